From an optimization exercise on the open Yosys and OpenROAD flow, aimed at a short achievable clock period and few clock cycles; shortcuts taken in it are not production practice. RTL that was checked went through simulation tests only; none was proved equivalent to the original. Runs are listed by start time; runs that overlapped did not see each other's results, and the first one shown may already differ from the original design. Not every run is shown, and edits may drop behaviour that the tests do not exercise. Function not checked in runs 4, 8 to 10 and 13: the RTL went through the layout flow alone. Power and IR drop assume default switching activity.

==> design/flow/design.v <==
module riscv_processor(clk, rst, imem_addr, imem_rdata, dmem_addr, dmem_wdata, dmem_we, dmem_rdata);
    input clk, rst;
    output [31:0] imem_addr;
    input  [31:0] imem_rdata;
    output [31:0] dmem_addr;
    output [31:0] dmem_wdata;
    output dmem_we;
    input  [31:0] dmem_rdata;
    reg [31:0] fa;                   
    reg        f2v;                  
    reg [31:0] f2pc;
    reg        skv;                  
    reg [31:0] sk, skpc;
    reg        dv;                   
    reg [31:0] ir, dpc;
    reg [31:0] ea, eb, eimm, epc4, ebt;             
    reg        eaM, eaW, ebM, ebW;                  
    reg        e_bimm, e_sub, e_rsum, e_rand, e_ror, e_rslt, e_rimm, e_rlink;
    reg        e_br, e_bne, e_pred, e_jalr, e_load, e_store, e_we;
    reg [4:0]  erd;
    reg [31:0] mres, mwd;                           
    reg        mst, mload, mwe;
    reg [4:0]  mrd;
    reg [31:0] wres;                                
    reg        wload, wwe;
    reg [4:0]  wrd;
    reg [31:0] wbv;                                 
    reg        w2we;
    reg [4:0]  w2rd;
    reg [31:0] rf [1:31];
    reg [31:1] rv;                                  
    wire [4:0] dop = ir[6:2];
    wire d_R  = dop == 5'b01100;
    wire d_I  = dop == 5'b00100;
    wire d_L  = dop == 5'b00000;
    wire d_S  = dop == 5'b01000;
    wire d_B  = dop == 5'b11000;
    wire d_J  = dop == 5'b11011;
    wire d_JR = dop == 5'b11001;
    wire d_U  = dop == 5'b01101;
    wire [2:0] f3 = ir[14:12];
    wire [4:0] rs1 = ir[19:15];
    wire [4:0] rs2 = ir[24:20];
    wire [4:0] rd  = ir[11:7];
    wire use1 = d_R | d_I | d_L | d_S | d_B | d_JR;
    wire use2 = d_R | d_S | d_B;
    wire d_we = (d_R | d_I | d_L | d_J | d_JR | d_U) & (rd != 5'd0);
    wire [31:0] immI = {{20{ir[31]}}, ir[31:20]};
    wire [31:0] immS = {{20{ir[31]}}, ir[31:25], ir[11:7]};
    wire [31:0] immB = {{20{ir[31]}}, ir[7], ir[30:25], ir[11:8], 1'b0};
    wire [31:0] immJ = {{12{ir[31]}}, ir[19:12], ir[20], ir[30:21], 1'b0};
    wire [31:0] immU = {ir[31:12], 12'b0};
    wire [31:0] dimm = d_S ? immS : (d_U ? immU : immI);
    wire [31:0] dbt  = dpc + (d_J ? immJ : immB);
    wire [31:0] dpc4 = dpc + 32'd4;
    wire [31:0] rv0 = {rv, 1'b0};
    wire [31:0] rf1 = rv0[rs1] ? rf[rs1] : 32'd0;
    wire [31:0] rf2 = rv0[rs2] ? rf[rs2] : 32'd0;
    wire hE1 = e_we & (erd == rs1);
    wire hM1 = mwe  & (mrd == rs1);
    wire hW1 = wwe  & (wrd == rs1);
    wire hX1 = w2we & (w2rd == rs1);
    wire hE2 = e_we & (erd == rs2);
    wire hM2 = mwe  & (mrd == rs2);
    wire hW2 = wwe  & (wrd == rs2);
    wire hX2 = w2we & (w2rd == rs2);
    wire st1 = use1 & ((hE1 & e_load) | (~hE1 & hM1 & mload));
    wire st2 = use2 & ((hE2 & e_load) | (~hE2 & hM2 & mload));
    wire stallD = dv & (st1 | st2);
    wire [31:0] dA = hM1 ? mres : hW1 ? wres : hX1 ? wbv : rf1;
    wire [31:0] dB = hM2 ? mres : hW2 ? wres : hX2 ? wbv : rf2;
    wire [31:0] A  = eaM ? mres : (eaW ? wbv : ea);
    wire [31:0] Bv = ebM ? mres : (ebW ? wbv : eb);
    wire [31:0] B  = e_bimm ? eimm : Bv;
    wire [33:0] s34 = {1'b0, A, 1'b1} + {1'b0, B ^ {32{e_sub}}, e_sub};
    wire [31:0] sum = s34[32:1];
    wire lt = ~s34[33];
    wire [31:0] res = ({32{e_rsum}} & sum) | ({32{e_rand}} & (A & B)) | ({32{e_ror}} & (A | B)) |
                      {31'd0, e_rslt & lt} | ({32{e_rimm}} & eimm) | ({32{e_rlink}} & epc4);
    wire eq = (A == Bv);
    wire taken = e_br & (eq ^ e_bne);
    wire redirE = (e_br & (taken ^ e_pred)) | e_jalr;
    wire [31:0] tgtE = e_jalr ? sum : (e_pred ? epc4 : ebt);
    wire redirD = dv & ~stallD & ~redirE & (d_J | (d_B & ir[31]));
    wire flush = redirE | redirD;
    wire issue = dv & ~stallD & ~redirE;
    assign imem_addr = fa;
    always @(posedge clk or posedge rst) begin
        if (rst) begin
            fa <= 32'd0; f2v <= 1'b0; skv <= 1'b0; dv <= 1'b0;
        end else begin
            fa   <= redirE ? tgtE : (redirD ? dbt : (stallD ? fa : fa + 32'd4));
            f2v  <= ~flush & ~stallD;
            if (flush) begin
                skv <= 1'b0;
                dv  <= 1'b0;
            end else if (stallD) begin
                if (~skv) skv <= f2v;
            end else begin
                skv <= 1'b0;
                dv  <= skv | f2v;
            end
        end
    end
    always @(posedge clk) begin
        f2pc <= fa;
        if (stallD) begin
            if (~skv) begin
                sk   <= imem_rdata;
                skpc <= f2pc;
            end
        end else begin
            ir  <= skv ? sk : imem_rdata;
            dpc <= skv ? skpc : f2pc;
        end
    end
    always @(posedge clk or posedge rst) begin
        if (rst) begin
            e_br <= 1'b0; e_jalr <= 1'b0; e_load <= 1'b0; e_store <= 1'b0; e_we <= 1'b0;
        end else begin
            e_br    <= issue & d_B;
            e_jalr  <= issue & d_JR;
            e_load  <= issue & d_L;
            e_store <= issue & d_S;
            e_we    <= issue & d_we;
        end
    end
    always @(posedge clk) begin
        begin
            ea   <= dA;
            eb   <= dB;
            eimm <= dimm;
            epc4 <= dpc4;
            ebt  <= dbt;
            eaM  <= hE1;
            eaW  <= ~hE1 & ~hM1 & hW1 & wload;
            ebM  <= hE2;
            ebW  <= ~hE2 & ~hM2 & hW2 & wload;
            e_bimm  <= d_I | d_L | d_S | d_JR | d_U;
            e_sub   <= (d_R & (f3 == 3'b000) & ir[30]) | ((d_R | d_I) & (f3 == 3'b010));
            e_rsum  <= ((d_R | d_I) & (f3 == 3'b000)) | d_L | d_S;
            e_rand  <= (d_R | d_I) & (f3 == 3'b111);
            e_ror   <= (d_R | d_I) & (f3 == 3'b110);
            e_rslt  <= (d_R | d_I) & (f3 == 3'b010);
            e_rimm  <= d_U;
            e_rlink <= d_J | d_JR;
            e_bne   <= ir[12];
            e_pred  <= ir[31];
            erd     <= rd;
        end
    end
    assign dmem_addr  = mres;
    assign dmem_wdata = mwd;
    assign dmem_we    = mst;
    always @(posedge clk or posedge rst) begin
        if (rst) begin
            mst <= 1'b0; mload <= 1'b0; mwe <= 1'b0;
            wload <= 1'b0; wwe <= 1'b0; w2we <= 1'b0;
        end else begin
            mst   <= e_store;
            mload <= e_load;
            mwe   <= e_we;
            wload <= mload;
            wwe   <= mwe;
            w2we  <= wwe;
        end
    end
    always @(posedge clk) begin
        mres <= res;
        mwd  <= Bv;
        mrd  <= erd;
        wres <= mres;
        wrd  <= mrd;
        wbv  <= wload ? dmem_rdata : wres;
        w2rd <= wrd;
    end
    always @(posedge clk or posedge rst) begin
        if (rst) rv <= 31'd0;
        else if (w2we) rv[w2rd] <= 1'b1;
    end
    always @(posedge clk) begin
        if (w2we) rf[w2rd] <= wbv;
    end
endmodule
==> design/flow/run.sh <==
#!/bin/bash
# synth_recipe.tcl (not shown) runs the flow's synth.tcl, then flattens the netlist and writes it again
# the make line also repeats each setting of config.mk as NAME=value (left out here)
make -C /OpenROAD-flow-scripts/flow DESIGN_CONFIG=/design/flow/config.mk WORK_HOME=/design/flow/orfs CLKGATE_MAP_FILE= SYNTH_SCRIPT=/design/flow/synth_recipe.tcl finish
==> design/flow/config.mk <==
export PLATFORM = sky130hd
export DESIGN_NAME = riscv_processor
export DESIGN_NICKNAME = riscv_processor
export VERILOG_FILES = /design/flow/design.v
export SDC_FILE = /design/flow/constraint.sdc
export NUM_CORES = 4
export LEC_CHECK = 0
export ABC_CLOCK_PERIOD_IN_PS = 3000
export CAP_MARGIN = 20
export CORE_MARGIN = 2
export CORE_UTILIZATION = 40
export SETUP_SLACK_MARGIN = 5
export SLEW_MARGIN = 20
==> design/flow/constraint.sdc <==
create_clock -name core_clock -period 12.0 [get_ports {clk}]
set_input_delay 2.4000 -clock core_clock [delete_from_list [all_inputs] [get_ports {clk}]]
set_output_delay 2.4000 -clock core_clock [all_outputs]
set_load 0.01 [all_outputs]
==> results.txt, run 1 <==
vias in the first global route between 40,000 and 50,000; DR WL/cell 30.4 um; first-pass GRT wire length roughly 320 mm; Fin Clk Skew ~22 ps; Final Cycle Share 0.476; fill count 15,600; HP Class flop to flop; area growth from synthesis to layout 13.2%; Final Hold Vio Count 0; top cells by area, synth edfxtp_1 46%, mux4_2 18%, dfxtp_1 9.9%; Port Buffers 160; Die Wd 431 um; #FFs+latches synth 1,555; Synth Instances 4,780; max_slew headroom 0.220; cell area after synthesis about 0.073 mm2; Resized Gates After CTS 0; simple-gate area share of the yosys netlist 0.0497; f_max 175 MHz; Worst Path Max Fanout 32; worst path arrival time approximately 6300 ps; sequential element share of the synthesized area 0.585; clock slew at reported path FFs 60 ps; Sink Count 1,555; met1 wire length about 95 mm; Peak VDD IR roughly 0.16 mV; Setup CP Type flop to flop; Main synth FF type edfxtp_1; DR vias/cell 6.12; synthesis warning total 1; DRC Markers 0; P_leak about 28 nW; post-synthesis mux area share 0.238; status complete, no violations; Num CTS Buffers 163; Initial DRC Count 6,004; Distinct cells, synth 88; xor/xnor share of the synthesized area 0.0247; worst-skew pair later-pin latency 790 ps; EDFF count, synth roughly 1,100; H-Tree Depth 4; routed wl met3 ~18 mm; largest net degree at the start of global routing 98; TritonCTS clock tree done; Die Y 431 um; starting density of the core 0.403; initial antenna violation count 7; Slew Limit Fails 0; IO Count between 150 and 200; Placement Cell Area around 0.077 mm2; placed insts ~7,100; Root Driver clkbuf_16; WP data required 12,620 ps; most frequent cells in the layout 1,116 x edfxtp_1, 594 x mux4_2, 357 x nand2_1; grt total ovfl 0; share of layout cells above drive strength 1 0.230; Final HPWL DP around 130 mm; Synthesized Nets between 4,000 and 5,000; DRT Wirelength 225 mm; Total GRT Usage 0.240; maxcap violations 0; compound-cell area share of the yosys netlist 0.0689; Power Density 168 mW/mm2; RSZ-0062 raised after global routing false; top routing layer used met4; met2 WL 104 mm; final setup TNS 0 ps; Syn Area/Cell 15.3 um2; Die ar. 0.186 mm2; crit path time final 5710 ps; Final Setup Violations 0; Synth top area share 0.459; drt pass-1 iters 8; GP Congestion 0.912; Final Non-Filler Cells around 7,400; via count 45,300; CP endpoint kind flop; NumNets Final 5,027; area share of fa/ha/maj cells after synthesis 0.0135; row cnt ~160; CP startpoint kind flop; top cell type by total area after synthesis edfxtp_1; design area 0.0826 mm2; CORE AREA 0.181 mm2; most common cell after layout, fill and taps aside edfxtp_1; DRT antenna net count 0; largest family of logic cells by synthesized area multiplexers; worst slew pin tran 1170 ps; Clock Path Buffers 3; hold buffers post-CTS 0; postcts setup bufs 0; Synth async-reset ratio 0.0495
## per-layer routing
layer,GRT usage,up-vias
met1,0.342,23600
met5,0,-
met4,0.0881,0
met3,0.0390,377
li1,-,19200
met2,0.371,2009
## sequential cells by signal (all words and copies together), names as in the netlist, 5 cells and up, named ones only
name  cells
w2rd      5
mrd       5
ir       30
rv       31
wrd       5
eb       32
dpc      32
ebt      32
rf      992
erd       5
wres     32
epc4     31
wbv      32
eimm     32
sk       30
ea       32
skpc     32
fa       32
f2pc     32
mres     32
mwd      32
## cell usage after synthesis (21+ instances only)
master    count
a211oi_1     29
nor3_1       30
ha_1         77
a22oi_1      34
mux2_2      121
nand3_1      59
o21bai_1     28
buf_2        31
nand2b_1     22
dfxtp_1     362
edfxtp_1   1116
nor2_1      196
o211ai_1     77
buf_1        77
nor2b_1      21
clkbuf_1    204
nand2_1     358
mux4_2      594
a21o_1       68
a221o_1      28
mux2i_1     256
o21ai_0     211
a21oi_1     134
inv_1        53
xor2_1       73
xnor2_1     133
o21ai_1      66
dfrtp_1      77
nand4_1      33
and3_1       29
## critical path, cell delays in order, from the launching register on
cell and delay, ps:
dfxtp_2 310, buf_4 570, mux2i_1 450, o21ai_1 200
mux2_2 360, xnor2_1 140, ha_1 370, o211ai_1 130
o211ai_1 260, a41oi_2 370, a2111oi_0 910, or3_1 270
o31ai_1 90, nand2_1 100, a21oi_1 140, o21ai_0 700
nand4_1 150
## cell type report
class                      count  area (um2)  share of cell area
clock buffer                 217        4390              0.0531
timing repair buffer         260        2410              0.0292
antenna                        4        10.0            0.000121
inverter                      56         211             0.00256
tap                         2370        2970              0.0359
clock inverter                84         817             0.00989
sequential                  1555       42800               0.518
multi-input combinational   2847       29100               0.352
## logic make-up (layout without fill, tap and decap cells)
family          after synthesis  after routing
mux                         973            973
xor+xnor                    206            206
simple gates                810            810
flops                      1555           1555
compound gates              780            780
buf+inv                     378            617
fa+ha+maj                    78             78
other cells                   0              4
## report_power, final
part | total [mW] | switching, mW | internal (mW)
Sequential | 6.73 | 0.493 | 6.24
Combinational | 2.17 | 1.18 | 0.996
Clock | 4.99 | 2.13 | 2.86
## metrics by stage
step	util	hold WS (ps)	power, mW	setup slack (ps)
after floorplan	-	331	8.06	7570
after global placement	0.428	344	8.96	6510
after detailed placement	0.428	348	8.98	6370
after CTS	0.456	361	13.9	6340
after global routing	0.457	373	14.4	6050
final	0.457	357	13.9	6290
## worst paths after layout
| kind | endpoint | depth (start not counted) | startpoint | slack [ps] |
|---|---|---|---|---|
| worst max-delay path | mres[0]$_DFF_P_ | 16 | ebW$_DFF_P_ | 6290 |
| worst min-delay path | mst$_DFF_PP0_ | 0 | e_store$_DFF_PP0_ | 360 |
| worst max register to register | mres[0]$_DFF_P_ | 16 | ebW$_DFF_P_ | 6290 |
| worst min register to register | mst$_DFF_PP0_ | 0 | e_store$_DFF_PP0_ | 360 |
| max in group asynchronous | skv$_DFF_PP0_ | 3 | rst | 8860 |
| min in group asynchronous | rv[31]$_DFFE_PP0P_ | 2 | rst | 1930 |
Testbench counts, summed over its fixed seeds: cycles 151,338.
==> run 2, diff against run 1 <==
--- a/design/flow/design.v
+++ b/design/flow/design.v
@@ -6,17 +6,33 @@
     output [31:0] dmem_wdata;
     output dmem_we;
     input  [31:0] dmem_rdata;
+    localparam NB = 4;
     reg [31:0] fa;                   
     reg        f2v;                  
     reg [31:0] f2pc;
+    reg        f2pt;                 
+    reg [NB-1:0] f2hv;               
     reg        skv;                  
     reg [31:0] sk, skpc;
+    reg        skpt;
+    reg [NB-1:0] skhv;
     reg        dv;                   
     reg [31:0] ir, dpc;
+    reg        dpt;
+    reg [NB-1:0] dhv;
+    reg [NB-1:0] bv;
+    reg [31:0] btag [0:NB-1];
+    reg [31:0] btgt [0:NB-1];
+    reg [NB-1:0] bptr;               
+    reg        u_alloc;              
+    reg [NB-1:0] u_inval;
+    reg [31:0] u_pc, u_tgt;
+    reg [31:0] epc;
+    reg [NB-1:0] ehv;
     reg [31:0] ea, eb, eimm, epc4, ebt;             
     reg        eaM, eaW, ebM, ebW;                  
     reg        e_bimm, e_sub, e_rsum, e_rand, e_ror, e_rslt, e_rimm, e_rlink;
-    reg        e_br, e_bne, e_pred, e_jalr, e_load, e_store, e_we;
+    reg        e_br, e_bne, e_pred, e_jalr, e_load, e_store, e_we, e_jal;
     reg [4:0]  erd;
     reg [31:0] mres, mwd;                           
     reg        mst, mload, mwe;
@@ -81,7 +97,19 @@
     wire taken = e_br & (eq ^ e_bne);
     wire redirE = (e_br & (taken ^ e_pred)) | e_jalr;
     wire [31:0] tgtE = e_jalr ? sum : (e_pred ? epc4 : ebt);
-    wire redirD = dv & ~stallD & ~redirE & (d_J | (d_B & ir[31]));
+    wire spred = d_J | (d_B & (ir[31] | (~ir[12] & (rs1 == rs2))));
+    wire redirD = dv & ~stallD & ~redirE & ~dpt & spred;
+    reg [NB-1:0] hv;
+    reg [31:0] btarget;
+    integer k;
+    always @(*) begin
+        btarget = 32'd0;
+        for (k = 0; k < NB; k = k + 1) begin
+            hv[k] = bv[k] & (btag[k] == fa);
+            btarget = btarget | ({32{hv[k]}} & btgt[k]);
+        end
+    end
+    wire bhit = |hv;
     wire flush = redirE | redirD;
     wire issue = dv & ~stallD & ~redirE;
     assign imem_addr = fa;
@@ -89,7 +117,7 @@
         if (rst) begin
             fa <= 32'd0; f2v <= 1'b0; skv <= 1'b0; dv <= 1'b0;
         end else begin
-            fa   <= redirE ? tgtE : (redirD ? dbt : (stallD ? fa : fa + 32'd4));
+            fa   <= redirE ? tgtE : (redirD ? dbt : (stallD ? fa : (bhit ? btarget : fa + 32'd4)));
             f2v  <= ~flush & ~stallD;
             if (flush) begin
                 skv <= 1'b0;
@@ -104,20 +132,28 @@
     end
     always @(posedge clk) begin
         f2pc <= fa;
+        f2pt <= bhit;
+        f2hv <= hv;
         if (stallD) begin
             if (~skv) begin
                 sk   <= imem_rdata;
                 skpc <= f2pc;
+                skpt <= f2pt;
+                skhv <= f2hv;
             end
         end else begin
             ir  <= skv ? sk : imem_rdata;
             dpc <= skv ? skpc : f2pc;
+            dpt <= skv ? skpt : f2pt;
+            dhv <= skv ? skhv : f2hv;
         end
     end
     always @(posedge clk or posedge rst) begin
         if (rst) begin
             e_br <= 1'b0; e_jalr <= 1'b0; e_load <= 1'b0; e_store <= 1'b0; e_we <= 1'b0;
-        end else begin
+            e_jal <= 1'b0;
+        end else begin
+            e_jal   <= issue & d_J;
             e_br    <= issue & d_B;
             e_jalr  <= issue & d_JR;
             e_load  <= issue & d_L;
@@ -145,7 +181,9 @@
             e_rimm  <= d_U;
             e_rlink <= d_J | d_JR;
             e_bne   <= ir[12];
-            e_pred  <= ir[31];
+            e_pred  <= dpt | spred;
+            epc     <= dpc;
+            ehv     <= dhv;
             erd     <= rd;
         end
     end
@@ -174,6 +212,34 @@
         wbv  <= wload ? dmem_rdata : wres;
         w2rd <= wrd;
     end
+    reg [NB-1:0] upres;
+    always @(*) begin
+        for (k = 0; k < NB; k = k + 1) upres[k] = bv[k] & (btag[k] == u_pc);
+    end
+    always @(posedge clk or posedge rst) begin
+        if (rst) begin
+            u_alloc <= 1'b0; u_inval <= {NB{1'b0}};
+            bv <= {NB{1'b0}}; bptr <= {{(NB-1){1'b0}}, 1'b1};
+        end else begin
+            u_alloc <= (taken | e_jal) & ~|ehv;
+            u_inval <= (e_br & ~taken) ? ehv : {NB{1'b0}};
+            if (u_alloc & ~|upres) begin
+                bv   <= (bv & ~u_inval) | bptr;
+                bptr <= {bptr[NB-2:0], bptr[NB-1]};
+            end else begin
+                bv   <= bv & ~u_inval;
+            end
+        end
+    end
+    always @(posedge clk) begin
+        u_pc  <= epc;
+        u_tgt <= ebt;
+        for (k = 0; k < NB; k = k + 1)
+            if (u_alloc & ~|upres & bptr[k]) begin
+                btag[k] <= u_pc;
+                btgt[k] <= u_tgt;
+            end
+    end
     always @(posedge clk or posedge rst) begin
         if (rst) rv <= 31'd0;
         else if (w2we) rv[w2rd] <= 1'b1;
==> design/flow/flow/run.sh (new file) <==
#!/bin/bash
set -euo pipefail
cd "$(dirname "$0")/.."
bash standard.sh SETUP_SLACK_MARGIN=8.3 finish > standard.log 2>&1
==> design/flow/standard.sh (new file) <==
#!/bin/bash
# synth_recipe.tcl (not shown) runs the flow's synth.tcl, then flattens the netlist and writes it again
# the make line also repeats each setting of config.mk as NAME=value (left out here)
make -C /OpenROAD-flow-scripts/flow DESIGN_CONFIG=/design/flow/config.mk WORK_HOME=/design/flow/orfs CLKGATE_MAP_FILE= SYNTH_SCRIPT=/design/flow/synth_recipe.tcl "${@:-finish}"
removed: design/flow/run.sh
==> results.txt, run 2 <==
Die ar. between 0.2 and 0.25 mm2; Sw Ratio 0.295; cell internal pwr 13.3 mW; Synth top cells by count 1,378 x edfxtp_1, 594 x mux4_2, 465 x dfxtp_1, 354 x nand2_1, 280 x clkbuf_1; DR vias/cell just over 6; Final Hold Vio Count 0; FF-to-FF path depth 19; DRT Wirelength 295 mm; Final Setup Violations 0; Peak VDD IR 0.138 mV; H-Tree Depth 4; top cells by area, synth edfxtp_1 47%, mux4_2 15%, dfxtp_1 11%; clock slew at reported path FFs 60 ps; most frequent cells in the layout 1,378 x edfxtp_1, 594 x mux4_2, 359 x dfxtp_1; hold path depth 0; worst path arrival time 5120 ps; CP endpoint kind flop; worst r2r src ebW$_DFF_P_; Switch Pwr 5.59 mW; IO Count 163; max_slew headroom 0.254; registers with the most flip-flops rf x992, btag x128, btgt x124; Port Buffers 160; GP Congestion 0.916; Slew Limit Fails 0; Sink Count 1,934; grt total ovfl 0; #FFs+latches synth 1,934; maxcap violations 0; Syn Area/Cell 15.3 um2; Total GRT Usage 0.258; largest net degree at the start of global routing 74; Top reg by flops rf; Setup CP Type flop to flop; initial antenna violation count 7; final setup TNS 0 ps; via count 56,000; largest family of logic cells by synthesized area multiplexers; worst-skew pair later-pin latency 890 ps; top cell type by total area after synthesis edfxtp_1; row cnt 171; sequential power share 0.467; DRC Markers 0; DRT antenna net count 0; Initial DRC Count between 7,000 and 8,000; Final HPWL DP ~170 mm; post-synthesis mux area share 0.200; WP data required 12,750 ps; f_max ~230 MHz; P_leak 35.7 nW; Die Wd around 470 um; EDFF count, synth 1,378; hold endpoint u_pc[5]$_DFF_P_; Synth async-reset ratio 0.0471; Synth Instances about 5,700; share of layout cells above drive strength 1 0.306; area growth from synthesis to layout 18.5%; Clock Path Buffers 3; Num CTS Buffers 204; status complete, no violations; Die Y 472 um; CP startpoint kind flop; drt pass-1 iters 6; compound-cell area share of the yosys netlist 0.0661; most common cell after layout, fill and taps aside edfxtp_1; simple-gate area share of the yosys netlist 0.0499; RSZ-0062 raised after global routing true; Power Density 182 mW/mm2; Distinct cells, synth just under 90; Main synth FF type edfxtp_1; area share of fa/ha/maj cells after synthesis 0.0112; Comb pwr share 0.186; vias in the first global route approximately 54,000; R2R setup slack 7630 ps; CORE AREA ~0.22 mm2; first-pass GRT wire length just over 400 mm; starting density of the core 0.403; reg2reg end mres[30]$_DFF_P_; clock power share 0.347; cell area after synthesis approximately 0.088 mm2; Final Cycle Share 0.364; HP Class flop to flop; Fin Clk Skew about 47 ps; crit path time final 4370 ps; TritonCTS clock tree done; NumNets Final 6,227; hold buffers post-CTS 0; max reg flops 992; Synth top area share 0.472; DR WL/cell 32.3 um; worst slew pin tran 1120 ps; xor/xnor share of the synthesized area 0.0479; Worst Path Max Fanout 8; hold path startpoint epc[5]$_DFF_P_; most frequent cell after synthesis edfxtp_1; synthesis warning total 3; worst hold slack 322 ps; sequential element share of the synthesized area 0.604; Root Driver clkbuf_16; Synthesized Nets 5,880
==> run 2: critical path: stages (launching register included) <==
cell and delay (ps):
dfxtp_4 420, buf_4 150, buf_12 130, buf_16 160
buf_4 150, mux2_4 340, o311ai_4 300, xnor2_1 100
ha_1 340, a211oi_2 210, nor2_2 70, o211ai_1 170
buf_4 180, a211oi_2 70, buf_4 160, o31ai_4 220
o21ai_2 120, a221o_1 410, xor2_2 190, a221o_1 330
==> run 2: cell families after synthesis <==
group,count (synthesis)
multiplexers,982
AO/OA/AOI/OAI,884
adder cells (fa/ha/maj),78
flip-flops,1934
buffers and inverters,464
XOR/XNOR,479
AND/OR/NAND/NOR,915
==> run 2: final cells by class <==
cell class	count	area, um2
Multi-Input combinational cell	3342	34500
Clock inverter	94	1010
Tap cell	2854	3570
Antenna cell	4	10.0
Inverter	71	287
Timing Repair Buffer	530	5130
Clock buffer	293	5990
Sequential cell	1934	53400
Fill cell	18400	114000
==> run 2: per-stage QoR <==
step	total power [mW]	instances	cell area, um2	utilization	worst slack, ps
2_1_floorplan	10.5	5736	87800	-	7360
3_3_place_gp	11.9	8483	92700	0.426	6660
5_1_grt	19.5	9119	104000	0.478	7500
4_1_cts	18.8	9036	102000	0.471	7680
6_report	18.9	9122	104000	0.478	7630
3_5_place_dp	11.9	8483	92700	0.426	6530
==> run 2: power groups by stage <==
| stage | sequential, mW | clock [mW] | combinational, mW |
|---|---|---|---|
| finish | 8.84 | 6.57 | 3.52 |
| floorplan | 8.43 | 0 | 2.04 |
| CTS | 8.82 | 6.65 | 3.33 |
| global placement | 9.10 | 0 | 2.76 |
| global route | 8.87 | 6.92 | 3.72 |
| detailed placement | 9.12 | 0 | 2.78 |
==> run 2: metal layers <==
metal	wire length, um	up-vias	part of all wire	track usage
met5	0	-	0	0
li1	-	23200	-	-
met1	119000	29100	0.40	0.360
met3	28400	558	0.096	0.0499
met4	14200	0	0.048	0.117
met2	133000	3116	0.45	0.390
==> run 2: how the worst max path moves through the flow <==
stage,from,end
2_1_floorplan,u_pc[8]$_DFF_P_,btag[0][0]$_DFFE_PP_
3_3_place_gp,ebW$_DFF_P_,mres[0]$_DFF_P_
3_5_place_dp,wbv[20]$_DFF_P_,fa[15]$_DFFE_PP0P_
4_1_cts,ebW$_DFF_P_,mres[30]$_DFF_P_
5_1_grt,ebW$_DFF_P_,fa[31]$_DFFE_PP0P_
6_report,ebW$_DFF_P_,mres[30]$_DFF_P_
==> run 2: repair_timing <==
item                       CTS  global route
gates resized for setup    897           163
setup buffers              157            80
pin swaps                   58            70
setup endpoints to repair  564           392
gates cloned                 9             1
Testbench counts for the RTL of run 2, summed over its fixed seeds: cycles 133,059.
==> run 3, diff against run 2 <==
--- a/design/flow/design.v
+++ b/design/flow/design.v
@@ -29,9 +29,8 @@
     reg [31:0] u_pc, u_tgt;
     reg [31:0] epc;
     reg [NB-1:0] ehv;
-    reg [31:0] ea, eb, eimm, epc4, ebt;             
-    reg        eaM, eaW, ebM, ebW;                  
-    reg        e_bimm, e_sub, e_rsum, e_rand, e_ror, e_rslt, e_rimm, e_rlink;
+    reg [31:0] ea, eb, es, eimm, epc4, ebt;
+    reg        e_sub, e_rsum, e_rand, e_ror, e_rslt, e_rimm, e_rlink;
     reg        e_br, e_bne, e_pred, e_jalr, e_load, e_store, e_we, e_jal;
     reg [4:0]  erd;
     reg [31:0] mres, mwd;                           
@@ -43,6 +42,7 @@
     reg [31:0] wbv;                                 
     reg        w2we;
     reg [4:0]  w2rd;
+    wire [31:0] res;                                
     reg [31:0] rf [1:31];
     reg [31:1] rv;                                  
     wire [4:0] dop = ir[6:2];
@@ -60,6 +60,7 @@
     wire [4:0] rd  = ir[11:7];
     wire use1 = d_R | d_I | d_L | d_S | d_B | d_JR;
     wire use2 = d_R | d_S | d_B;
+    wire d_bimm = d_I | d_L | d_S | d_JR | d_U;
     wire d_we = (d_R | d_I | d_L | d_J | d_JR | d_U) & (rd != 5'd0);
     wire [31:0] immI = {{20{ir[31]}}, ir[31:20]};
     wire [31:0] immS = {{20{ir[31]}}, ir[31:25], ir[11:7]};
@@ -67,7 +68,9 @@
     wire [31:0] immJ = {{12{ir[31]}}, ir[19:12], ir[20], ir[30:21], 1'b0};
     wire [31:0] immU = {ir[31:12], 12'b0};
     wire [31:0] dimm = d_S ? immS : (d_U ? immU : immI);
-    wire [31:0] dbt  = dpc + (d_J ? immJ : immB);
+    wire [31:0] dbtJ = dpc + immJ;
+    wire [31:0] dbtB = dpc + immB;
+    wire [31:0] dbt  = ({32{d_J}} & dbtJ) | ({32{~d_J}} & dbtB);    
     wire [31:0] dpc4 = dpc + 32'd4;
     wire [31:0] rv0 = {rv, 1'b0};
     wire [31:0] rf1 = rv0[rs1] ? rf[rs1] : 32'd0;
@@ -83,20 +86,22 @@
     wire st1 = use1 & ((hE1 & e_load) | (~hE1 & hM1 & mload));
     wire st2 = use2 & ((hE2 & e_load) | (~hE2 & hM2 & mload));
     wire stallD = dv & (st1 | st2);
-    wire [31:0] dA = hM1 ? mres : hW1 ? wres : hX1 ? wbv : rf1;
-    wire [31:0] dB = hM2 ? mres : hW2 ? wres : hX2 ? wbv : rf2;
-    wire [31:0] A  = eaM ? mres : (eaW ? wbv : ea);
-    wire [31:0] Bv = ebM ? mres : (ebW ? wbv : eb);
-    wire [31:0] B  = e_bimm ? eimm : Bv;
-    wire [33:0] s34 = {1'b0, A, 1'b1} + {1'b0, B ^ {32{e_sub}}, e_sub};
+    wire [31:0] wbv_n = wload ? dmem_rdata : wres;
+    wire [31:0] dA = hE1 ? res : hM1 ? mres : hW1 ? wbv_n : hX1 ? wbv : rf1;
+    wire [31:0] dB = hE2 ? res : hM2 ? mres : hW2 ? wbv_n : hX2 ? wbv : rf2;
+    wire d_sub = (d_R & (f3 == 3'b000) & ir[30]) | ((d_R | d_I) & (f3 == 3'b010));
+    wire [31:0] A  = ea;
+    wire [31:0] B  = eb;
+    wire [33:0] s34 = {1'b0, A, 1'b1} + {1'b0, B, e_sub};
+    wire [31:0] jt = A + eimm;
     wire [31:0] sum = s34[32:1];
     wire lt = ~s34[33];
-    wire [31:0] res = ({32{e_rsum}} & sum) | ({32{e_rand}} & (A & B)) | ({32{e_ror}} & (A | B)) |
+    assign res = ({32{e_rsum}} & sum) | ({32{e_rand}} & (A & B)) | ({32{e_ror}} & (A | B)) |
                       {31'd0, e_rslt & lt} | ({32{e_rimm}} & eimm) | ({32{e_rlink}} & epc4);
-    wire eq = (A == Bv);
+    wire eq = (A == B);
     wire taken = e_br & (eq ^ e_bne);
     wire redirE = (e_br & (taken ^ e_pred)) | e_jalr;
-    wire [31:0] tgtE = e_jalr ? sum : (e_pred ? epc4 : ebt);
+    wire [31:0] tgtE = e_jalr ? jt : (e_pred ? epc4 : ebt);
     wire spred = d_J | (d_B & (ir[31] | (~ir[12] & (rs1 == rs2))));
     wire redirD = dv & ~stallD & ~redirE & ~dpt & spred;
     reg [NB-1:0] hv;
@@ -164,16 +169,12 @@
     always @(posedge clk) begin
         begin
             ea   <= dA;
-            eb   <= dB;
+            eb   <= (d_bimm ? dimm : dB) ^ {32{d_sub}};
+            es   <= dB;
             eimm <= dimm;
             epc4 <= dpc4;
             ebt  <= dbt;
-            eaM  <= hE1;
-            eaW  <= ~hE1 & ~hM1 & hW1 & wload;
-            ebM  <= hE2;
-            ebW  <= ~hE2 & ~hM2 & hW2 & wload;
-            e_bimm  <= d_I | d_L | d_S | d_JR | d_U;
-            e_sub   <= (d_R & (f3 == 3'b000) & ir[30]) | ((d_R | d_I) & (f3 == 3'b010));
+            e_sub   <= d_sub;
             e_rsum  <= ((d_R | d_I) & (f3 == 3'b000)) | d_L | d_S;
             e_rand  <= (d_R | d_I) & (f3 == 3'b111);
             e_ror   <= (d_R | d_I) & (f3 == 3'b110);
@@ -205,11 +206,11 @@
     end
     always @(posedge clk) begin
         mres <= res;
-        mwd  <= Bv;
+        mwd  <= es;
         mrd  <= erd;
         wres <= mres;
         wrd  <= mrd;
-        wbv  <= wload ? dmem_rdata : wres;
+        wbv  <= wbv_n;
         w2rd <= wrd;
     end
     reg [NB-1:0] upres;
--- a/design/flow/config.mk
+++ b/design/flow/config.mk
@@ -8,6 +8,6 @@
 export ABC_CLOCK_PERIOD_IN_PS = 3000
 export CAP_MARGIN = 20
 export CORE_MARGIN = 2
-export CORE_UTILIZATION = 40
+export CORE_UTILIZATION = 60
 export SETUP_SLACK_MARGIN = 5
 export SLEW_MARGIN = 20
==> results.txt, run 3 <==
Final Cycle Share 0.328; CP top delay family flip-flops; cell area after synthesis 0.0906 mm2; Synth top cells by count 1,382 x edfxtp_1, 544 x mux4_2, 494 x dfxtp_1, 365 x xnor2_1, 346 x a21oi_1; Die Y 393 um; clock power share 0.329; DR vias/cell 6.93; top cells by area, synth edfxtp_1 46%, mux4_2 14%, dfxtp_1 11%; sequential element share of the synthesized area 0.593; Die ar. 0.154 mm2; Worst Path Max Fanout 2; vias in the first global route 58,200; Top reg by flops rf; initial antenna violation count 15; Port Buffers 160; clock slew at reported path FFs 70 ps; Final Hold Vio Count 0; max reg flops 992; worst r2r src fa[11]$_DFFE_PP0P_; worst path arrival time 1540 ps; Num CTS Buffers a little under 200; max_slew headroom 0.160; Final HPWL DP 184 mm; starting density of the core 0.605; routed wl met3 34.5 mm; Main synth FF type edfxtp_1; area growth from synthesis to layout 15.2%; worst slew pin tran 1260 ps; crit path cell chain buf_12, buf_6; DRC Markers 0; EDFF count, synth 1,382; most frequent cell after synthesis edfxtp_1; Root Driver clkbuf_16; DR WL/cell 35.2 um; P_leak between 30 and 40 nW; WP data required 9600 ps; Initial DRC Count 8,189; Crit path buffers/inverters 2; row cnt 142; Synth Instances 6,246; top routing layer used met5; TritonCTS clock tree done; share of layout cells above drive strength 1 0.251; CORE AREA around 0.15 mm2; top cell type by total area after synthesis edfxtp_1; NumNets Final 6,727; Synth async-reset ratio 0.0463; Place WS 6940 ps; Final Worst Setup Slack 8060 ps; Sink Count 1,967; hold path startpoint es[16]$_DFF_P_; Clock Path Buffers 3; CP startpoint kind flop; f_max about 250 MHz; slowest CP cell dfrtp_2; Distinct cells, synth 93; final setup TNS 0 ps; DRT antenna net count 0; most common cell after layout, fill and taps aside edfxtp_1; #FFs+latches synth 1,967; hold buffers post-CTS 0; RSZ-0062 raised after global routing true; Syn Area/Cell 14.5 um2; Slew Limit Fails 0; H-Tree Depth 4; most frequent cells in the layout 1,382 x edfxtp_1, 544 x mux4_2, 387 x dfxtp_1; DRT Wirelength 307 mm; Switch Pwr 5.92 mW; Total GRT Usage 0.397; Fin Clk Skew 50.8 ps; crit path time final 3940 ps; grt total ovfl 0; met2 WL 140 mm; drt pass-1 iters 7; sequential power share 0.463; Setup CP Type flop to output port; CP max stage delay 430 ps; cell internal pwr around 13 mW; Synthesized Nets around 6,500; met1 wire length 111 mm; GP Congestion between 0.9 and 1; Worst Setup SP fa[5]$_DFFE_PP0P_; Sw Ratio 0.305; Die Wd 393 um; worst-skew pair later-pin latency 840 ps; HP Class flop to flop; Final Setup Violations 0; status complete, no violations; first-pass GRT wire length roughly 430 mm; via count just over 60,000; registers with the most flip-flops rf x992, btag x128, btgt x128; Power Density between 150 and 200 mW/mm2; Synth top area share 0.458; fill count 10,100; largest net degree at the start of global routing around 100; IO Count 163; maxcap violations 0; Peak VDD IR 0.150 mV; Comb pwr share 0.208; synthesis warning total 3; CP endpoint kind output port
==> run 3: metal layers <==
metal	vias up	track usage
met1	30600	0.514
met5	-	0
li1	24800	-
met4	14	0.229
met2	3979	0.610
met3	919	0.104
==> run 3: power groups by stage <==
stage                     Sequential [mW]  Combinational, mW  Clock, mW
after floorplan                      8.55               2.30          0
after global placement               9.11               3.34          0
after detailed placement             9.13               3.36          0
after CTS                            8.92               3.88       6.41
after global routing                 8.98               4.24       6.68
final                                8.96               4.04       6.38
==> run 3: path summary, 6_finish.rpt <==
check	end	slack [ps]	depth (start not counted)
min reg2reg	mwd[16]$_DFF_P_	320	0
max in group asynchronous	fa[24]$_DFFE_PP0P_	8880	3
min in group asynchronous	u_inval[2]$_DFF_PP0_	1890	2
max reg2reg	fa[16]$_DFFE_PP0P_	8300	14
min	mwd[16]$_DFF_P_	320	0
max	imem_addr[5]	8060	2
==> run 3: metrics by stage <==
stage | area [um2] | util | hold slack [ps] | std cells | power, mW
detailed placement | 94500 | 0.631 | 313 | 8159 | 12.5
CTS | 104000 | 0.692 | 324 | 8663 | 19.2
finish | 104000 | 0.697 | 321 | 8704 | 19.4
floorplan | 90600 | - | 310 | 6246 | 10.9
global route | 104000 | 0.696 | 327 | 8696 | 19.9
global placement | 94500 | 0.631 | 310 | 8159 | 12.5
==> run 3: logic make-up after synthesis <==
kind of cell,Yosys count,share of synthesized area
buf+inv,591,0.0269
compound gates,1130,0.0814
xor+xnor,469,0.0455
flops,1967,0.593
simple gates,1027,0.0549
fa+ha+maj,156,0.0219
mux,906,0.177
==> run 3: final cells by class <==
class	instances	area, um2	share of cell area
sequential	1967	54000	0.517
tap	2016	2520	0.0242
multi-input combinational	3690	35400	0.340
clock buffer	246	5280	0.0506
clock inverter	125	1410	0.0135
timing repair buffer	471	5010	0.0480
antenna	10	25.0	0.000240
inverter	179	682	0.00654
==> run 3: repair_timing <==
action | in CTS | in global routing
gates cloned | 10 | 3
hold endpoints to repair | 0 | 0
resized for setup | 826 | 110
pin swaps | 22 | 18
setup buffers | 123 | 27
setup endpoints to repair | 641 | 267
Testbench counts for the RTL of run 3, summed over its fixed seeds: cycles 133,059.
==> run 4, diff against run 3 <==
--- a/design/flow/design.v
+++ b/design/flow/design.v
@@ -8,6 +8,7 @@
     input  [31:0] dmem_rdata;
     localparam NB = 4;
     reg [31:0] fa;                   
+    reg [31:0] fa_o;                 
     reg        f2v;                  
     reg [31:0] f2pc;
     reg        f2pt;                 
@@ -117,12 +118,11 @@
     wire bhit = |hv;
     wire flush = redirE | redirD;
     wire issue = dv & ~stallD & ~redirE;
-    assign imem_addr = fa;
-    always @(posedge clk or posedge rst) begin
-        if (rst) begin
-            fa <= 32'd0; f2v <= 1'b0; skv <= 1'b0; dv <= 1'b0;
-        end else begin
-            fa   <= redirE ? tgtE : (redirD ? dbt : (stallD ? fa : (bhit ? btarget : fa + 32'd4)));
+    assign imem_addr = fa_o;
+    always @(posedge clk or posedge rst) begin
+        if (rst) begin
+            f2v <= 1'b0; skv <= 1'b0; dv <= 1'b0;
+        end else begin
             f2v  <= ~flush & ~stallD;
             if (flush) begin
                 skv <= 1'b0;
@@ -134,6 +134,15 @@
                 dv  <= skv | f2v;
             end
         end
+    end
+    wire [31:0] fa_n = redirE ? tgtE : (redirD ? dbt : (stallD ? fa : (bhit ? btarget : fa + 32'd4)));
+    always @(posedge clk or posedge rst) begin
+        if (rst) fa <= 32'd0;
+        else     fa <= fa_n;
+    end
+    always @(posedge clk) begin
+        if (rst) fa_o <= 32'd0;
+        else     fa_o <= fa_n;
     end
     always @(posedge clk) begin
         f2pc <= fa;
@@ -188,21 +197,27 @@
             erd     <= rd;
         end
     end
-    assign dmem_addr  = mres;
+    reg [31:0] maddr;
+    assign dmem_addr  = maddr;
     assign dmem_wdata = mwd;
     assign dmem_we    = mst;
     always @(posedge clk or posedge rst) begin
         if (rst) begin
-            mst <= 1'b0; mload <= 1'b0; mwe <= 1'b0;
+            mload <= 1'b0; mwe <= 1'b0;
             wload <= 1'b0; wwe <= 1'b0; w2we <= 1'b0;
         end else begin
-            mst   <= e_store;
             mload <= e_load;
             mwe   <= e_we;
             wload <= mload;
             wwe   <= mwe;
             w2we  <= wwe;
         end
+    end
+    always @(posedge clk) begin
+        mst <= ~rst & e_store;
+    end
+    always @(posedge clk) begin
+        if (e_load | e_store) maddr <= res;
     end
     always @(posedge clk) begin
         mres <= res;
==> design/flow/flow/run.sh (replaced) <==
#!/bin/bash
set -euo pipefail
cd "$(dirname "$0")/.."
bash standard.sh SETUP_SLACK_MARGIN=8.8 "BUFFER_PORTS_ARGS=-buffer_cell sky130_fd_sc_hd__buf_4" finish > standard.log 2>&1
==> results.txt, run 4 <==
DRC Markers 0; first-pass GRT wire length 459 mm; CORE AREA ~0.15 mm2; HP Class flop to flop; Fin Clk Skew 54.6 ps; Setup CP Type flop to output port; Die ar. 0.158 mm2; Initial DRC Count 9,352; maxcap violations 0; Root Driver clkbuf_16; initial antenna violation count 14; Power Density 179 mW/mm2; IO Count around 160; Total GRT Usage 0.419; CP max stage delay a little under 500 ps; largest net degree at the start of global routing 65; GP Congestion 0.998; #FFs+latches synth 2,031; Clock Path Buffers 3; Synthesized Nets 6,527; DRT antenna net count 0; NumNets Final 7,163; share of layout cells above drive strength 1 0.364; Worst Path Max Fanout 1; worst slew pin tran between 1000 and 1500 ps; H-Tree Depth 4; top cell type by total area after synthesis edfxtp_1; Synth async-reset ratio 0.0443; slowest CP cell edfxtp_1; RSZ-0062 raised after global routing true; grt total ovfl 0; vias in the first global route between 60,000 and 70,000; Final HPWL DP 195 mm; DRT Wirelength 339 mm; worst path arrival time between 1500 and 2000 ps; crit path cell chain buf_6; row cnt around 140; Sink Count approximately 2,000; via count 64,200; EDFF count, synth around 1,400; cell area after synthesis 0.0928 mm2; TritonCTS clock tree done; CP startpoint kind flop; Final Setup Violations 0; max_slew headroom 0.254; Synth top cells by count 1,414 x edfxtp_1, 559 x mux4_2, 527 x dfxtp_1, 320 x xnor2_1, 279 x a21oi_1; Distinct cells, synth 105; synthesis warning total 3; Final Cycle Share 0.326; max reg flops 992; Crit path buffers/inverters 1; fill count 9,441; post-layout util 0.743; hold buffers post-CTS 0; P_leak around 40 nW; Port Buffers 160; Peak VDD IR 0.153 mV; Die Y ~400 um; WP data required around 9600 ps; Main synth FF type edfxtp_1; DR WL/cell 36.9 um; starting density of the core 0.603; f_max 256 MHz; crit path time final between 3000 and 4000 ps; status complete, no violations; Syn Area/Cell 14.7 um2; clock slew at reported path FFs 70 ps; area growth from synthesis to layout 23.2%; Synth Instances approximately 6,300; Die Wd 397 um; DR vias/cell around 7; drt pass-1 iters 6; total power 20.5 mW; worst-skew pair later-pin latency a little under 900 ps; Final Hold Vio Count 0; Num CTS Buffers 203; most frequent cells in the layout 1,414 x edfxtp_1, 559 x mux4_2, 490 x buf_4; CP endpoint kind output port; Slew Limit Fails 0; top cells by area, synth edfxtp_1 46%, mux4_2 14%, dfxtp_1 11%; Synth top area share 0.457; final setup TNS 0 ps; registers with the most flip-flops rf x992, btag x128, btgt x128; most common cell after layout, fill and taps aside edfxtp_1; CP top delay family flip-flops; sequential element share of the synthesized area 0.595; most frequent cell after synthesis edfxtp_1; Top reg by flops rf
==> run 4: layer usage <==
layer	track usage	up-vias	routed length [um]
met5	0	-	52
met4	0.274	8	29200
met3	0.101	1139	40900
met2	0.626	4661	150000
met1	0.551	32500	119000
li1	-	25900	-
==> run 4: cells by family after synthesis <==
kind of cell             Yosys count  share of synthesized area
AO/OA/AOI/OAI                   1122                     0.0817
XOR/XNOR                         438                     0.0415
buffers and inverters            593                     0.0284
multiplexers                     924                      0.177
adder cells (fa/ha/maj)          156                     0.0213
flip-flops                      2031                      0.595
AND/OR/NAND/NOR                 1041                     0.0550
==> run 4: cell type report <==
cell class                      count  area [um2]  share of cell area
Multi-Input combinational cell   3686       38900               0.340
Clock inverter                    106        1280              0.0112
Antenna cell                        5        12.5            0.000109
Timing Repair inverter              6        76.3            0.000667
Clock buffer                      274        5660              0.0495
Inverter                          180         772             0.00675
Sequential cell                  2031       55600               0.486
Tap cell                         2044        2560              0.0224
Timing Repair Buffer              833        9560              0.0836
==> run 4: worst register-to-register path, cell delays in order, from the launching register on <==
cell and delay (ps):
edfxtp_1 420, buf_6 140, buf_12 130, mux4_2 450, mux4_2 490, a22oi_2 250
buf_4 150, buf_6 90, buf_6 140, a311o_2 320, a21oi_4 110, a211o_4 350
a211o_1 300, a311oi_2 170
==> run 4: timing repair <==
item / 4_1_cts / 5_1_grt
pin swaps: 128 / 271
setup buffers: 263 / 206
setup endpoints to repair: 1006 / 626
gates cloned: 60 / 13
gates resized for setup: 820 / 455
==> run 4: final timing paths <==
check,start,end,slack (ps),cells past startpoint
worst min-delay path,es[13]$_DFF_P_,mwd[13]$_DFF_P_,320,0
worst min register to register,es[13]$_DFF_P_,mwd[13]$_DFF_P_,320,0
min in group asynchronous,rst,fa[22]$_DFF_PP0_,1770,2
max in group asynchronous,rst,fa[17]$_DFF_PP0_,9310,3
worst max-delay path,maddr[21]$_DFFE_PP_,dmem_addr[21],8090,1
worst max register to register,ir[20]$_DFFE_PN_,eb[29]$_DFF_P_,8450,13
==> run 4: power by group <==
| part | internal, mW | leakage, nW | switching, mW |
|---|---|---|---|
| Sequential | 8.34 | 18.6 | 1.00 |
| Combinational | 2.09 | 18.9 | 2.48 |
| Clock | 3.80 | 3.39 | 2.81 |
==> run 4: metrics by stage <==
step	hold WS (ps)	setup slack [ps]	instance area, um2	instances
3_5_place_dp	312	5820	96300	8238
4_1_cts	320	8060	111000	8941
3_3_place_gp	310	5950	96200	8238
6_report	317	8090	114000	9165
2_1_floorplan	310	8240	93000	6305
5_1_grt	321	8080	114000	9161
==> run 5, diff against run 4 <==
--- a/design/flow/design.v
+++ b/design/flow/design.v
@@ -33,6 +33,8 @@
     reg [31:0] ea, eb, es, eimm, epc4, ebt;
     reg        e_sub, e_rsum, e_rand, e_ror, e_rslt, e_rimm, e_rlink;
     reg        e_br, e_bne, e_pred, e_jalr, e_load, e_store, e_we, e_jal;
+    reg        e_addi;                              
+    reg [31:0] e_nimm;                              
     reg [4:0]  erd;
     reg [31:0] mres, mwd;                           
     reg        mst, mload, mwe;
@@ -103,8 +105,12 @@
     wire taken = e_br & (eq ^ e_bne);
     wire redirE = (e_br & (taken ^ e_pred)) | e_jalr;
     wire [31:0] tgtE = e_jalr ? jt : (e_pred ? epc4 : ebt);
-    wire spred = d_J | (d_B & (ir[31] | (~ir[12] & (rs1 == rs2))));
-    wire redirD = dv & ~stallD & ~redirE & ~dpt & spred;
+    wire fz = d_B & e_addi & (((rs1 == erd) & (rs2 == 5'd0)) | ((rs1 == 5'd0) & (rs2 == erd)));
+    wire fz_taken = (ea == e_nimm) ^ ir[12];
+    wire spred = ir[31] | (~ir[12] & (rs1 == rs2));
+    wire d_des = d_J | (d_B & (fz ? fz_taken : (dpt | spred)));
+    wire redirD = dv & ~stallD & ~redirE & (d_des ^ dpt);
+    wire [31:0] tgtD = d_des ? dbt : dpc4;
     reg [NB-1:0] hv;
     reg [31:0] btarget;
     integer k;
@@ -135,7 +141,7 @@
             end
         end
     end
-    wire [31:0] fa_n = redirE ? tgtE : (redirD ? dbt : (stallD ? fa : (bhit ? btarget : fa + 32'd4)));
+    wire [31:0] fa_n = redirE ? tgtE : (redirD ? tgtD : (stallD ? fa : (bhit ? btarget : fa + 32'd4)));
     always @(posedge clk or posedge rst) begin
         if (rst) fa <= 32'd0;
         else     fa <= fa_n;
@@ -165,7 +171,7 @@
     always @(posedge clk or posedge rst) begin
         if (rst) begin
             e_br <= 1'b0; e_jalr <= 1'b0; e_load <= 1'b0; e_store <= 1'b0; e_we <= 1'b0;
-            e_jal <= 1'b0;
+            e_jal <= 1'b0; e_addi <= 1'b0;
         end else begin
             e_jal   <= issue & d_J;
             e_br    <= issue & d_B;
@@ -173,6 +179,7 @@
             e_load  <= issue & d_L;
             e_store <= issue & d_S;
             e_we    <= issue & d_we;
+            e_addi  <= issue & d_we & d_I & (f3 == 3'b000);
         end
     end
     always @(posedge clk) begin
@@ -191,7 +198,8 @@
             e_rimm  <= d_U;
             e_rlink <= d_J | d_JR;
             e_bne   <= ir[12];
-            e_pred  <= dpt | spred;
+            e_pred  <= d_des;
+            e_nimm  <= 32'd0 - immI;
             epc     <= dpc;
             ehv     <= dhv;
             erd     <= rd;
@@ -217,7 +225,7 @@
         mst <= ~rst & e_store;
     end
     always @(posedge clk) begin
-        if (e_load | e_store) maddr <= res;
+        maddr <= rst ? 32'd0 : res;
     end
     always @(posedge clk) begin
         mres <= res;
==> results.txt, run 5 <==
DRT Wirelength 343 mm; HP Class flop to flop; RSZ-0062 raised after global routing true; registers with the most flip-flops rf x992, btag x128, btgt x128; NumNets Final between 7,000 and 8,000; Power Density 179 mW/mm2; clock power share 0.327; maxcap violations 0; DRT antenna net count 0; worst slew pin tran 1150 ps; top cell type by total area after synthesis edfxtp_1; row cnt 144; Num CTS Buffers approximately 200; Slew Limit Fails 0; DR WL/cell 37.3 um; cell area after synthesis 0.0934 mm2; hold buffers post-CTS 0; sequential power share 0.469; Setup CP Type flop to flop; Place WS 6640 ps; Synth Instances approximately 6,400; CP startpoint kind flop; CP max stage delay roughly 580 ps; WP data required 12,690 ps; max_slew headroom 0.235; FF/Latch Area between 0.05 and 0.06 mm2; worst-skew pair later-pin latency 840 ps; Switch Pwr 6.26 mW; share of layout cells above drive strength 1 0.347; design area 0.114 mm2; max reg flops 992; top cells by area, synth edfxtp_1 44%, mux4_2 14%, dfxtp_1 12%; Peak VDD IR 0.153 mV; Main synth FF type edfxtp_1; cell internal pwr 14.1 mW; Final Worst Setup Slack 8190 ps; Synth top area share 0.445; initial antenna violation count 16; crit path cell chain buf_12, xor2_1, nor4_2, and3_4, buf_12, nor2_1, buf_6, a22oi_1, nor2_1, a2111oi_4, a21oi_2, mux2_4, xnor2_2; Total GRT Usage 0.421; P_leak a little over 40 nW; H-Tree Depth 4; DRC Markers 0; Final Cycle Share 0.318; CP endpoint kind flop; starting density of the core 0.605; GP Congestion 0.985; Root Driver clkbuf_16; clock slew at reported path FFs around 70 ps; Die Wd roughly 400 um; Final HPWL DP just under 200 mm; Initial DRC Count 9,173; Syn Area/Cell 14.5 um2; Placement Cell Area ~0.097 mm2; EDFF count, synth 1,382; Distinct cells, synth 102; Sw Ratio 0.307; CORE AREA 0.154 mm2; Worst Path Max Fanout 16; vias in the first global route 62,700; Final Setup Violations 0; TritonCTS clock tree done; Die ar. between 0.15 and 0.2 mm2; first-pass GRT wire length 466 mm; #FFs+latches synth 2,045; Fin Clk Skew 55.9 ps; Comb pwr share 0.204; final setup TNS 0 ps; worst path arrival time approximately 4500 ps; drt pass-1 iters 8; f_max 262 MHz; Top reg by flops rf; sequential element share of the synthesized area 0.592; via count 65,000; largest net degree at the start of global routing 108; Crit path buffers/inverters 3; synthesis warning total 3; footprint of the multi-input gates a little under 0.04 mm2; most common cell after layout, fill and taps aside edfxtp_1; grt total ovfl 0; most frequent cells in the layout 1,382 x edfxtp_1, 561 x mux4_2, 377 x dfxtp_1; fill count 9,517; Synth top cells by count 1,382 x edfxtp_1, 572 x dfxtp_1, 561 x mux4_2, 340 x nor2_1, 324 x xnor2_1; most frequent cell after synthesis edfxtp_1; Synth async-reset ratio 0.0445; Clock Path Buffers 3; Synthesized Nets approximately 6,700; slowest CP cell a2111oi_4; area growth from synthesis to layout 21.9%; IO Count 163; crit path time final 3810 ps; Port Buffers 160; Final Hold Vio Count 0; Die Y 398 um; Sink Count approximately 2,000; DR vias/cell 7.07; status complete, no violations; CP top delay family simple AND/OR/NAND/NOR gates
run 5: cell types whose count changed after synthesis, sizes merged, moves of 13 or more:
cell    previous run  this run
dfxtp            527       572
a211oi            81       108
o211ai            91        75
nor3              55        68
nand2            269       249
mux2i            241       262
clkbuf           195       225
a21oi            290       310
buf              218       182
xor2             117       135
edfxtp          1414      1382
a22oi             85        98
nor2             277       341
o21ai            190       172
run 5: cells by family (layout without fill, tap and decap cells):
group,after synthesis,count (layout),synth area share
DFF,2045,2045,0.592
AOI/OAI and AO/OA,1135,1137,0.0812
and+or+nand+nor,1114,1119,0.0581
muxes,945,945,0.178
buffers and inverters,581,1269,0.0260
xor gates and xnor gates,461,461,0.0434
adders and majority gates,158,158,0.0215
other,0,13,0
run 5: layer usage:
layer | global-route usage | up-vias | routed length, um
li1 | - | 26100 | -
met1 | 0.525 | 32900 | 115000
met2 | 0.660 | 4801 | 158000
met3 | 0.0890 | 1229 | 38600
met4 | 0.295 | 8 | 31100
met5 | 0 | - | 56
run 5: final timing paths:
check,startpoint,to,slack (ps),cells past startpoint
worst max register to register,ir[22]$_DFFE_PN_,eb[28]$_DFF_P_,8190,13
max in group asynchronous,rst,wload$_DFF_PP0_,9230,2
worst min-delay path,epc[3]$_DFF_P_,u_pc[3]$_DFF_P_,320,0
worst max-delay path,ir[22]$_DFFE_PN_,eb[28]$_DFF_P_,8190,13
worst min register to register,epc[3]$_DFF_P_,u_pc[3]$_DFF_P_,320,0
min in group asynchronous,rst,fa[28]$_DFF_PP0_,1890,2
run 5: worst register-to-register path, delay by kind of cell, from the launching register on:
family	cells	cell delay (ps)
AND/OR/NAND/NOR	4	1000
AO/OA/AOI/OAI	3	960
buffers and inverters	3	550
flip-flops	1	500
multiplexers	1	350
XOR/XNOR	2	330
run 5: power by group through the flow:
stage | sequential, mW | clock (mW) | combinational [mW]
3_5_place_dp | 9.66 | 0 | 2.98
4_1_cts | 9.44 | 6.67 | 3.80
2_1_floorplan | 8.84 | 0 | 2.28
5_1_grt | 9.55 | 6.96 | 4.36
3_3_place_gp | 9.63 | 0 | 2.96
6_report | 9.55 | 6.67 | 4.16
run 5: area by class of cell:
class / instances / share of cell area
well taps: 2044 / 0.0225
flip-flops and latches: 2045 / 0.489
clock buffers: 270 / 0.0498
repair inverters: 4 / 0.000363
multi-input cells: 3820 / 0.346
inverters: 174 / 0.00627
repair buffers: 711 / 0.0742
clock inverters: 110 / 0.0115
diodes: 13 / 0.000286
run 5: timing repair:
item / in CTS / in global routing
resized for setup: 875 / 353
pin swaps: 161 / 194
gates cloned: 48 / 11
setup buffers: 273 / 111
setup endpoints to repair: 856 / 499
endpoints found under the hold margin: 0 / 0
run 5: stage by stage:
step	hold WS [ps]	cells	total power, mW	utilization
after floorplan	310	6439	11.1	-
after CTS	318	9056	19.9	0.721
after global placement	310	8354	12.6	0.628
final	321	9191	20.4	0.738
after global routing	326	9187	20.9	0.738
after detailed placement	312	8355	12.6	0.628
Testbench counts for the RTL of run 5, summed over its fixed seeds: cycles 131,336.
==> run 6, diff against run 5 <==
--- a/design/flow/design.v
+++ b/design/flow/design.v
@@ -21,6 +21,7 @@
     reg [31:0] ir, dpc;
     reg        dpt;
     reg [NB-1:0] dhv;
+    reg        c1E, c1M, c1W, c1X, c2E, c2M, c2W, c2X;
     reg [NB-1:0] bv;
     reg [31:0] btag [0:NB-1];
     reg [31:0] btgt [0:NB-1];
@@ -78,14 +79,14 @@
     wire [31:0] rv0 = {rv, 1'b0};
     wire [31:0] rf1 = rv0[rs1] ? rf[rs1] : 32'd0;
     wire [31:0] rf2 = rv0[rs2] ? rf[rs2] : 32'd0;
-    wire hE1 = e_we & (erd == rs1);
-    wire hM1 = mwe  & (mrd == rs1);
-    wire hW1 = wwe  & (wrd == rs1);
-    wire hX1 = w2we & (w2rd == rs1);
-    wire hE2 = e_we & (erd == rs2);
-    wire hM2 = mwe  & (mrd == rs2);
-    wire hW2 = wwe  & (wrd == rs2);
-    wire hX2 = w2we & (w2rd == rs2);
+    wire hE1 = e_we & c1E;
+    wire hM1 = mwe  & c1M;
+    wire hW1 = wwe  & c1W;
+    wire hX1 = w2we & c1X;
+    wire hE2 = e_we & c2E;
+    wire hM2 = mwe  & c2M;
+    wire hW2 = wwe  & c2W;
+    wire hX2 = w2we & c2X;
     wire st1 = use1 & ((hE1 & e_load) | (~hE1 & hM1 & mload));
     wire st2 = use2 & ((hE2 & e_load) | (~hE2 & hM2 & mload));
     wire stallD = dv & (st1 | st2);
@@ -105,7 +106,7 @@
     wire taken = e_br & (eq ^ e_bne);
     wire redirE = (e_br & (taken ^ e_pred)) | e_jalr;
     wire [31:0] tgtE = e_jalr ? jt : (e_pred ? epc4 : ebt);
-    wire fz = d_B & e_addi & (((rs1 == erd) & (rs2 == 5'd0)) | ((rs1 == 5'd0) & (rs2 == erd)));
+    wire fz = d_B & e_addi & ((c1E & (rs2 == 5'd0)) | ((rs1 == 5'd0) & c2E));
     wire fz_taken = (ea == e_nimm) ^ ir[12];
     wire spred = ir[31] | (~ir[12] & (rs1 == rs2));
     wire d_des = d_J | (d_B & (fz ? fz_taken : (dpt | spred)));
@@ -150,6 +151,18 @@
         if (rst) fa_o <= 32'd0;
         else     fa_o <= fa_n;
     end
+    wire [31:0] nir = skv ? sk : imem_rdata;
+    always @(posedge clk) begin
+        if (stallD) begin
+            c1E <= 1'b0; c1M <= c1E; c1W <= c1M; c1X <= c1W;
+            c2E <= 1'b0; c2M <= c2E; c2W <= c2M; c2X <= c2W;
+        end else begin
+            c1E <= nir[19:15] == rd;  c1M <= nir[19:15] == erd;
+            c1W <= nir[19:15] == mrd; c1X <= nir[19:15] == wrd;
+            c2E <= nir[24:20] == rd;  c2M <= nir[24:20] == erd;
+            c2W <= nir[24:20] == mrd; c2X <= nir[24:20] == wrd;
+        end
+    end
     always @(posedge clk) begin
         f2pc <= fa;
         f2pt <= bhit;
@@ -162,7 +175,7 @@
                 skhv <= f2hv;
             end
         end else begin
-            ir  <= skv ? sk : imem_rdata;
+            ir  <= nir;
             dpc <= skv ? skpc : f2pc;
             dpt <= skv ? skpt : f2pt;
             dhv <= skv ? skhv : f2hv;
==> results.txt, run 6 <==
CP startpoint kind flop; Die Wd 398 um; DRT antenna net count 0; Clock Path Buffers 3; Synth Instances 6,361; H-Tree Depth 4; Sink Count a little over 2,000; share of layout cells above drive strength 1 0.352; DRC Markers 0; registers with the most flip-flops rf x992, btag x128, btgt x128; grt total ovfl 0; Final Hold Vio Count 0; via count 63,100; #FFs+latches synth 2,053; Peak VDD IR 0.161 mV; vias in the first global route approximately 60,000; slowest CP cell dfxtp_4; design area 0.113 mm2; area growth from synthesis to layout 21.6%; Setup CP Type flop to output port; fill count between 9,000 and 10,000; first-pass GRT wire length 449 mm; Die ar. 0.158 mm2; CORE AREA about 0.15 mm2; Fin Clk Skew between 30 and 40 ps; TritonCTS clock tree done; R2R setup slack ~8500 ps; Power Density 179 mW/mm2; synthesis warning total 3; P_leak 40.4 nW; worst path arrival time 1360 ps; IO Count 163; CP max stage delay 400 ps; EDFF count, synth between 1,000 and 1,500; CP endpoint kind output port; DRT Wirelength 323 mm; Main synth FF type edfxtp_1; WP data required 9600 ps; Worst Path Max Fanout 1; final setup TNS 0 ps; Synth top cells by count 1,382 x edfxtp_1, 593 x mux4_2, 580 x dfxtp_1, 319 x a21oi_1, 297 x nor2_1; max_slew headroom 0.144; top cell type by total area after synthesis edfxtp_1; CP top delay family flip-flops; Crit path buffers/inverters 1; Final Setup Violations 0; HP Class flop to flop; Num CTS Buffers 204; Initial DRC Count ~8,600; largest net degree at the start of global routing 94; Syn Area/Cell 14.6 um2; Distinct cells, synth 95; RSZ-0062 raised after global routing true; most common cell after layout, fill and taps aside edfxtp_1; Root Driver clkbuf_16; worst-skew pair later-pin latency about 860 ps; Synth top area share 0.446; Placement Cell Area 0.0970 mm2; sequential element share of the synthesized area 0.595; DR WL/cell 35.4 um; top cells by area, synth edfxtp_1 45%, mux4_2 14%, dfxtp_1 12%; Synth async-reset ratio 0.0443; starting density of the core 0.605; most frequent cell after synthesis edfxtp_1; hold path startpoint epc[20]$_DFF_P_; NumNets Final just over 7,000; post-layout util 0.735; Slew Limit Fails 0; cell area after synthesis between 0.09 and 0.1 mm2; Final Cycle Share 0.314; Synthesized Nets 6,585; Die Y about 400 um; worst slew pin tran 1280 ps; clock slew at reported path FFs 60 ps; Worst Setup SP fa_o[5]$_SDFF_PP0_; Top reg by flops rf; GP Congestion 1.01; Total GRT Usage 0.404; max reg flops 992; maxcap violations 0; crit path time final 3760 ps; crit path cell chain buf_6; row cnt 144; Port Buffers 160; f_max 266 MHz; worst r2r src ir[14]$_DFFE_PN_; hold buffers post-CTS 0; most frequent cells in the layout 1,382 x edfxtp_1, 593 x mux4_2, 404 x buf_4; initial antenna violation count 10; DR vias/cell 6.92; status complete, no violations; drt pass-1 iters 8; Final HPWL DP 196 mm
[run 6: changes by cell type in the layout (fill, tap and decap cells not counted), moves of 32 or more]
cell,change
mux4_2,+32
buf_12,-33
o21ai_0,+36
nor2_1,-44
mux2i_1,-67
xor2_1,+88
dfxtp_2,-35
a211oi_1,-53
xnor2_1,-87
buf_4,+33
[run 6: where the power goes]
| group | internal [mW] | switching [mW] | total, mW |
|---|---|---|---|
| clock network | 3.79 | 2.79 | 6.58 |
| registers | 8.37 | 0.964 | 9.33 |
| logic | 1.93 | 2.41 | 4.34 |
| total | 14.1 | 6.16 | 20.2 |
[run 6: final timing paths]
| check | end | cells after the start |
|---|---|---|
| max | imem_addr[5] | 1 |
| min | u_pc[20]$_DFF_P_ | 0 |
| max reg2reg | fa_o[25]$_SDFF_PP0_ | 13 |
| min reg2reg | u_pc[20]$_DFF_P_ | 0 |
| max in group asynchronous | fa[17]$_DFF_PP0_ | 3 |
| min in group asynchronous | fa[23]$_DFF_PP0_ | 2 |
[run 6: timing repair]
action,CTS,global route
buffers inserted,290,97
gates cloned,27,7
gates resized for setup,981,304
setup endpoints to repair,794,534
pin swaps,216,197
[run 6: kinds of logic (layout without fill, tap and decap cells)]
logic type,count (synthesis),count (layout),synth area share
XOR/XNOR,462,462,0.0435
buffers and inverters,575,1282,0.0248
adder cells (fa/ha/maj),158,158,0.0216
flip-flops,2053,2053,0.595
AO/OA/AOI/OAI,1101,1102,0.0771
multiplexers,923,924,0.180
other,0,2,0
AND/OR/NAND/NOR,1089,1091,0.0580
[run 6: metal layers]
metal	vias up	GRT usage	wire [um]
li1	25900	-	-
met1	32100	0.508	112000
met2	4019	0.631	150000
met3	1092	0.0896	33300
met4	6	0.271	27100
met5	-	0	45
[run 6: area by class of cell]
class | count | area [um2] | share of cell area
timing repair buffer | 711 | 7650 | 0.0675
multi-input combinational | 3737 | 39600 | 0.349
timing repair inverter | 1 | 7.51 | 0.0000663
antenna | 2 | 5.00 | 0.0000442
inverter | 186 | 782 | 0.00690
sequential | 2053 | 55800 | 0.493
clock inverter | 121 | 1280 | 0.0113
clock buffer | 263 | 5620 | 0.0496
tap | 2044 | 2560 | 0.0226
[run 6: per-stage QoR]
stage          setup WS [ps]  hold WS [ps]  total power [mW]  instances
2_1_floorplan           8570           310              11.0       6361
3_3_place_gp            6740           310              12.5       8311
3_5_place_dp            6850           312              12.5       8311
4_1_cts                 8210           310              19.8       9012
5_1_grt                 8210           322              20.8       9116
6_report                8240           302              20.2       9118
Testbench counts for the RTL of run 6, summed over its fixed seeds: cycles 131,336.
==> run 7, diff against run 6 <==
--- a/design/flow/config.mk
+++ b/design/flow/config.mk
@@ -9,5 +9,8 @@
 export CAP_MARGIN = 20
 export CORE_MARGIN = 2
 export CORE_UTILIZATION = 60
+export CTS_CLUSTER_DIAMETER = 100
+export CTS_CLUSTER_SIZE = 22
+export PLACE_DENSITY = 0.75
 export SETUP_SLACK_MARGIN = 5
 export SLEW_MARGIN = 20
==> results.txt, run 7 <==
first-pass GRT wire length 453 mm; Final Hold Vio Count 0; Crit path buffers/inverters 1; DRC Markers 0; Clock Path Buffers 3; Final Cycle Share 0.307; Main synth FF type edfxtp_1; RSZ-0062 raised after global routing true; P_leak 38.3 nW; CP max stage delay 400 ps; TritonCTS clock tree done; max reg flops 992; final setup TNS 0 ps; vias in the first global route 62,100; most frequent cells in the layout 1,382 x edfxtp_1, 593 x mux4_2, 395 x dfxtp_1; IO Count 163; Final Setup Violations 0; Final Worst Setup Slack 8320 ps; grt total ovfl 0; largest net degree at the start of global routing 76; Final HPWL DP 192 mm; design area 0.109 mm2; Root Driver clkbuf_16; Slew Limit Fails 0; DR vias/cell 7.16; sequential element share of the synthesized area 0.595; worst slew pin tran 1350 ps; most common cell after layout, fill and taps aside edfxtp_1; NumNets Final about 7,000; hold path startpoint epc[10]$_DFF_P_; initial antenna violation count 14; Total GRT Usage 0.406; Synth Instances 6,361; Worst Path Max Fanout 1; Fin Clk Skew 46.6 ps; maxcap violations 0; row cnt 144; Synth async-reset ratio 0.0443; EDFF count, synth 1,382; slowest CP cell dfxtp_4; FF/Latch Area 0.0558 mm2; #FFs+latches synth 2,053; CP top delay family flip-flops; hold endpoint u_pc[10]$_DFF_P_; cell area after synthesis 0.0931 mm2; Num CTS Buffers 103; hold path depth 0; worst-skew pair later-pin latency 810 ps; HP Class flop to flop; Peak VDD IR about 0.15 mV; WP data required 9600 ps; R2R setup slack approximately 8500 ps; Setup CP Type flop to output port; FF-to-FF path depth 9; Die Y ~400 um; Power Density 162 mW/mm2; Port Buffers 160; Die Wd 398 um; status complete, no violations; Sink Count 2,053; H-Tree Depth 3; crit path time final 3680 ps; drt pass-1 iters 8; top cells by area, synth edfxtp_1 45%, mux4_2 14%, dfxtp_1 12%; registers with the most flip-flops rf x992, btag x128, btgt x128; Initial DRC Count roughly 9,700; top cell type by total area after synthesis edfxtp_1; footprint of the multi-input gates just under 0.04 mm2; area growth from synthesis to layout 17.5%; Die ar. 0.158 mm2; DR WL/cell 36.7 um; f_max 272 MHz; hold buffers post-CTS 0; CP startpoint kind flop; synthesis warning total 3; DRT Wirelength between 300 and 400 mm; Distinct cells, synth 95; crit path cell chain buf_6; Synth top cells by count 1,382 x edfxtp_1, 593 x mux4_2, 580 x dfxtp_1, 319 x a21oi_1, 297 x nor2_1; most frequent cell after synthesis edfxtp_1; DRT antenna net count 0; via count 63,600; max_slew headroom 0.0931; Placement Cell Area 0.0969 mm2; Top reg by flops rf; clock slew at reported path FFs 100 ps; reg2reg end eb[24]$_DFF_P_; worst path arrival time 1280 ps; share of layout cells above drive strength 1 0.332; Place WS 6700 ps; Syn Area/Cell about 15 um2; CP endpoint kind output port; Synth top area share 0.446; starting density of the core 0.605; Synthesized Nets 6,585; GP Congestion between 1 and 1.5; CORE AREA 0.154 mm2; fill count about 9,600
[run 7: cell counts after synthesis]
Identical to the previous run, type by type.
[run 7: how the worst max path moves through the flow]
stage | start | end | slack [ps] | depth (start not counted)
5_1_grt | maddr[20]$_SDFF_PP0_ | dmem_addr[20] | 8300 | 1
4_1_cts | maddr[20]$_SDFF_PP0_ | dmem_addr[20] | 8300 | 1
6_report | maddr[20]$_SDFF_PP0_ | dmem_addr[20] | 8320 | 1
3_5_place_dp | flop | eb[8]$_DFF_P_ | 6700 | 11
3_3_place_gp | flop | eb[4]$_DFF_P_ | 6750 | 11
2_1_floorplan | dmem_rdata[30] | eb[30]$_DFF_P_ | 8570 | 5
[run 7: kinds of logic after synthesis]
family,Yosys count,synth area share
flops,2053,0.595
compound gates,1101,0.0771
simple gates,1089,0.0580
mux,923,0.180
buf+inv,575,0.0248
xor+xnor,462,0.0435
fa+ha+maj,158,0.0216
[run 7: per-layer routing]
metal,up-vias,GRT usage,share of wire
met2,5171,0.621,0.45
met1,31500,0.499,0.33
met4,10,0.303,0.095
met3,1373,0.106,0.13
li1,25500,-,-
met5,-,0,0.00018
[run 7: area by class of cell]
type                    instances  share of cell area
diodes                          6            0.000137
clock buffers                 169              0.0258
clock inverters                 9             0.00138
inverters                     186             0.00716
multi-input cells            3737               0.362
flip-flops and latches       2053               0.510
well taps                    2044              0.0234
repair buffers                677              0.0699
repair inverters                2            0.000149
[run 7: power by group]
group / internal (mW) / switching, mW
clock: 1.64 / 2.29
sequential: 8.36 / 1.06
combinational: 1.98 / 2.44
[run 7: what timing repair did]
action,4_1_cts,5_1_grt
pin swaps,207,192
cloned,35,5
setup endpoints to repair,741,523
buffers inserted,271,89
resized for setup,1039,272
[run 7: per-stage QoR]
| stage | utilization | power, mW | hold WS, ps | instances |
|---|---|---|---|---|
| 2_1_floorplan | - | 11.0 | 310 | 6361 |
| 3_3_place_gp | 0.629 | 12.5 | 311 | 8298 |
| 3_5_place_dp | 0.629 | 12.5 | 312 | 8298 |
| 4_1_cts | 0.696 | 17.2 | 321 | 8782 |
| 5_1_grt | 0.710 | 18.1 | 325 | 8878 |
| 6_report | 0.710 | 17.8 | 309 | 8883 |
==> run 8, diff against run 7 <==
--- a/design/flow/design.v
+++ b/design/flow/design.v
@@ -9,6 +9,7 @@
     localparam NB = 4;
     reg [31:0] fa;                   
     reg [31:0] fa_o;                 
+    reg [31:0] fa_b;                 
     reg        f2v;                  
     reg [31:0] f2pc;
     reg        f2pt;                 
@@ -91,8 +92,14 @@
     wire st2 = use2 & ((hE2 & e_load) | (~hE2 & hM2 & mload));
     wire stallD = dv & (st1 | st2);
     wire [31:0] wbv_n = wload ? dmem_rdata : wres;
-    wire [31:0] dA = hE1 ? res : hM1 ? mres : hW1 ? wbv_n : hX1 ? wbv : rf1;
-    wire [31:0] dB = hE2 ? res : hM2 ? mres : hW2 ? wbv_n : hX2 ? wbv : rf2;
+    wire sE1 = hE1, sM1 = ~hE1 & hM1, sW1 = ~hE1 & ~hM1 & hW1, sX1 = ~hE1 & ~hM1 & ~hW1 & hX1;
+    wire sR1 = ~hE1 & ~hM1 & ~hW1 & ~hX1;
+    wire sE2 = hE2, sM2 = ~hE2 & hM2, sW2 = ~hE2 & ~hM2 & hW2, sX2 = ~hE2 & ~hM2 & ~hW2 & hX2;
+    wire sR2 = ~hE2 & ~hM2 & ~hW2 & ~hX2;
+    wire [31:0] dA = ({32{sE1}} & res) | ({32{sM1}} & mres) | ({32{sW1}} & wbv_n) |
+                     ({32{sX1}} & wbv) | ({32{sR1}} & rf1);
+    wire [31:0] dB = ({32{sE2}} & res) | ({32{sM2}} & mres) | ({32{sW2}} & wbv_n) |
+                     ({32{sX2}} & wbv) | ({32{sR2}} & rf2);
     wire d_sub = (d_R & (f3 == 3'b000) & ir[30]) | ((d_R | d_I) & (f3 == 3'b010));
     wire [31:0] A  = ea;
     wire [31:0] B  = eb;
@@ -118,7 +125,7 @@
     always @(*) begin
         btarget = 32'd0;
         for (k = 0; k < NB; k = k + 1) begin
-            hv[k] = bv[k] & (btag[k] == fa);
+            hv[k] = bv[k] & (btag[k] == fa_b);
             btarget = btarget | ({32{hv[k]}} & btgt[k]);
         end
     end
@@ -150,6 +157,9 @@
     always @(posedge clk) begin
         if (rst) fa_o <= 32'd0;
         else     fa_o <= fa_n;
+    end
+    always @(posedge clk) begin
+        fa_b <= fa_n;
     end
     wire [31:0] nir = skv ? sk : imem_rdata;
     always @(posedge clk) begin
==> results.txt, run 8 <==
status complete, no violations; DRT antenna net count 0; vias in the first global route 60,800; Final Worst Setup Slack 8260 ps; worst path arrival time 4390 ps; Num CTS Buffers 105; DRC Markers 0; f_max 268 MHz; initial antenna violation count 23; Worst Path Max Fanout 17; starting density of the core 0.602; most frequent cell after synthesis edfxtp_1; Final Hold Vio Count 0; max_slew headroom 0.224; area growth from synthesis to layout 16.0%; post-synthesis mux area share 0.177; hold path startpoint es[2]$_DFF_P_; R2R setup slack 8260 ps; worst slew pin tran 1160 ps; DR WL/cell 36.3 um; final setup TNS 0 ps; maxcap violations 0; drt pass-1 iters 9; H-Tree Depth 3; share of layout cells above drive strength 1 0.314; largest family of logic cells by synthesized area multiplexers; worst-skew pair later-pin latency 810 ps; CP endpoint kind flop; Die ar. 0.159 mm2; Die Y roughly 400 um; Place WS 6870 ps; grt total ovfl 0; area share of fa/ha/maj cells after synthesis 0.0214; Setup CP Type flop to flop; largest net degree at the start of global routing 67; HP Class flop to flop; Synth top area share 0.443; Final HPWL DP 195 mm; DRT Wirelength roughly 320 mm; most common cell after layout, fill and taps aside edfxtp_1; Main synth FF type edfxtp_1; most frequent cells in the layout 1,382 x edfxtp_1, 593 x mux4_2, 395 x dfxtp_1; FF-to-FF path depth 13; synthesis warning total 3; Clock Path Buffers 3; row cnt 145; Fin Clk Skew 59.4 ps; worst r2r src btag[0][18]$_DFFE_PP_; CORE AREA about 0.16 mm2; Root Driver clkbuf_16; TritonCTS clock tree done; Synth Instances ~6,300; Final Setup Violations 0; top cells by area, synth edfxtp_1 44%, mux4_2 14%, dfxtp_1 13%; compound-cell area share of the yosys netlist 0.0757; DR vias/cell 7.13; max reg flops between 900 and 1,000; Initial DRC Count 9,270; WP data required 12,660 ps; Distinct cells, synth 91; Peak VDD IR 0.165 mV; registers with the most flip-flops rf x992, btag x128, btgt x128; Synth top cells by count 1,382 x edfxtp_1, 612 x dfxtp_1, 593 x mux4_2, 326 x xnor2_1, 271 x nor2_1; Synth async-reset ratio 0.0436; CP startpoint kind flop; Final Cycle Share 0.311; IO Count 163; Total GRT Usage 0.396; footprint of the multi-input gates 0.0394 mm2; first-pass GRT wire length 444 mm; cell area after synthesis ~0.094 mm2; via count about 63,000; Sink Count 2,085; EDFF count, synth 1,382; #FFs+latches synth 2,085; RSZ-0062 raised after global routing true; fill count around 10,000; top cell type by total area after synthesis edfxtp_1; sequential element share of the synthesized area 0.598; reg2reg end fa_o[2]$_SDFF_PP0_; Synthesized Nets 6,558; hold path depth 0; Slew Limit Fails 0; P_leak 37.7 nW; clock slew at reported path FFs 100 ps; xor/xnor share of the synthesized area 0.0441; NumNets Final slightly below 7,000; hold endpoint mwd[2]$_DFF_P_; Syn Area/Cell 14.8 um2; Port Buffers 160; Die Wd 399 um; FF/Latch Area approximately 0.056 mm2; Top reg by flops rf; simple-gate area share of the yosys netlist 0.0600; GP Congestion slightly above 1; Power Density 167 mW/mm2; crit path time final 3740 ps
[run 8: worst max-delay path: stages (launching register included)]
cell,delay (ps)
edfxtp_1,440
xnor2_2,220
nand4_1,130
nor4_1,60
and4_1,200
buf_6,180
buf_4,250
a22o_1,270
a221oi_1,860
o211ai_1,260
o211ai_1,220
a31oi_4,140
buf_12,180
and2_1,150
[run 8: per-stage QoR]
stage / instance area [um2] / cells / util / power (mW) / hold slack [ps]
floorplan: 94200 / 6334 / - / 11.4 / 310
global placement: 97600 / 8284 / 0.627 / 13.1 / 312
detailed placement: 97600 / 8285 / 0.627 / 13.1 / 312
CTS: 107000 / 8718 / 0.686 / 17.7 / 329
global route: 109000 / 8814 / 0.698 / 18.6 / 332
finish: 109000 / 8817 / 0.698 / 18.1 / 323
[run 8: kinds of logic after synthesis]
group | count (synthesis)
buffers and inverters | 569
adders and majority gates | 158
and+or+nand+nor | 1118
xor gates and xnor gates | 472
AOI/OAI and AO/OA | 1029
DFF | 2085
muxes | 903
[run 8: final cells by class]
| type | instances | area share |
|---|---|---|
| antenna | 3 | 0.0000691 |
| clock buffer | 190 | 0.0273 |
| clock inverter | 9 | 0.00140 |
| inverter | 188 | 0.00704 |
| multi-input combinational | 3680 | 0.362 |
| sequential | 2085 | 0.519 |
| tap | 2058 | 0.0237 |
| timing repair buffer | 600 | 0.0592 |
| timing repair inverter | 4 | 0.000242 |
[run 8: how the worst max path moves through the flow]
stage               slack, ps  cells after the start                   from                    to
floorplan                8300                      6         dmem_rdata[14]        eb[14]$_DFF_P_
global placement         6930                      5                    rst  maddr[30]$_SDFF_PP0_
detailed placement       6870                      5                    rst  maddr[30]$_SDFF_PP0_
CTS                      8300                      1         mwd[1]$_DFF_P_         dmem_wdata[1]
global route             8290                     13         ea[13]$_DFF_P_   fa_o[19]$_SDFF_PP0_
finish                   8260                     13  btag[0][18]$_DFFE_PP_    fa_o[2]$_SDFF_PP0_
[run 8: routing by layer]
layer	wire [um]	up-vias	global-route usage
met5	148	-	0
met4	26200	22	0.265
met3	36600	1173	0.0940
met2	148000	4587	0.620
met1	109000	31600	0.494
li1	-	25400	-
[run 8: what timing repair did]
action	4_1_cts	5_1_grt
cloned	22	2
buffers inserted	212	93
pin swaps	161	124
setup endpoints to repair	733	540
hold buffers	0	0
endpoints found under the hold margin	0	0
gates resized for setup	857	256
[run 8: power breakdown]
| part | internal, mW | total, mW | switching (mW) |
|---|---|---|---|
| Combinational | 1.91 | 4.38 | 2.47 |
| Clock | 1.71 | 4.05 | 2.34 |
| Sequential | 8.55 | 9.67 | 1.12 |
==> run 9, diff against run 8 <==
--- a/design/flow/design.v
+++ b/design/flow/design.v
@@ -36,6 +36,7 @@
     reg        e_sub, e_rsum, e_rand, e_ror, e_rslt, e_rimm, e_rlink;
     reg        e_br, e_bne, e_pred, e_jalr, e_load, e_store, e_we, e_jal;
     reg        e_addi;                              
+    reg        e_t4;                                
     reg [31:0] e_nimm;                              
     reg [4:0]  erd;
     reg [31:0] mres, mwd;                           
@@ -111,13 +112,15 @@
                       {31'd0, e_rslt & lt} | ({32{e_rimm}} & eimm) | ({32{e_rlink}} & epc4);
     wire eq = (A == B);
     wire taken = e_br & (eq ^ e_bne);
-    wire redirE = (e_br & (taken ^ e_pred)) | e_jalr;
+    wire redirE = (e_br & ~e_t4 & (taken ^ e_pred)) | e_jalr;
     wire [31:0] tgtE = e_jalr ? jt : (e_pred ? epc4 : ebt);
     wire fz = d_B & e_addi & ((c1E & (rs2 == 5'd0)) | ((rs1 == 5'd0) & c2E));
     wire fz_taken = (ea == e_nimm) ^ ir[12];
     wire spred = ir[31] | (~ir[12] & (rs1 == rs2));
     wire d_des = d_J | (d_B & (fz ? fz_taken : (dpt | spred)));
-    wire redirD = dv & ~stallD & ~redirE & (d_des ^ dpt);
+    wire d_t4 = (d_B & (ir[31:25] == 7'd0) & (ir[11:7] == 5'b00100)) |
+                (d_J & (ir[31:12] == 20'h00400));
+    wire redirD = dv & ~stallD & ~redirE & ~d_t4 & (d_des ^ dpt);
     wire [31:0] tgtD = d_des ? dbt : dpc4;
     reg [NB-1:0] hv;
     reg [31:0] btarget;
@@ -222,6 +225,7 @@
             e_rlink <= d_J | d_JR;
             e_bne   <= ir[12];
             e_pred  <= d_des;
+            e_t4    <= d_t4;
             e_nimm  <= 32'd0 - immI;
             epc     <= dpc;
             ehv     <= dhv;
@@ -268,7 +272,7 @@
             u_alloc <= 1'b0; u_inval <= {NB{1'b0}};
             bv <= {NB{1'b0}}; bptr <= {{(NB-1){1'b0}}, 1'b1};
         end else begin
-            u_alloc <= (taken | e_jal) & ~|ehv;
+            u_alloc <= (taken | e_jal) & ~|ehv & ~e_t4;
             u_inval <= (e_br & ~taken) ? ehv : {NB{1'b0}};
             if (u_alloc & ~|upres) begin
                 bv   <= (bv & ~u_inval) | bptr;
==> results.txt, run 9 <==
NumNets Final 6,794; hold path depth 0; Final Setup Violations 0; simple-gate area share of the yosys netlist 0.0549; clock slew at reported path FFs 90 ps; RSZ-0062 raised after global routing true; WP data required approximately 13,000 ps; post-synthesis mux area share 0.178; via count 62,600; vias in the first global route about 60,000; registers with the most flip-flops rf x992, btag x128, btgt x128; #FFs+latches synth 2,086; worst slew pin tran 1150 ps; area share of fa/ha/maj cells after synthesis 0.0216; hold buffers post-CTS 0; HP Class flop to flop; Final HPWL DP about 180 mm; Top reg by flops rf; Setup CP Type flop to flop; DR vias/cell 7.19; Comb pwr share 0.230; Clock Path Buffers 3; drt pass-1 iters 9; Worst Path Max Fanout 5; area growth from synthesis to layout 16.0%; Die Wd between 300 and 400 um; R2R setup slack between 8000 and 9000 ps; Total GRT Usage 0.383; P_leak 38.0 nW; CP startpoint kind flop; DRT antenna net count 0; DR WL/cell 35.4 um; Placement Cell Area between 0.09 and 0.1 mm2; first-pass GRT wire length 430 mm; sequential power share 0.542; initial antenna violation count 19; worst r2r src ea[13]$_DFF_P_; max_slew headroom 0.232; cell area after synthesis about 0.093 mm2; hold path startpoint epc[15]$_DFF_P_; share of layout cells above drive strength 1 0.315; DRC Markers 0; Fin Clk Skew 37.3 ps; Distinct cells, synth 97; Syn Area/Cell 15.0 um2; compound-cell area share of the yosys netlist 0.0747; worst-skew pair later-pin latency 800 ps; Final Cycle Share 0.312; most common cell after layout, fill and taps aside edfxtp_1; Synth top area share 0.446; Slew Limit Fails 0; Sw Ratio 0.317; status complete, no violations; FF-to-FF path depth 11; clock power share 0.229; design area approximately 0.11 mm2; EDFF count, synth 1,382; Num CTS Buffers 106; Power Density 165 mW/mm2; Switch Pwr about 5.6 mW; Synth Instances 6,215; DRT Wirelength 308 mm; cell internal pwr around 12 mW; crit path time final between 3000 and 4000 ps; most frequent cells in the layout 1,382 x edfxtp_1, 594 x mux4_2, 422 x dfxtp_1; final setup TNS 0 ps; Synth top cells by count 1,382 x edfxtp_1, 613 x dfxtp_1, 594 x mux4_2, 303 x xnor2_1, 279 x nor2_1; synthesis warning total 3; CORE AREA roughly 0.15 mm2; top cells by area, synth edfxtp_1 45%, mux4_2 14%, dfxtp_1 13%; largest family of logic cells by synthesized area multiplexers; worst path arrival time 4410 ps; GP Congestion 1.04; Final Hold Vio Count 0; sequential element share of the synthesized area 0.602; Synth async-reset ratio 0.0436; Main synth FF type edfxtp_1; Sink Count 2,086; f_max 267 MHz; Peak VDD IR 0.172 mV; row cnt 144; hold endpoint u_pc[15]$_DFF_P_; starting density of the core 0.604; H-Tree Depth 3; IO Count 163; CP endpoint kind flop; Synthesized Nets 6,439; Initial DRC Count 10,400; xor/xnor share of the synthesized area 0.0460; grt total ovfl 0; largest net degree at the start of global routing between 100 and 150; reg2reg end fa_o[28]$_SDFF_PP0_; max reg flops ~1,000; most frequent cell after synthesis edfxtp_1; maxcap violations 0; Port Buffers 160; Die Y 398 um; TritonCTS clock tree done; Root Driver clkbuf_16; Die ar. 0.158 mm2; top cell type by total area after synthesis edfxtp_1
-- run 9: final cells by class --
class / instances / area [um2]
flip-flops and latches: 2086 / 56400
fillers: 9823 / 46100
multi-input cells: 3589 / 38700
repair buffers: 602 / 6330
clock buffers: 188 / 2980
well taps: 2044 / 2560
inverters: 184 / 758
clock inverters: 12 / 179
diodes: 4 / 10.0
repair inverters: 1 / 7.51
-- run 9: cells by family after synthesis --
family / after synthesis
simple gates: 1025
mux: 900
buf+inv: 544
flops: 2086
fa+ha+maj: 158
compound gates: 1013
xor+xnor: 489
-- run 9: metal layers --
layer	vias up	global-route usage	part of all wire
li1	25000	-	-
met1	31600	0.501	0.34
met2	4969	0.579	0.46
met3	1035	0.0934	0.13
met4	12	0.241	0.073
met5	-	0	0.00028
-- run 9: worst max-delay path by stage --
stage,startpoint,to,slack [ps],cells past startpoint
4_1_cts,fa_o[30]$_SDFF_PP0_,imem_addr[30],8270,1
2_1_floorplan,dmem_rdata[30],eb[30]$_DFF_P_,8290,7
5_1_grt,ea[13]$_DFF_P_,fa_o[28]$_SDFF_PP0_,8270,11
3_5_place_dp,ea[20]$_DFF_P_,fa_o[7]$_SDFF_PP0_,6730,12
3_3_place_gp,ea[20]$_DFF_P_,fa_o[7]$_SDFF_PP0_,6790,12
6_report,ea[13]$_DFF_P_,fa_o[28]$_SDFF_PP0_,8260,11
-- run 9: worst max-delay path: stages, from the launching register on --
cell and delay (ps):
dfxtp_4 380, or4_4 550, mux2i_4 250, nand4_1 250, or3_4 420, a211oi_4 320, nor3_4 80, o31a_4 460
buf_8 170, and3_4 170, a2111o_1 380, and2_1 190
-- run 9: timing repair --
item | 4_1_cts | 5_1_grt
buffers inserted | 198 | 107
pin swaps | 144 | 174
gates resized for setup | 781 | 312
cloned | 16 | 5
setup endpoints to repair | 756 | 568
-- run 9: power by group through the flow --
stage	clock network [mW]	logic (mW)	registers, mW
after detailed placement	0	3.04	9.75
after global placement	0	3.00	9.71
final	4.06	4.08	9.62
after global routing	4.31	4.25	9.66
after floorplan	0	2.17	9.17
after CTS	4.06	3.70	9.55
-- run 9: per-stage QoR --
| step | hold WS, ps | util | total power [mW] | worst slack [ps] | std cells |
|---|---|---|---|---|---|
| 2_1_floorplan | 310 | - | 11.3 | 8290 | 6215 |
| 3_3_place_gp | 310 | 0.631 | 12.7 | 6790 | 8180 |
| 3_5_place_dp | 312 | 0.631 | 12.8 | 6730 | 8180 |
| 4_1_cts | 325 | 0.685 | 17.3 | 8270 | 8594 |
| 5_1_grt | 335 | 0.701 | 18.2 | 8270 | 8706 |
| 6_report | 315 | 0.701 | 17.8 | 8260 | 8710 |
==> run 10, diff against run 9 <==
--- a/design/flow/design.v
+++ b/design/flow/design.v
@@ -41,6 +41,7 @@
     reg [4:0]  erd;
     reg [31:0] mres, mwd;                           
     reg        mst, mload, mwe;
+    reg        e_early, m_early;                    
     reg [4:0]  mrd;
     reg [31:0] wres;                                
     reg        wload, wwe;
@@ -89,17 +90,20 @@
     wire hM2 = mwe  & c2M;
     wire hW2 = wwe  & c2W;
     wire hX2 = w2we & c2X;
-    wire st1 = use1 & ((hE1 & e_load) | (~hE1 & hM1 & mload));
-    wire st2 = use2 & ((hE2 & e_load) | (~hE2 & hM2 & mload));
+    wire d_ldx0 = dv & d_L & (rs1 == 5'd0) & ~e_load & ~e_store;
+    wire mld = mload & ~m_early;                    
+    wire st1 = use1 & ((hE1 & e_load) | (~hE1 & hM1 & mld));
+    wire st2 = use2 & ((hE2 & e_load) | (~hE2 & hM2 & mld));
     wire stallD = dv & (st1 | st2);
     wire [31:0] wbv_n = wload ? dmem_rdata : wres;
     wire sE1 = hE1, sM1 = ~hE1 & hM1, sW1 = ~hE1 & ~hM1 & hW1, sX1 = ~hE1 & ~hM1 & ~hW1 & hX1;
     wire sR1 = ~hE1 & ~hM1 & ~hW1 & ~hX1;
     wire sE2 = hE2, sM2 = ~hE2 & hM2, sW2 = ~hE2 & ~hM2 & hW2, sX2 = ~hE2 & ~hM2 & ~hW2 & hX2;
     wire sR2 = ~hE2 & ~hM2 & ~hW2 & ~hX2;
-    wire [31:0] dA = ({32{sE1}} & res) | ({32{sM1}} & mres) | ({32{sW1}} & wbv_n) |
+    wire [31:0] mres_n = m_early ? dmem_rdata : mres;
+    wire [31:0] dA = ({32{sE1}} & res) | ({32{sM1}} & mres_n) | ({32{sW1}} & wbv_n) |
                      ({32{sX1}} & wbv) | ({32{sR1}} & rf1);
-    wire [31:0] dB = ({32{sE2}} & res) | ({32{sM2}} & mres) | ({32{sW2}} & wbv_n) |
+    wire [31:0] dB = ({32{sE2}} & res) | ({32{sM2}} & mres_n) | ({32{sW2}} & wbv_n) |
                      ({32{sX2}} & wbv) | ({32{sR2}} & rf2);
     wire d_sub = (d_R & (f3 == 3'b000) & ir[30]) | ((d_R | d_I) & (f3 == 3'b010));
     wire [31:0] A  = ea;
@@ -197,9 +201,10 @@
     always @(posedge clk or posedge rst) begin
         if (rst) begin
             e_br <= 1'b0; e_jalr <= 1'b0; e_load <= 1'b0; e_store <= 1'b0; e_we <= 1'b0;
-            e_jal <= 1'b0; e_addi <= 1'b0;
+            e_jal <= 1'b0; e_addi <= 1'b0; e_early <= 1'b0;
         end else begin
             e_jal   <= issue & d_J;
+            e_early <= issue & d_ldx0;
             e_br    <= issue & d_B;
             e_jalr  <= issue & d_JR;
             e_load  <= issue & d_L;
@@ -238,10 +243,11 @@
     assign dmem_we    = mst;
     always @(posedge clk or posedge rst) begin
         if (rst) begin
-            mload <= 1'b0; mwe <= 1'b0;
+            mload <= 1'b0; mwe <= 1'b0; m_early <= 1'b0;
             wload <= 1'b0; wwe <= 1'b0; w2we <= 1'b0;
         end else begin
             mload <= e_load;
+            m_early <= e_early;
             mwe   <= e_we;
             wload <= mload;
             wwe   <= mwe;
@@ -252,7 +258,7 @@
         mst <= ~rst & e_store;
     end
     always @(posedge clk) begin
-        maddr <= rst ? 32'd0 : res;
+        maddr <= rst ? 32'd0 : (d_ldx0 ? immI : res);
     end
     always @(posedge clk) begin
         mres <= res;
==> results.txt, run 10 <==
clock slew at reported path FFs 90 ps; clock power share 0.230; Synth async-reset ratio 0.0445; Main synth FF type edfxtp_1; Die ar. 0.160 mm2; largest family of logic cells by synthesized area multiplexers; H-Tree Depth 3; CORE AREA 0.156 mm2; Synth Instances 6,415; max_slew headroom 0.232; Comb pwr share 0.223; met2 WL 148 mm; Die Wd 401 um; most common cell after layout, fill and taps aside edfxtp_1; Setup CP Type flop to flop; Switch Pwr 5.65 mW; CP startpoint kind flop; DRT antenna net count 0; met1 wire length 108 mm; IO Count 163; most frequent cell after synthesis edfxtp_1; registers with the most flip-flops rf x992, btag x128, btgt x128; Die Y 401 um; vias in the first global route roughly 62,000; via count ~64,000; Final Cycle Share 0.311; area growth from synthesis to layout 16.6%; RSZ-0062 raised after global routing true; Num CTS Buffers around 110; Place WS 6710 ps; first-pass GRT wire length 441 mm; EDFF count, synth about 1,400; synthesis warning total 3; post-synthesis mux area share 0.179; CP endpoint kind flop; simple-gate area share of the yosys netlist 0.0586; cell internal pwr 12.1 mW; cell area after synthesis 0.0944 mm2; Final Hold Vio Count 0; Distinct cells, synth 95; Port Buffers 160; top cell type by total area after synthesis edfxtp_1; P_leak 38.4 nW; #FFs+latches synth 2,088; area share of fa/ha/maj cells after synthesis 0.0213; Peak VDD IR 0.161 mV; Synth top cells by count 1,382 x edfxtp_1, 613 x dfxtp_1, 594 x mux4_2, 322 x xnor2_1, 296 x a21oi_1; largest net degree at the start of global routing 110; hold buffers post-CTS 0; WP data required 12,620 ps; NumNets Final roughly 7,000; Final HPWL DP 192 mm; routed wl met3 34.9 mm; max reg flops 992; DR vias/cell 7.12; Sw Ratio 0.319; crit path time final 3730 ps; worst-skew pair later-pin latency 790 ps; worst slew pin tran 1150 ps; Total GRT Usage 0.383; Fin Clk Skew 27.0 ps; share of layout cells above drive strength 1 0.322; worst path arrival time 4360 ps; Top reg by flops rf; drt pass-1 iters 8; Clock Path Buffers 3; most frequent cells in the layout 1,382 x edfxtp_1, 594 x mux4_2, 385 x dfxtp_1; Final Setup Violations 0; Final Worst Setup Slack approximately 8300 ps; DRC Markers 0; TritonCTS clock tree done; initial antenna violation count 16; final setup TNS 0 ps; Synthesized Nets 6,639; f_max around 270 MHz; status complete, no violations; Worst Path Max Fanout 3; post-layout util 0.704; top routing layer used met5; compound-cell area share of the yosys netlist 0.0780; Syn Area/Cell between 10 and 15 um2; Sink Count 2,088; xor/xnor share of the synthesized area 0.0445; fill count 9,887; Power Density 161 mW/mm2; maxcap violations 0; sequential element share of the synthesized area 0.594; grt total ovfl 0; DRT Wirelength 315 mm; Initial DRC Count 9,325; Synth top area share 0.440; Root Driver clkbuf_16; HP Class flop to flop; Slew Limit Fails 0; top cells by area, synth edfxtp_1 44%, mux4_2 14%, dfxtp_1 13%; starting density of the core 0.604; sequential power share 0.547; GP Congestion 0.988; DR WL/cell between 30 and 40 um; row cnt ~150
## run 10: changes by cell type in the layout (fill, tap and decap cells not counted), moves of 19 or more
| cell | before | now |
|---|---|---|
| a21oi_1 | 193 | 255 |
| o22ai_1 | 10 | 62 |
| xor2_1 | 183 | 141 |
| dfxtp_1 | 422 | 385 |
| nand2_1 | 207 | 240 |
| o21ai_0 | 133 | 101 |
| a222oi_1 | 42 | 13 |
| dfxtp_2 | 148 | 171 |
| xnor2_1 | 291 | 311 |
| a22oi_1 | 56 | 37 |
## run 10: power groups by stage
stage	Sequential [mW]	Clock (mW)	Combinational (mW)
after floorplan	9.09	0	2.26
after global placement	9.74	0	2.98
after detailed placement	9.78	0	3.01
after CTS	9.63	4.08	3.59
after global routing	9.73	4.32	4.17
final	9.71	4.08	3.96
## run 10: per-layer routing
layer | up-vias | GRT usage
met1 | 32100 | 0.489
met5 | - | 0
li1 | 25800 | -
met3 | 1097 | 0.0762
met2 | 4693 | 0.609
met4 | 6 | 0.234
## run 10: worst paths after layout
path                                start                 end  slack, ps  cells past startpoint
setup / recovery           ea[10]$_DFF_P_  fa_o[4]$_SDFF_PP0_       8270                     16
hold / removal             epc[4]$_DFF_P_     u_pc[4]$_DFF_P_        330                      0
setup reg to reg           ea[10]$_DFF_P_  fa_o[4]$_SDFF_PP0_       8270                     16
hold reg to reg            epc[4]$_DFF_P_     u_pc[4]$_DFF_P_        330                      0
max in group asynchronous             rst       skv$_DFF_PP0_       9090                      4
min in group asynchronous             rst      w2we$_DFF_PP0_       1680                      2
## run 10: layout make-up
type / instances / area [um2] / area share
repair inverters: 2 / 17.5 / 0.000159
clock buffers: 190 / 3020 / 0.0275
repair buffers: 633 / 6830 / 0.0621
multi-input cells: 3764 / 40100 / 0.364
clock inverters: 10 / 158 / 0.00143
flip-flops and latches: 2088 / 56500 / 0.514
diodes: 5 / 12.5 / 0.000114
well taps: 2058 / 2570 / 0.0234
inverters: 194 / 786 / 0.00714
## run 10: cell families after synthesis
logic type	count (synthesis)
simple gates	1106
xor+xnor	480
buf+inv	566
fa+ha+maj	158
mux	937
flops	2088
compound gates	1080
## run 10: through the flow
stage / hold WS, ps / total power [mW] / cells / cell area [um2]
finish: 325 / 17.7 / 8944 / 110000
global route: 326 / 18.2 / 8944 / 110000
CTS: 328 / 17.3 / 8845 / 108000
detailed placement: 312 / 12.8 / 8393 / 98700
global placement: 311 / 12.7 / 8393 / 98700
floorplan: 310 / 11.3 / 6415 / 95100
## run 10: what timing repair did
item / in CTS / in global routing
setup buffers: 231 / 91
pin swaps: 127 / 144
gates cloned: 21 / 2
setup endpoints to repair: 710 / 437
gates resized for setup: 860 / 301
## run 10: worst max-delay path: stages (launching register included)
cell and delay, ps:
dfxtp_4 400, buf_6 140, buf_4 130, xor2_2 180, nor4_4 330, o2111ai_1 170
or3_4 390, o311ai_4 430, nor3_4 90, buf_6 150, buf_6 110, buf_6 100
a21o_4 210, buf_12 130, a21oi_4 130, nor2_4 60, a2111oi_4 420
==> run 11, diff against run 10 <==
--- a/design/flow/design.v
+++ b/design/flow/design.v
@@ -9,7 +9,6 @@
     localparam NB = 4;
     reg [31:0] fa;                   
     reg [31:0] fa_o;                 
-    reg [31:0] fa_b;                 
     reg        f2v;                  
     reg [31:0] f2pc;
     reg        f2pt;                 
@@ -132,7 +131,7 @@
     always @(*) begin
         btarget = 32'd0;
         for (k = 0; k < NB; k = k + 1) begin
-            hv[k] = bv[k] & (btag[k] == fa_b);
+            hv[k] = bv[k] & (btag[k] == fa);
             btarget = btarget | ({32{hv[k]}} & btgt[k]);
         end
     end
@@ -165,9 +164,6 @@
         if (rst) fa_o <= 32'd0;
         else     fa_o <= fa_n;
     end
-    always @(posedge clk) begin
-        fa_b <= fa_n;
-    end
     wire [31:0] nir = skv ? sk : imem_rdata;
     always @(posedge clk) begin
         if (stallD) begin
==> design/flow/flow/run.sh (replaced) <==
#!/bin/bash
set -euo pipefail
cd "$(dirname "$0")/.."
bash standard.sh SETUP_SLACK_MARGIN=8.45 "BUFFER_PORTS_ARGS=-buffer_cell sky130_fd_sc_hd__buf_4" finish > standard.log 2>&1
==> results.txt, run 11 <==
status complete, no violations; initial antenna violation count 32; Clock Path Buffers 3; Port Buffers between 150 and 200; sequential element share of the synthesized area 0.593; Peak VDD IR 0.150 mV; GP Congestion 1.00; clock slew at reported path FFs 90 ps; Die ar. 0.159 mm2; final setup TNS 0 ps; Final Setup Violations 0; FF/Latch Area 0.0559 mm2; Placement Cell Area between 0.09 and 0.1 mm2; footprint of the multi-input gates 0.0384 mm2; max_slew headroom 0.152; Top reg by flops rf; Final Hold Vio Count 0; via count between 60,000 and 70,000; worst-skew pair later-pin latency 800 ps; Total GRT Usage 0.393; top cells by area, synth edfxtp_1 44%, mux4_2 14%, dfxtp_1 12%; Synthesized Nets 6,585; Distinct cells, synth 97; CP max stage delay 420 ps; EDFF count, synth around 1,400; starting density of the core 0.606; Synth top cells by count 1,382 x edfxtp_1, 594 x mux4_2, 581 x dfxtp_1, 286 x a21oi_1, 277 x nor2_1; CP startpoint kind flop; Final Cycle Share 0.309; Syn Area/Cell 14.7 um2; cell area after synthesis 0.0935 mm2; share of layout cells above drive strength 1 0.289; first-pass GRT wire length 440 mm; DR WL/cell 36.2 um; P_leak 37.3 nW; worst slew pin tran 1270 ps; most frequent cell after synthesis edfxtp_1; placed insts 8,309; vias in the first global route 60,200; maxcap violations 0; H-Tree Depth 3; Synth async-reset ratio 0.0452; Main synth FF type edfxtp_1; NumNets Final 6,834; area growth from synthesis to layout 13.6%; Worst Path Max Fanout 1; DR vias/cell 7.11; Sink Count 2,056; Final Non-Filler Cells between 8,000 and 9,000; crit path time final 3710 ps; Synth Instances 6,361; TritonCTS clock tree done; Initial DRC Count 9,054; WP data required 9600 ps; Setup CP Type flop to output port; Num CTS Buffers approximately 100; Die Y 399 um; grt total ovfl 0; Fin Clk Skew 50.5 ps; CP top delay family flip-flops; CORE AREA 0.154 mm2; DRC Markers 0; hold buffers post-CTS 0; IO Count ~160; design area ~0.11 mm2; total power 17.5 mW; Synth top area share 0.444; DRT antenna net count 0; slowest CP cell dfxtp_4; DRT Wirelength 317 mm; row cnt 144; worst path arrival time 1310 ps; max reg flops 992; Die Wd 399 um; CP endpoint kind output port; Final Worst Setup Slack 8290 ps; Final HPWL DP approximately 200 mm; f_max 270 MHz; registers with the most flip-flops rf x992, btag x128, btgt x128; RSZ-0062 raised after global routing true; Slew Limit Fails 0; Crit path buffers/inverters 1; fill count 10,200; top cell type by total area after synthesis edfxtp_1; most common cell after layout, fill and taps aside edfxtp_1; HP Class flop to flop; synthesis warning total 3; Power Density between 150 and 200 mW/mm2; Place WS 6780 ps; Root Driver clkbuf_16; crit path cell chain buf_6; #FFs+latches synth around 2,100; most frequent cells in the layout 1,382 x edfxtp_1, 594 x mux4_2, 401 x dfxtp_1; largest net degree at the start of global routing 91; drt pass-1 iters 7
## run 11: final cells by class
cell class / instances / share of cell area
Tap cell: 2044 / 0.0241
Clock inverter: 10 / 0.00168
Clock buffer: 185 / 0.0276
Inverter: 212 / 0.00797
Multi-Input combinational cell: 3703 / 0.361
Antenna cell: 9 / 0.000212
Sequential cell: 2056 / 0.526
Timing Repair Buffer: 533 / 0.0514
## run 11: stage by stage
stage               hold slack, ps   util
floorplan                      310      -
global placement               310  0.630
detailed placement             312  0.630
CTS                            322  0.674
global route                   332  0.688
finish                         317  0.688
## run 11: report_power, final
part           internal, mW  switching [mW]
combinational          1.73            2.25
clock                  1.72            2.29
sequential             8.38            1.10
## run 11: cells by family after synthesis
group	share of synthesized area
flip-flops	0.593
buffers and inverters	0.0260
adder cells (fa/ha/maj)	0.0215
multiplexers	0.181
AO/OA/AOI/OAI	0.0780
XOR/XNOR	0.0443
AND/OR/NAND/NOR	0.0560
## run 11: path summary, 6_finish.rpt
check,end,cells after the start,from,slack [ps]
worst max-delay path,dmem_addr[31],1,maddr[31]$_SDFF_PP0_,8290
min in group asynchronous,fa[10]$_DFF_PP0_,2,rst,1900
worst min-delay path,mwd[7]$_DFF_P_,0,es[7]$_DFF_P_,320
worst min register to register,mwd[7]$_DFF_P_,0,es[7]$_DFF_P_,320
max in group asynchronous,fa[7]$_DFF_PP0_,3,rst,8880
worst max register to register,fa_o[13]$_SDFF_PP0_,12,ea[12]$_DFF_P_,8360
## run 11: per-layer routing
| layer | up-vias | share of wire | wire [um] | global-route usage |
|---|---|---|---|---|
| met5 | - | 0.00032 | 100 | 0.00787 |
| met4 | 16 | 0.086 | 27400 | 0.274 |
| met3 | 1047 | 0.12 | 36500 | 0.0951 |
| met2 | 4519 | 0.46 | 145000 | 0.604 |
| met1 | 31500 | 0.34 | 108000 | 0.496 |
| li1 | 25200 | - | - | - |
## run 11: what timing repair did
action / 4_1_cts / 5_1_grt
endpoints found under the setup margin: 562 / 310
setup buffers: 110 / 114
hold endpoints to repair: 0 / 0
cloned: 10 / 4
pin swaps: 77 / 88
gates resized for setup: 625 / 257
Testbench counts for the RTL of run 11, summed over its fixed seeds: cycles 128,965.
==> run 12, diff against run 11 <==
==> design/flow/flow/run.sh (replaced) <==
#!/bin/bash
set -euo pipefail
cd "$(dirname "$0")/.."
bash standard.sh SETUP_SLACK_MARGIN=8.8 "BUFFER_PORTS_ARGS=-buffer_cell sky130_fd_sc_hd__buf_4" finish > standard.log 2>&1
==> results.txt, run 12 <==
status complete, no violations; Main synth FF type edfxtp_1; Clock Path Buffers 3; crit path time final 3690 ps; grt total ovfl 0; most common cell after layout, fill and taps aside edfxtp_1; share of layout cells above drive strength 1 0.332; Power Density 161 mW/mm2; P_leak a little under 40 nW; Die Wd 399 um; Fin Clk Skew a little over 50 ps; CORE AREA 0.154 mm2; worst slew pin tran 1220 ps; Synth async-reset ratio 0.0452; DR WL/cell 37.7 um; design area between 0.1 and 0.15 mm2; f_max 271 MHz; max_slew headroom 0.182; EDFF count, synth 1,382; RSZ-0062 raised after global routing true; worst-skew pair later-pin latency 800 ps; top cell type by total area after synthesis edfxtp_1; worst r2r src ir[21]$_DFFE_PN_; NumNets Final 6,974; Total GRT Usage 0.411; area growth from synthesis to layout 17.6%; Syn Area/Cell roughly 15 um2; starting density of the core 0.606; CP endpoint kind flop; CP startpoint kind flop; drt pass-1 iters 8; hold buffers post-CTS 0; GP Congestion 1.02; Synthesized Nets roughly 6,600; Placement Cell Area around 0.098 mm2; max reg flops 992; Final Setup Violations 0; synthesis warning total 3; Synth top area share 0.444; Peak VDD IR 0.138 mV; Top reg by flops rf; Worst Path Max Fanout 6; HP Class flop to flop; clock slew at reported path FFs roughly 100 ps; R2R setup slack 8310 ps; hold path startpoint epc[8]$_DFF_P_; total power between 15 and 20 mW; registers with the most flip-flops rf x992, btag x128, btgt x128; worst hold slack 313 ps; DRT antenna net count 0; Final Cycle Share 0.307; Port Buffers 160; DR vias/cell 7.25; Final HPWL DP 199 mm; DRT Wirelength 335 mm; Num CTS Buffers 104; maxcap violations 0; IO Count approximately 160; Distinct cells, synth 97; H-Tree Depth 3; Sink Count 2,056; #FFs+latches synth 2,056; final setup TNS 0 ps; WP data required 12,680 ps; first-pass GRT wire length between 400 and 500 mm; Final Hold Vio Count 0; row cnt 144; hold path depth 0; reg2reg end fa_o[27]$_SDFF_PP0_; DRC Markers 0; hold endpoint u_pc[8]$_DFF_P_; largest net degree at the start of global routing 105; initial antenna violation count 31; cell area after synthesis between 0.09 and 0.1 mm2; Initial DRC Count 9,821; vias in the first global route 62,600; most frequent cells in the layout 1,382 x edfxtp_1, 594 x mux4_2, 387 x buf_4; Die Y 399 um; via count about 64,000; Slew Limit Fails 0; Root Driver clkbuf_16; Die ar. 0.159 mm2; top cells by area, synth edfxtp_1 44%, mux4_2 14%, dfxtp_1 12%; Synth Instances 6,361; worst path arrival time 4360 ps; FF-to-FF path depth 20; Setup CP Type flop to flop; most frequent cell after synthesis edfxtp_1; Synth top cells by count 1,382 x edfxtp_1, 594 x mux4_2, 581 x dfxtp_1, 286 x a21oi_1, 277 x nor2_1; TritonCTS clock tree done; sequential element share of the synthesized area 0.593
run 12: power by group:
part           total, mW  switching (mW)  internal [mW]
clock               3.99            2.32           1.67
sequential          9.47            1.09           8.38
combinational       4.20            2.37           1.83
run 12: metal layers:
layer	part of all wire	up-vias	track usage
met4	0.096	28	0.297
met3	0.12	1354	0.102
li1	-	25600	-
met2	0.46	5316	0.641
met1	0.33	32200	0.503
met5	0.00053	-	0
run 12: layout make-up:
| type | instances | area [um2] |
|---|---|---|
| antenna | 5 | 12.5 |
| timing repair buffer | 667 | 7440 |
| clock inverter | 12 | 173 |
| tap | 2044 | 2560 |
| fill | 9617 | 44400 |
| clock buffer | 181 | 2890 |
| sequential | 2056 | 55900 |
| multi-input combinational | 3705 | 40100 |
| timing repair inverter | 4 | 31.3 |
| inverter | 212 | 875 |
run 12: through the flow:
| step | setup WS, ps | util | cells |
|---|---|---|---|
| floorplan | 8330 | - | 6361 |
| finish | 8310 | 0.712 | 8886 |
| CTS | 8330 | 0.693 | 8740 |
| global placement | 6700 | 0.632 | 8305 |
| detailed placement | 6690 | 0.632 | 8307 |
| global route | 8320 | 0.712 | 8882 |
run 12: worst max-delay path by stage:
| stage | from | to | slack (ps) | depth (start not counted) |
|---|---|---|---|---|
| finish | ir[21]$_DFFE_PN_ | fa_o[27]$_SDFF_PP0_ | 8310 | 20 |
| global route | fa_o[4]$_SDFF_PP0_ | imem_addr[4] | 8320 | 1 |
| CTS | fa_o[4]$_SDFF_PP0_ | imem_addr[4] | 8330 | 1 |
| detailed placement | fa[22]$_DFF_PP0_ | fa_o[3]$_SDFF_PP0_ | 6690 | 13 |
| global placement | flop | eb[1]$_DFF_P_ | 6700 | 9 |
| floorplan | dmem_rdata[9] | eb[9]$_DFF_P_ | 8330 | 7 |
run 12: repair_timing:
action                     CTS  global route
gates cloned                32            11
setup endpoints to repair  723           428
gates resized for setup    937           306
buffers inserted           208           130
pin swaps                  151           145
run 12: critical path, cell delays in order, from the launching register on:
cell        delay, ps
edfxtp_1          400
buf_12            130
clkinvlp_4        250
ha_4              280
nand2b_4          130
nor2_4             50
ha_4              160
a32o_2            230
nand2_4           100
buf_6             100
o31ai_4            70
o32ai_4           260
nor2_4            100
buf_12            160
inv_16             60
buf_12            140
nor3_4             50
buf_12            160
o2bb2ai_4         110
a2111o_1          430
and2_4            170
run 12: logic make-up (layout without fill, tap and decap cells):
logic type	after synthesis	in the layout	synth area share
compound gates	1085	1087	0.0780
xor+xnor	471	471	0.0443
fa+ha+maj	158	158	0.0215
buf+inv	603	1076	0.0260
flops	2056	2056	0.593
mux	941	941	0.181
other cells	0	5	0
simple gates	1047	1048	0.0560
==> run 13, diff against run 12 <==
--- a/design/flow/design.v
+++ b/design/flow/design.v
@@ -155,7 +155,11 @@
             end
         end
     end
-    wire [31:0] fa_n = redirE ? tgtE : (redirD ? tgtD : (stallD ? fa : (bhit ? btarget : fa + 32'd4)));
+    wire redirD_nE = dv & ~stallD & ~d_t4 & (d_des ^ dpt);
+    wire [31:0] fa_nD = redirD_nE ? tgtD : (stallD ? fa : (bhit ? btarget : fa + 32'd4));
+    wire [31:0] fa_bT = (e_pred | e_t4) ? fa_nD : ebt;      
+    wire [31:0] fa_bN = (e_pred & ~e_t4) ? epc4 : fa_nD;    
+    wire [31:0] fa_n = e_jalr ? jt : (e_br ? (taken ? fa_bT : fa_bN) : fa_nD);
     always @(posedge clk or posedge rst) begin
         if (rst) fa <= 32'd0;
         else     fa <= fa_n;
==> results.txt, run 13 <==
area share of fa/ha/maj cells after synthesis 0.0214; Distinct cells, synth 99; initial antenna violation count 19; share of layout cells above drive strength 1 0.346; largest family of logic cells by synthesized area multiplexers; Final Setup Violations 0; sequential element share of the synthesized area 0.590; clock slew at reported path FFs 90 ps; drt pass-1 iters 10; slowest CP cell dfxtp_4; Sw Ratio 0.327; status complete, no violations; HP Class flop to flop; DRT antenna net count 0; Root Driver clkbuf_16; Num CTS Buffers between 100 and 150; area growth from synthesis to layout 18.7%; DRT Wirelength 336 mm; Synthesized Nets 6,654; Die Y 400 um; P_leak 39.2 nW; first-pass GRT wire length 467 mm; Main synth FF type edfxtp_1; crit path time final 3780 ps; most frequent cell after synthesis edfxtp_1; Comb pwr share 0.252; xor/xnor share of the synthesized area 0.0443; largest net degree at the start of global routing 68; EDFF count, synth 1,382; top cells by area, synth edfxtp_1 44%, mux4_2 14%, dfxtp_1 12%; Placement Cell Area a little under 0.1 mm2; Fin Clk Skew 46.2 ps; grt total ovfl 0; CP endpoint kind output port; total power 18.1 mW; Power Density 162 mW/mm2; CP max stage delay 460 ps; cell internal pwr about 12 mW; Clock Path Buffers 3; NumNets Final 7,119; worst slew pin tran approximately 1300 ps; TritonCTS clock tree done; CP top delay family flip-flops; Initial DRC Count 11,100; most frequent cells in the layout 1,382 x edfxtp_1, 594 x mux4_2, 458 x buf_4; GP Congestion 1.03; cell area after synthesis between 0.09 and 0.1 mm2; Die ar. 0.160 mm2; max_slew headroom 0.166; Synth top area share 0.442; Worst Path Max Fanout 1; final setup TNS 0 ps; DRC Markers 0; Top reg by flops rf; Syn Area/Cell roughly 15 um2; vias in the first global route 63,700; starting density of the core 0.603; compound-cell area share of the yosys netlist 0.0840; f_max 264 MHz; Final Cycle Share 0.315; Sink Count 2,056; WP data required between 9000 and 10,000 ps; Final Hold Vio Count 0; RSZ-0062 raised after global routing true; Die Wd 400 um; Switch Pwr 5.93 mW; Slew Limit Fails 0; Port Buffers 160; H-Tree Depth 3; via count 65,900; worst-skew pair later-pin latency roughly 800 ps; Peak VDD IR 0.219 mV; Synth top cells by count 1,382 x edfxtp_1, 594 x mux4_2, 581 x dfxtp_1, 303 x xnor2_1, 296 x a21oi_1; Synth Instances about 6,400; #FFs+latches synth 2,056; worst hold slack 323 ps; simple-gate area share of the yosys netlist 0.0565; Setup CP Type flop to output port; IO Count 163; CORE AREA 0.156 mm2; Crit path buffers/inverters 1; clock power share 0.223; maxcap violations 0; Final HPWL DP 197 mm; CP startpoint kind flop; top cell type by total area after synthesis edfxtp_1; max reg flops 992; worst path arrival time between 1000 and 1500 ps; synthesis warning total 3; DR WL/cell 37.1 um; DR vias/cell 7.28; row cnt 145; crit path cell chain buf_6; Synth async-reset ratio 0.0452; design area 0.112 mm2; sequential power share 0.525; most common cell after layout, fill and taps aside edfxtp_1; registers with the most flip-flops rf x992, btag x128, btgt x128; post-synthesis mux area share 0.177; Total GRT Usage 0.417
==> run 13: cell types whose count changed in the layout (fill, tap and decap cells not counted), sizes merged, moves of 14 or more <==
cell / change
buf: +93
xnor2: +68
xor2: -64
mux2i: -24
nor2: -20
a21o: -19
inv: -15
nor4: -15
o22ai: +14
==> run 13: layout make-up <==
type	count	area, um2
flip-flops and latches	2056	55900
inverters	201	820
well taps	2058	2570
fillers	9579	44300
repair buffers	767	8520
repair inverters	1	8.76
multi-input cells	3764	40600
diodes	9	22.5
clock buffers	192	3040
clock inverters	4	61.3
==> run 13: worst paths after layout <==
path	to	from	slack [ps]	cells after the start
hold reg to reg	u_pc[30]$_DFF_P_	epc[30]$_DFF_P_	320	0
min in group asynchronous	fa[27]$_DFF_PP0_	rst	1880	3
max in group asynchronous	fa[16]$_DFF_PP0_	rst	9160	4
hold / removal	u_pc[30]$_DFF_P_	epc[30]$_DFF_P_	320	0
setup / recovery	dmem_addr[23]	maddr[23]$_SDFF_PP0_	8220	1
setup reg to reg	fa_o[27]$_SDFF_PP0_	ir[21]$_DFFE_PN_	8380	16
==> run 13: cell families (layout without fill, tap and decap cells) <==
group	count (synthesis)	after routing
fa+ha+maj	158	158
mux	909	909
flops	2056	2056
compound gates	1156	1156
buf+inv	612	1165
other cells	0	9
simple gates	1065	1067
xor+xnor	474	474
==> run 13: layer usage <==
| layer | part of all wire | GRT usage | vias to the layer above |
|---|---|---|---|
| met5 | 0.00045 | 0 | - |
| met4 | 0.085 | 0.272 | 16 |
| met3 | 0.13 | 0.125 | 1372 |
| met2 | 0.44 | 0.623 | 5484 |
| met1 | 0.34 | 0.534 | 33000 |
| li1 | - | - | 26100 |
==> run 13: power by group through the flow <==
stage               Combinational, mW  Sequential (mW)  Clock [mW]
detailed placement               3.01             9.63           0
floorplan                        2.29             8.87           0
global placement                 2.99             9.60           0
global route                     4.71             9.51        4.25
CTS                              3.96             9.38        4.01
finish                           4.57             9.50        4.03
==> run 13: per-stage QoR <==
stage	cells	utilization	setup WS (ps)
after global placement	8372	0.628	6790
final	9052	0.716	8220
after floorplan	6430	-	8210
after detailed placement	8372	0.628	6770
after CTS	8903	0.697	8220
after global routing	9043	0.716	8190
==> run 13: what timing repair did <==
item	4_1_cts	5_1_grt
buffers inserted	298	136
cloned	37	4
pin swaps	188	232
resized for setup	990	366
hold buffers	0	0
endpoints found under the setup margin	787	526
==> run 13: worst reg2reg max path, stage by stage, from the launching register on <==
cell,delay [ps]
edfxtp_1,400
buf_6,140
buf_12,130
ha_4,160
inv_2,50
fa_2,200
nor2b_2,50
o31a_1,290
o2111a_2,310
o21ai_4,310
a31oi_4,160
a311oi_2,260
buf_4,200
xnor2_4,130
nand3_1,90
and3b_2,250
a211oi_4,340
==> run 14, diff against run 13 <==
--- a/design/flow/design.v
+++ b/design/flow/design.v
@@ -95,15 +95,9 @@
     wire st2 = use2 & ((hE2 & e_load) | (~hE2 & hM2 & mld));
     wire stallD = dv & (st1 | st2);
     wire [31:0] wbv_n = wload ? dmem_rdata : wres;
-    wire sE1 = hE1, sM1 = ~hE1 & hM1, sW1 = ~hE1 & ~hM1 & hW1, sX1 = ~hE1 & ~hM1 & ~hW1 & hX1;
-    wire sR1 = ~hE1 & ~hM1 & ~hW1 & ~hX1;
-    wire sE2 = hE2, sM2 = ~hE2 & hM2, sW2 = ~hE2 & ~hM2 & hW2, sX2 = ~hE2 & ~hM2 & ~hW2 & hX2;
-    wire sR2 = ~hE2 & ~hM2 & ~hW2 & ~hX2;
     wire [31:0] mres_n = m_early ? dmem_rdata : mres;
-    wire [31:0] dA = ({32{sE1}} & res) | ({32{sM1}} & mres_n) | ({32{sW1}} & wbv_n) |
-                     ({32{sX1}} & wbv) | ({32{sR1}} & rf1);
-    wire [31:0] dB = ({32{sE2}} & res) | ({32{sM2}} & mres_n) | ({32{sW2}} & wbv_n) |
-                     ({32{sX2}} & wbv) | ({32{sR2}} & rf2);
+    wire [31:0] dA = hE1 ? res : hM1 ? mres_n : hW1 ? wbv_n : hX1 ? wbv : rf1;
+    wire [31:0] dB = hE2 ? res : hM2 ? mres_n : hW2 ? wbv_n : hX2 ? wbv : rf2;
     wire d_sub = (d_R & (f3 == 3'b000) & ir[30]) | ((d_R | d_I) & (f3 == 3'b010));
     wire [31:0] A  = ea;
     wire [31:0] B  = eb;
@@ -155,11 +149,7 @@
             end
         end
     end
-    wire redirD_nE = dv & ~stallD & ~d_t4 & (d_des ^ dpt);
-    wire [31:0] fa_nD = redirD_nE ? tgtD : (stallD ? fa : (bhit ? btarget : fa + 32'd4));
-    wire [31:0] fa_bT = (e_pred | e_t4) ? fa_nD : ebt;      
-    wire [31:0] fa_bN = (e_pred & ~e_t4) ? epc4 : fa_nD;    
-    wire [31:0] fa_n = e_jalr ? jt : (e_br ? (taken ? fa_bT : fa_bN) : fa_nD);
+    wire [31:0] fa_n = redirE ? tgtE : (redirD ? tgtD : (stallD ? fa : (bhit ? btarget : fa + 32'd4)));
     always @(posedge clk or posedge rst) begin
         if (rst) fa <= 32'd0;
         else     fa <= fa_n;
==> results.txt, run 14 <==
Main synth FF type edfxtp_1; Sw Ratio 0.321; initial antenna violation count 21; Slew Limit Fails 0; Top reg by flops rf; top cells by area, synth edfxtp_1 44%, mux4_2 14%, dfxtp_1 12%; FF-to-FF path depth 18; drt pass-1 iters 8; largest net degree at the start of global routing between 70 and 80; Final Setup Violations 0; via count 65,800; area growth from synthesis to layout 18.5%; DR WL/cell between 30 and 40 um; top cell type by total area after synthesis edfxtp_1; Synth top cells by count 1,382 x edfxtp_1, 593 x mux4_2, 581 x dfxtp_1, 414 x a21oi_1, 344 x nor2_1; TritonCTS clock tree done; Sink Count between 2,000 and 2,500; NumNets Final 7,206; hold endpoint u_pc[18]$_DFF_P_; row cnt 145; max_slew headroom 0.124; IO Count 163; registers with the most flip-flops rf x992, btag x128, btgt x128; clock power share 0.222; Final Cycle Share 0.313; Synth Instances 6,509; share of layout cells above drive strength 1 0.344; synthesis warning total 3; hold path startpoint epc[18]$_DFF_P_; DRT antenna net count 0; Clock Path Buffers 3; CORE AREA 0.156 mm2; Switch Pwr 5.69 mW; worst hold slack ~310 ps; starting density of the core 0.602; sequential element share of the synthesized area 0.591; DR vias/cell 7.23; HP Class flop to flop; Synthesized Nets 6,733; Synth async-reset ratio 0.0452; most frequent cell after synthesis edfxtp_1; maxcap violations 0; EDFF count, synth 1,382; fill count 9,625; RSZ-0062 raised after global routing true; Worst Path Max Fanout 6; FF/Latch Area 0.0559 mm2; DRT Wirelength 333 mm; P_leak 39.2 nW; f_max 266 MHz; Die Wd 399 um; reg2reg end fa_o[7]$_SDFF_PP0_; GP Congestion 0.985; slowest CP cell dfxtp_4; post-layout util 0.714; Comb pwr share 0.240; most common cell after layout, fill and taps aside edfxtp_1; cell area after synthesis 0.0938 mm2; Num CTS Buffers 104; DRC Markers 0; Initial DRC Count between 10,000 and 15,000; status complete, no violations; Fin Clk Skew 69.0 ps; cell internal pwr 12.0 mW; clock slew at reported path FFs 100 ps; Final HPWL DP 192 mm; max reg flops 992; #FFs+latches synth 2,056; worst r2r src ea[5]$_DFF_P_; sequential power share 0.538; vias in the first global route between 60,000 and 70,000; Power Density 160 mW/mm2; R2R setup slack 8240 ps; Total GRT Usage 0.402; worst path arrival time 4450 ps; hold buffers post-CTS 0; crit path cell chain inv_1, ha_4, nor4_4, nand4_1, buf_4, a2111oi_4, nor3_4, buf_12, and3b_1, a21boi_4, buf_12, buf_6, buf_6, a21o_4, buf_6, a211oi_2, o22ai_2, and2_4; Die Y around 400 um; crit path time final 3760 ps; footprint of the multi-input gates 0.0402 mm2; H-Tree Depth 3; most frequent cell on the critical path buf_6; Final Hold Vio Count 0; Port Buffers 160; Syn Area/Cell 14.4 um2; hold path depth 0; Distinct cells, synth ~100; Root Driver clkbuf_16; grt total ovfl 0; CP max stage delay 400 ps; worst-skew pair later-pin latency 820 ps; CP endpoint kind flop; final setup TNS 0 ps; worst slew pin tran between 1000 and 1500 ps; Die ar. approximately 0.16 mm2; most frequent cells in the layout 1,382 x edfxtp_1, 593 x mux4_2, 439 x buf_4; Peak VDD IR 0.210 mV; Synth top area share 0.443; first-pass GRT wire length 453 mm; WP data required 12,690 ps; CP startpoint kind flop; Setup CP Type flop to flop
[run 14: changes by cell type after synthesis, sizes merged, moves of 14 or more]
cell and delta:
a21oi +119, nor2 +87, o21ai +60, o22ai -54
xor2 -45, o221ai -35, mux2i +31, xnor2 +30
a221oi -22, buf -20, a211oi +17, clkbuf +17
o211ai +16, a222oi -14
[run 14: power by group through the flow]
stage	logic [mW]	registers (mW)	clock network (mW)
2_1_floorplan	2.30	8.93	0
3_3_place_gp	3.02	9.61	0
3_5_place_dp	3.06	9.64	0
4_1_cts	3.83	9.46	3.91
5_1_grt	4.46	9.54	4.15
6_report	4.26	9.54	3.94
[run 14: worst max-delay path by stage]
stage	slack, ps	endpoint	cells past startpoint	startpoint
after floorplan	8530	eb[30]$_DFF_P_	7	dmem_rdata[30]
after global placement	6810	eb[14]$_DFF_P_	12	flop
after detailed placement	6730	eb[14]$_DFF_P_	12	flop
after CTS	8300	imem_addr[14]	1	fa_o[14]$_SDFF_PP0_
after global routing	8160	fa_o[7]$_SDFF_PP0_	18	ea[5]$_DFF_P_
final	8240	fa_o[7]$_SDFF_PP0_	18	ea[5]$_DFF_P_
[run 14: cell families after synthesis]
group / share of synthesized area
xor gates and xnor gates: 0.0429
buffers and inverters: 0.0260
and+or+nand+nor: 0.0567
AOI/OAI and AO/OA: 0.0812
muxes: 0.180
DFF: 0.591
adders and majority gates: 0.0214
[run 14: through the flow]
| step | cells | setup WS [ps] | instance area, um2 | total power, mW |
|---|---|---|---|---|
| 2_1_floorplan | 6509 | 8530 | 94200 | 11.2 |
| 3_3_place_gp | 8458 | 6810 | 97700 | 12.6 |
| 3_5_place_dp | 8459 | 6730 | 97700 | 12.7 |
| 4_1_cts | 8930 | 8300 | 108000 | 17.2 |
| 5_1_grt | 9106 | 8160 | 111000 | 18.2 |
| 6_report | 9109 | 8240 | 111000 | 17.7 |
[run 14: routing by layer]
layer,GRT usage,up-vias,part of all wire
met5,0,-,0.00048
met4,0.322,22,0.10
met3,0.0994,1457,0.12
met2,0.609,5553,0.45
met1,0.495,32700,0.32
li1,-,26100,-
[run 14: critical path: cells and delay by family (launching register included)]
family	cells	cell delay, ps
simple gates	5	950
compound gates	5	1160
flops	1	400
buf+inv	7	930
fa+ha+maj	1	240
[run 14: final cells by class]
| cell class | count | area share |
|---|---|---|
| repair buffers | 773 | 0.0779 |
| diodes | 9 | 0.000203 |
| clock inverters | 8 | 0.00108 |
| clock buffers | 158 | 0.0256 |
| inverters | 204 | 0.00744 |
| flip-flops and latches | 2056 | 0.503 |
| multi-input cells | 3843 | 0.362 |
| well taps | 2058 | 0.0232 |
[run 14: repair_timing]
action | CTS | global route
endpoints found under the setup margin | 731 | 552
buffers inserted | 271 | 163
resized for setup | 1020 | 406
pin swaps | 153 | 211
cloned | 34 | 7
Testbench counts for the RTL of run 14, summed over its fixed seeds: cycles 128,965.

==> port drivers added, routing unchanged <==
The flow's constraints put no driver on any port. The routed layouts listed below were extracted and timed again, unchanged, in two steps.
Step 1, drivers: a clkbuf_16 drives clk and a buf_2 each remaining input, both assumed.
Step 2 moves the port delays by t, midway between the first and last clock arrival at a register: inputs arrive t later, outputs are due t later. That takes back most of the time a late clock gives input paths.
Three values: no drivers, after step 1, after step 2; two values: the first two.
| run | t (ns) | setup WS [ns] | hold WS [ns] | slew at the worst register clock pin (ns) | cell pins on the clock port's net |
|---|---|---|---|---|---|
| run 1 | 0.861 | 6.291 / 6.291 / 6.291 | 0.357 / 0.357 / 0.357 | 0.07 / 0.07 | 1 |
| run 2 | 0.956 | 7.627 / 7.627 / 7.627 | 0.322 / 0.322 / 0.322 | 0.07 / 0.07 | 1 |
| run 3 | 0.909 | 8.063 / 7.972 / 7.388 | 0.321 / 0.321 / 0.321 | 0.07 / 0.07 | 1 |
| run 4 | 0.928 | 8.088 / 8.005 / 7.789 | 0.317 / 0.317 / 0.317 | 0.07 / 0.07 | 1 |
| run 5 | 0.899 | 8.189 / 8.189 / 7.524 | 0.321 / 0.321 / 0.321 | 0.08 / 0.08 | 1 |
| run 6 | 0.919 | 8.236 / 8.155 / 7.789 | 0.302 / 0.302 / 0.302 | 0.07 / 0.07 | 1 |
| run 7 | 0.873 | 8.318 / 8.232 / 7.844 | 0.309 / 0.309 / 0.309 | 0.11 / 0.11 | 1 |
| run 8 | 0.866 | 8.265 / 8.265 / 7.807 | 0.323 / 0.323 / 0.323 | 0.11 / 0.11 | 1 |
| run 9 | 0.873 | 8.256 / 8.231 / 7.832 | 0.315 / 0.315 / 0.315 | 0.11 / 0.11 | 1 |
| run 10 | 0.874 | 8.268 / 8.185 / 7.834 | 0.325 / 0.325 / 0.325 | 0.11 / 0.11 | 1 |
| run 11 | 0.864 | 8.291 / 8.199 / 7.579 | 0.317 / 0.317 / 0.317 | 0.10 / 0.10 | 1 |
| run 12 | 0.861 | 8.314 / 8.258 / 7.925 | 0.313 / 0.313 / 0.313 | 0.10 / 0.10 | 1 |
| run 13 | 0.875 | 8.218 / 8.130 / 7.838 | 0.323 / 0.323 / 0.323 | 0.11 / 0.11 | 1 |
| run 14 | 0.869 | 8.243 / 8.228 / 7.790 | 0.309 / 0.309 / 0.309 | 0.10 / 0.10 | 1 |
After both steps every run listed still meets setup and hold. For run 11, which loses most, drivers alone change the setup slack by -0.092 ns; drivers and shift together by -0.712 ns.
